Context: an optimization exercise on an open-source flow, tuned for small area, a short achievable clock period and few clock cycles. The choices shown serve that exercise and are no tape-out recipe. Only simulation tests tie the RTL to the original design; equivalence was not proved. Runs are listed by start time; runs that overlapped did not see each other's results, and the first one shown may already differ from the original design. Not every run is shown, and edits may drop behaviour that the tests do not exercise. In runs 2 to 12 the design's own scripts or RTL, not TritonCTS, make the clock network. No driver is modelled on the clock port, so clock power and skew are understated where the tree is cut down; a real chip needs a root buffer or a tree. Power figures rest on the tool's default switching activity, not on a simulated workload.

==> flow/design.v <==
module ALU(
	input [3:0] ALUop,
	input signed [31:0] alu_a,
	input signed [31:0] alu_b,
	output reg signed [31:0] Result,
	output Zero
); 
wire carry, Inv_a, Inv_b;
wire [31:0] a,b;
assign Zero = ~|Result;
assign a = alu_a;
assign b = alu_b;
always @(*)
begin
	case(ALUop)
		4'h0 : Result = a & b;
		4'h1 : Result = a | b;
		4'h2 : Result = a + b;
		4'h7 : Result = a < b;
		4'h8 : Result = a <= b;
		4'hc : Result = ~(a | b);
		default : Result = 32'd0;
	endcase
end
endmodule
module Ext #(parameter SIZE=16)(
	input sigExt,
	input [SIZE-1:0] imm,
	output [31:0] Ext_out
);
assign Ext_out = {{(32 - SIZE){sigExt & imm[SIZE-1]}}, imm};
endmodule
module pc(
	input clk,
	input rst_n,
	input PCSrc,
	input [31:0] SignImm,
	input [25:0] jaddr,
	input Jump,
	output reg [31:0] PC,
	output [31:0] PCPlus
);
wire [31:0] PCj, PCb;
assign PCPlus = PC + 4;
assign PCj = Jump ? {PCPlus[31:28], jaddr, 2'b0} : PCb;
assign PCb = PCSrc ? PCPlus + (SignImm << 2) : PCPlus;
always @(posedge clk, negedge rst_n)
begin
	if(~rst_n)
		PC <= 32'd0;
	else
		PC <= PCj;
end
endmodule
module control(
	input [5:0] op,
	input [5:0] funct,
	output RegDst,
	output ALUSrc,
	output MemtoReg,
	output RegWrite,
	output MemRead,
	output MemWrite,
	output Branch,
	output [3:0]ALUOp,
	output Jump
);
parameter ADD = 6'b0;
parameter ADDI = 6'b1000;
parameter AND = 6'b0;
parameter BGTZ = 6'b111;
parameter J = 6'b10;
parameter LW = 6'b100011;
parameter SW = 6'b101011;
parameter ORI = 6'b001101;
reg [11:0] pack;
assign Jump = pack[11];
assign ALUOp = pack[10:7];
assign Branch = pack[6];
assign MemWrite = pack[5];
assign MemRead = pack[4];
assign RegWrite = pack[3];
assign MemtoReg = pack[2];
assign ALUSrc = pack[1];
assign RegDst = pack[0];
always @*
begin
	case(op)
		ADD: pack = 'b0_0010_0_001_001;
		ADDI:pack = 'b0_0010_0_001_010;
		BGTZ:pack = 'b0_1000_1_000_010;
		J:   pack = 'b1_0000_0_000_000;
		LW:  pack = 'b0010_0_011_110;
		ORI: pack = 'b0001_0_001_010;
		SW:  pack = 'b0010_0_100_010;
		default:
			pack = 0;
	endcase
end
endmodule
module mux(
    input opt,
    input [31:0] op1,
    input [31:0] op2,
    output [31:0] out
    );
assign out = opt ? op2 : op1;
endmodule
module reg_file(
	input	clk,
	input	rst_n,
	input[4:0]	r1_addr,
	input[4:0]	r2_addr,
	input[4:0]	r3_addr,
	input[31:0]	r3_din,
	input		r3_wr,
	output	[31:0]	r1_dout,
	output	[31:0]	r2_dout
);
reg	[31:0] regs[31:0];
integer i;
always @(posedge clk, negedge rst_n)
begin
	if(~rst_n)
	begin
		for(i = 0;i <= 31;i = i + 1)
			regs[i] <= 0;
	end
	else
	begin
		if(r3_wr)
			regs[r3_addr] <= r3_din;
	end
end
assign r1_dout = regs[r1_addr];
assign r2_dout = regs[r2_addr];
endmodule
`timescale 1ns/1ps
module mips_cpu(
	input clk,
	input rst_n,
	output [9:0] imem_addr,
	input [31:0] imem_rdata,
	output [9:0] dmem_addr,
	output [31:0] dmem_wdata,
	output dmem_we,
	input [31:0] dmem_rdata
);
wire [31:0] Instr, PC, ALUResult, WriteData, ReadData, RD1, RD2, SrcA, SrcB, PCPlus, SigImm, Result;
wire [4:0] Regfile_A3;
wire [3:0] ALUOp;
wire ALUSrc, MemtoReg, RegDst, Zero;
assign SrcA = RD1;
assign WriteData = RD2;
and branch(
    PCSrc,
    Zero,
    Branch
);
assign imem_addr = PC[11:2];
assign Instr = imem_rdata;
assign dmem_addr = ALUResult[11:2];
assign dmem_wdata = WriteData;
assign dmem_we = MemWrite;
assign ReadData = dmem_rdata;
ALU mainALU (
    ALUOp,
    SrcA,
    SrcB,
    ALUResult,
    Zero
);
Ext SignExt(
    1'b1,
    Instr[15:0],
    SigImm
);
pc prog_cnt(
    clk,
    rst_n,
	PCSrc,
	SigImm,
	Instr[25:0],
	Jump,
	PC,
	PCPlus
);
control ct1 (
    Instr[31:26],
    Instr[5:0],
	RegDst,
	ALUSrc,
	MemtoReg,
	RegWrite,
	MemRead,
	MemWrite,
	Branch,
	ALUOp,
	Jump
);
reg_file Reg(
    clk,
    rst_n,
    Instr[25:21],
    Instr[20:16],
    Regfile_A3,
    Result,
    RegWrite,
    RD1,
    RD2
);
mux alumux(
    ALUSrc,
    RD2,
    SigImm,
    SrcB
);
mux resmux(
    MemtoReg,
    ALUResult,
    ReadData,
    Result
);
mux regmux(
    RegDst,
    {27'd0,Instr[20:16]},
    {27'd0,Instr[15:11]},
    Regfile_A3
);
endmodule
==> flow/run.sh <==
#!/bin/bash
# synth_recipe.tcl (not shown) runs the flow's synth.tcl, then flattens the netlist and writes it again
# the make line also repeats each setting of config.mk as NAME=value (left out here)
make -C /OpenROAD-flow-scripts/flow DESIGN_CONFIG=/design/flow/config.mk WORK_HOME=/design/flow/orfs CLKGATE_MAP_FILE= SYNTH_SCRIPT=/design/flow/synth_recipe.tcl finish
==> flow/config.mk <==
export PLATFORM = sky130hd
export DESIGN_NAME = mips_cpu
export DESIGN_NICKNAME = mips_cpu
export VERILOG_FILES = /design/flow/design.v
export SDC_FILE = /design/flow/constraint.sdc
export NUM_CORES = 8
export LEC_CHECK = 0
export CAP_MARGIN = 20
export CORE_MARGIN = 2
export CORE_UTILIZATION = 40
export SETUP_SLACK_MARGIN = 0.2
export SLEW_MARGIN = 20
==> flow/constraint.sdc <==
create_clock -name core_clock -period 7.0 [get_ports {clk}]
set_input_delay 1.4000 -clock core_clock [delete_from_list [all_inputs] [get_ports {clk}]]
set_output_delay 1.4000 -clock core_clock [all_outputs]
set_load 0.01 [all_outputs]
==> flow_summary.toml, run 1 <==
[outcome]
status = "complete, no violations"

[power_and_ir_drop]
power_mw = 14.3
p_clk_share_pct = 44.9
switching_share_pct = 27.3
p_sw_mw = 3.90
p_leak_nw = 30.4
p_comb_share_pct = 11.0
vdd_drop_max_mv = 0.217
powerDensity_nw_per_um2 = 207
p_seq_share_pct = 44.1
p_int_mw = 10.4

[yosys]
synth.largest_area_cell = "dfrtp_1"
netlist_instances = 5906
synth_cell_types = 83
yosys_most_used_dff = "dfrtp_1"
yosysTopAreaCellShare_pct = 47.5
yosys_warnings = 12
async_reset_ff_share_pct = 100
synth.area.top_cells = "dfrtp_1 48%, nand2_1 6.7%, a22oi_1 6.7%"
synth-seq-cells = 1034
yosysSeqAreaShare_pct = 47.5
syn-cell-area_um2 = 54400
avgSynthCellArea_um2 = 9.22
synth_edf_count = 0

[sta]
fmax_mhz = 148
fin_skew_ns = 0.0340
rsz0062_at_grt = "false"
hold_violations = 0
tightest_slew_ns = 1.23
slew_violations = 0
finalSetupViolCount = 0
period_share_pct = 96.6
post-route-min-period_ns = 6.76
fin_hold_ws_ns = 0.511
max_slew_margin_pct = 17.5

[layout]
layout_common_cells = "1,034 x dfrtp_1, 941 x nand2_1, 692 x buf_4, 537 x o21ai_0, 479 x a22oi_1"
area_growth_pct = 26.5
drive_gt1_share_pct = 22.2
final_common_cell = "dfrtp_1"
num-nets-final = 6609
finalCoreUtilization_pct = 50.9
n_fill_cell = 12500

[clocking]
clk_pin_slew_ns = 0.06
cts_tree = "done"
root_buffer = "clkbuf_16"
htree_levels = 3
clock-sinks = 1034
clock_path_buffers = 3
numCtsBuffers = 115
clkLatencyLatePin_ns = 0.80

[critical_path]
arrival_ns = 5.36
crit_type = "in2out"
startpoint_type = "primary input"
crit_slowest_cell = "nor2_4"
crit_path_start = "imem_rdata[23]"
critPathRequiredTime_ns = 5.60
reg2reg_slack_ns = 1.98
reg2reg_to = "Reg.regs[23][26]$_DFFE_PN0P_"
cp-end-kind = "output port"
cp_cell_sequence = "buf_2, buf_4, nand3b_1, buf_4, nor2_4, buf_12, buf_4, a22oi_1, nand4_1, nor3_1, nand3_1, o21a_1, ha_2, inv_2, nand4_1, a211oi_4, nor2_2, xor2_1, o221ai_2, buf_2"
critPathMaxFanout = 8
r2r-start = "Reg.regs[11][0]$_DFFE_PN0P_"
crit_path_frequent_cell = "buf_4"
cpPeakStageDelay_ns = 0.42
ff2ff_path_depth = 18

[hold_path]
hold_start = "Reg.regs[28][17]$_DFFE_PN0P_"
min_delay_worst_endpoint = "Reg.regs[28][17]$_DFFE_PN0P_"
hold_path.class = "reg2reg"
worstHoldPathCells = 2

[floorplan]
initial_utilization_pct = 40.2
core_um2 = 135000
die_h_um = 373
dieArea_um2 = 139000
rows = 135
pin_count = 119
die_x_um = 373

[drt]
drt_pre_antenna_iters = 13
post_drt_wl_per_cell_um = 38.9
totalWireLength_mm = 324
num_vias = 57600
route.detailed.drc = 0
drt_iter0_markers = 10100
ant_nets = 0
via_per_inst = 6.92

[place]
port_buffers = 118
post-dp-hpwl_mm = 217
routabilityCongestion = 1.06

[flow_run]
cap_violations = 0

[grt]
grt_pass1_wl_mm = 444
grt_max_degree = 157
first_global_vias = 53900
grtUsageTotal_pct = 45.4
overflow = 0
antenna_found_initial = 16
[cell type report]
type	instances	area, µm²	share of cell area [%]
clock inverters	47	566	0.821
well taps	1781	2230	3.23
multi-input cells	4283	27800	40.3
repair buffers	947	8870	12.9
clock buffers	164	3330	4.84
diodes	12	30.0	0.0436
inverters	54	203	0.294
flip-flops and latches	1034	25900	37.6
[cell usage after synthesis (7+ instances only)]
| master | instances |
|---|---|
| o221ai_1 | 11 |
| o31ai_1 | 106 |
| o32a_1 | 31 |
| nand2_1 | 977 |
| inv_1 | 53 |
| mux2_4 | 30 |
| nand2b_1 | 19 |
| o21ai_0 | 539 |
| dfrtp_1 | 1034 |
| buf_2 | 50 |
| a31oi_1 | 106 |
| mux2i_1 | 49 |
| xnor2_1 | 24 |
| nor3_1 | 32 |
| a22o_1 | 183 |
| clkbuf_1 | 463 |
| nand4_1 | 100 |
| buf_6 | 7 |
| o211ai_1 | 12 |
| a21oi_1 | 200 |
| nor4_1 | 33 |
| a221oi_1 | 192 |
| o21ai_1 | 157 |
| a222oi_1 | 62 |
| o21bai_1 | 7 |
| nor2_1 | 413 |
| or3_1 | 10 |
| a21o_1 | 28 |
| and3_1 | 9 |
| nand3_1 | 108 |
| or2_2 | 11 |
| a211oi_1 | 11 |
| a22oi_1 | 485 |
| mux2_2 | 110 |
| a221o_1 | 8 |
| ha_1 | 106 |
| nor2b_1 | 13 |
| buf_1 | 15 |
[per-layer routing]
| layer | track usage, % | wire length [µm] | part of all wire [%] |
|---|---|---|---|
| met5 | 0.349 | 115 | 0.036 |
| met4 | 31.8 | 29700 | 9.2 |
| met3 | 16.7 | 45300 | 14 |
| met2 | 62.2 | 127000 | 39 |
| met1 | 58.8 | 122000 | 38 |
[critical path, delay by kind of cell]
kind	cells	cell delay, ns
compound gates	4	0.93
fa+ha+maj	1	0.34
buf+inv	7	1.33
xor+xnor	1	0.16
simple gates	7	1.18
[registers in the layout (all words and copies together) (netlist names)]
register,flops
prog_cnt.PC,10
Reg.regs,1024
[how the worst max path moves through the flow]
stage	to	slack, ns	cells past startpoint
after floorplan	dmem_addr[6]	0.27	18
after global placement	dmem_addr[9]	-0.98	21
after detailed placement	dmem_addr[9]	-0.97	21
after CTS	dmem_addr[8]	0.20	21
after global routing	dmem_addr[6]	0.14	19
final	dmem_addr[9]	0.24	20
[stage by stage]
stage / setup WS [ns] / std cells / setup TNS, ns / area [µm²]
after global placement: -0.984 / 8062 / -172.50 / 63900
after CTS: 0.197 / 8293 / 0 / 68400
after floorplan: 0.273 / 5906 / 0 / 54500
after detailed placement: -0.971 / 8062 / -180.75 / 63900
after global routing: 0.138 / 8311 / 0 / 68900
final: 0.237 / 8322 / 0 / 68900
[power by group through the flow]
| stage | clock network, mW | registers, mW | logic [mW] |
|---|---|---|---|
| floorplan | 0 | 6.34 | 0.679 |
| global placement | 0 | 6.39 | 1.47 |
| detailed placement | 0 | 6.39 | 1.49 |
| CTS | 6.40 | 6.28 | 1.51 |
| global route | 6.63 | 6.30 | 1.66 |
| finish | 6.41 | 6.29 | 1.57 |
[cells by family (layout without fill, tap and decap cells)]
group	after synthesis	after routing	synth area share, %
other cells	0	12	0
flops	1034	1034	47.5
fa+ha+maj	108	108	2.51
mux	189	189	4.00
xor+xnor	29	29	0.466
buf+inv	589	1212	4.27
simple gates	1761	1761	13.7
compound gates	2196	2196	27.6
[repair_timing]
action / 4_1_cts / 5_1_grt
setup endpoints to repair: 10 / 9
gates resized for setup: 144 / 83
buffers inserted: 20 / 16
endpoints found under the hold margin: 0 / 0
pin swaps: 37 / 49
hold buffers: 0 / 0
Testbench counts, summed over its fixed seeds: cycles 195,638.
==> run 2: changes to the inputs <==
==> flow/design.v (replaced) <==
module add32(input [31:0] a, input [31:0] b, output [31:0] s);
wire [31:0] g0, t0, p;
c_nand2 #(32) u_g0(a, b, g0);
c_nor2  #(32) u_t0(a, b, t0);
c_xor2  #(32) u_p(a, b, p);
wire [31:0] g1;
c_o21ai #(16) u_g1({t0[31],t0[29],t0[27],t0[25],t0[23],t0[21],t0[19],t0[17],t0[15],t0[13],t0[11],t0[9],t0[7],t0[5],t0[3],t0[1]}, {g0[30],g0[28],g0[26],g0[24],g0[22],g0[20],g0[18],g0[16],g0[14],g0[12],g0[10],g0[8],g0[6],g0[4],g0[2],g0[0]}, {g0[31],g0[29],g0[27],g0[25],g0[23],g0[21],g0[19],g0[17],g0[15],g0[13],g0[11],g0[9],g0[7],g0[5],g0[3],g0[1]}, {g1[31],g1[29],g1[27],g1[25],g1[23],g1[21],g1[19],g1[17],g1[15],g1[13],g1[11],g1[9],g1[7],g1[5],g1[3],g1[1]});
c_inv #(16) u_gi1({g0[30],g0[28],g0[26],g0[24],g0[22],g0[20],g0[18],g0[16],g0[14],g0[12],g0[10],g0[8],g0[6],g0[4],g0[2],g0[0]}, {g1[30],g1[28],g1[26],g1[24],g1[22],g1[20],g1[18],g1[16],g1[14],g1[12],g1[10],g1[8],g1[6],g1[4],g1[2],g1[0]});
wire [31:0] t1;
c_nor2 #(15) u_t1({t0[31],t0[29],t0[27],t0[25],t0[23],t0[21],t0[19],t0[17],t0[15],t0[13],t0[11],t0[9],t0[7],t0[5],t0[3]}, {t0[30],t0[28],t0[26],t0[24],t0[22],t0[20],t0[18],t0[16],t0[14],t0[12],t0[10],t0[8],t0[6],t0[4],t0[2]}, {t1[31],t1[29],t1[27],t1[25],t1[23],t1[21],t1[19],t1[17],t1[15],t1[13],t1[11],t1[9],t1[7],t1[5],t1[3]});
c_inv #(15) u_ti1({t0[30],t0[28],t0[26],t0[24],t0[22],t0[20],t0[18],t0[16],t0[14],t0[12],t0[10],t0[8],t0[6],t0[4],t0[2]}, {t1[30],t1[28],t1[26],t1[24],t1[22],t1[20],t1[18],t1[16],t1[14],t1[12],t1[10],t1[8],t1[6],t1[4],t1[2]});
wire [31:0] g2;
c_a21oi #(16) u_g2({t1[31],t1[30],t1[27],t1[26],t1[23],t1[22],t1[19],t1[18],t1[15],t1[14],t1[11],t1[10],t1[7],t1[6],t1[3],t1[2]}, {g1[29],g1[29],g1[25],g1[25],g1[21],g1[21],g1[17],g1[17],g1[13],g1[13],g1[9],g1[9],g1[5],g1[5],g1[1],g1[1]}, {g1[31],g1[30],g1[27],g1[26],g1[23],g1[22],g1[19],g1[18],g1[15],g1[14],g1[11],g1[10],g1[7],g1[6],g1[3],g1[2]}, {g2[31],g2[30],g2[27],g2[26],g2[23],g2[22],g2[19],g2[18],g2[15],g2[14],g2[11],g2[10],g2[7],g2[6],g2[3],g2[2]});
c_inv #(16) u_gi2({g1[29],g1[28],g1[25],g1[24],g1[21],g1[20],g1[17],g1[16],g1[13],g1[12],g1[9],g1[8],g1[5],g1[4],g1[1],g1[0]}, {g2[29],g2[28],g2[25],g2[24],g2[21],g2[20],g2[17],g2[16],g2[13],g2[12],g2[9],g2[8],g2[5],g2[4],g2[1],g2[0]});
wire [31:0] t2;
c_nand2 #(14) u_t2({t1[31],t1[30],t1[27],t1[26],t1[23],t1[22],t1[19],t1[18],t1[15],t1[14],t1[11],t1[10],t1[7],t1[6]}, {t1[29],t1[29],t1[25],t1[25],t1[21],t1[21],t1[17],t1[17],t1[13],t1[13],t1[9],t1[9],t1[5],t1[5]}, {t2[31],t2[30],t2[27],t2[26],t2[23],t2[22],t2[19],t2[18],t2[15],t2[14],t2[11],t2[10],t2[7],t2[6]});
c_inv #(14) u_ti2({t1[29],t1[28],t1[25],t1[24],t1[21],t1[20],t1[17],t1[16],t1[13],t1[12],t1[9],t1[8],t1[5],t1[4]}, {t2[29],t2[28],t2[25],t2[24],t2[21],t2[20],t2[17],t2[16],t2[13],t2[12],t2[9],t2[8],t2[5],t2[4]});
wire [31:0] g3;
c_o21ai #(16) u_g3({t2[31],t2[30],t2[29],t2[28],t2[23],t2[22],t2[21],t2[20],t2[15],t2[14],t2[13],t2[12],t2[7],t2[6],t2[5],t2[4]}, {g2[27],g2[27],g2[27],g2[27],g2[19],g2[19],g2[19],g2[19],g2[11],g2[11],g2[11],g2[11],g2[3],g2[3],g2[3],g2[3]}, {g2[31],g2[30],g2[29],g2[28],g2[23],g2[22],g2[21],g2[20],g2[15],g2[14],g2[13],g2[12],g2[7],g2[6],g2[5],g2[4]}, {g3[31],g3[30],g3[29],g3[28],g3[23],g3[22],g3[21],g3[20],g3[15],g3[14],g3[13],g3[12],g3[7],g3[6],g3[5],g3[4]});
c_inv #(16) u_gi3({g2[27],g2[26],g2[25],g2[24],g2[19],g2[18],g2[17],g2[16],g2[11],g2[10],g2[9],g2[8],g2[3],g2[2],g2[1],g2[0]}, {g3[27],g3[26],g3[25],g3[24],g3[19],g3[18],g3[17],g3[16],g3[11],g3[10],g3[9],g3[8],g3[3],g3[2],g3[1],g3[0]});
wire [31:0] t3;
c_nor2 #(12) u_t3({t2[31],t2[30],t2[29],t2[28],t2[23],t2[22],t2[21],t2[20],t2[15],t2[14],t2[13],t2[12]}, {t2[27],t2[27],t2[27],t2[27],t2[19],t2[19],t2[19],t2[19],t2[11],t2[11],t2[11],t2[11]}, {t3[31],t3[30],t3[29],t3[28],t3[23],t3[22],t3[21],t3[20],t3[15],t3[14],t3[13],t3[12]});
c_inv #(12) u_ti3({t2[27],t2[26],t2[25],t2[24],t2[19],t2[18],t2[17],t2[16],t2[11],t2[10],t2[9],t2[8]}, {t3[27],t3[26],t3[25],t3[24],t3[19],t3[18],t3[17],t3[16],t3[11],t3[10],t3[9],t3[8]});
wire [31:0] g4;
c_a21oi #(16) u_g4({t3[31],t3[30],t3[29],t3[28],t3[27],t3[26],t3[25],t3[24],t3[15],t3[14],t3[13],t3[12],t3[11],t3[10],t3[9],t3[8]}, {g3[23],g3[23],g3[23],g3[23],g3[23],g3[23],g3[23],g3[23],g3[7],g3[7],g3[7],g3[7],g3[7],g3[7],g3[7],g3[7]}, {g3[31],g3[30],g3[29],g3[28],g3[27],g3[26],g3[25],g3[24],g3[15],g3[14],g3[13],g3[12],g3[11],g3[10],g3[9],g3[8]}, {g4[31],g4[30],g4[29],g4[28],g4[27],g4[26],g4[25],g4[24],g4[15],g4[14],g4[13],g4[12],g4[11],g4[10],g4[9],g4[8]});
c_inv #(16) u_gi4({g3[23],g3[22],g3[21],g3[20],g3[19],g3[18],g3[17],g3[16],g3[7],g3[6],g3[5],g3[4],g3[3],g3[2],g3[1],g3[0]}, {g4[23],g4[22],g4[21],g4[20],g4[19],g4[18],g4[17],g4[16],g4[7],g4[6],g4[5],g4[4],g4[3],g4[2],g4[1],g4[0]});
wire [31:0] t4;
c_nand2 #(8) u_t4({t3[31],t3[30],t3[29],t3[28],t3[27],t3[26],t3[25],t3[24]}, {t3[23],t3[23],t3[23],t3[23],t3[23],t3[23],t3[23],t3[23]}, {t4[31],t4[30],t4[29],t4[28],t4[27],t4[26],t4[25],t4[24]});
c_inv #(8) u_ti4({t3[23],t3[22],t3[21],t3[20],t3[19],t3[18],t3[17],t3[16]}, {t4[23],t4[22],t4[21],t4[20],t4[19],t4[18],t4[17],t4[16]});
wire [31:0] g5;
c_o21ai #(16) u_g5({t4[31],t4[30],t4[29],t4[28],t4[27],t4[26],t4[25],t4[24],t4[23],t4[22],t4[21],t4[20],t4[19],t4[18],t4[17],t4[16]}, {g4[15],g4[15],g4[15],g4[15],g4[15],g4[15],g4[15],g4[15],g4[15],g4[15],g4[15],g4[15],g4[15],g4[15],g4[15],g4[15]}, {g4[31],g4[30],g4[29],g4[28],g4[27],g4[26],g4[25],g4[24],g4[23],g4[22],g4[21],g4[20],g4[19],g4[18],g4[17],g4[16]}, {g5[31],g5[30],g5[29],g5[28],g5[27],g5[26],g5[25],g5[24],g5[23],g5[22],g5[21],g5[20],g5[19],g5[18],g5[17],g5[16]});
c_inv #(16) u_gi5({g4[15],g4[14],g4[13],g4[12],g4[11],g4[10],g4[9],g4[8],g4[7],g4[6],g4[5],g4[4],g4[3],g4[2],g4[1],g4[0]}, {g5[15],g5[14],g5[13],g5[12],g5[11],g5[10],g5[9],g5[8],g5[7],g5[6],g5[5],g5[4],g5[3],g5[2],g5[1],g5[0]});
c_xor2 #(31) u_s(p[31:1], g5[30:0], s[31:1]);
assign s[0] = p[0];
endmodule
module add11(input [10:0] a, input [10:0] b, output [10:0] s);
wire [10:0] g0, t0, p;
c_nand2 #(11) u_g0(a, b, g0);
c_nor2  #(11) u_t0(a, b, t0);
c_xor2  #(11) u_p(a, b, p);
wire [10:0] g1;
c_o21ai #(10) u_g1(t0[10:1], g0[9:0], g0[10:1], g1[10:1]);
c_inv #(1) u_gi1(g0[0:0], g1[0:0]);
wire [10:2] t1;
c_nor2 #(9) u_t1(t0[10:2], t0[9:1], t1[10:2]);
wire [10:0] g2;
c_a21oi #(9) u_g2(t1[10:2], g1[8:0], g1[10:2], g2[10:2]);
c_inv #(2) u_gi2(g1[1:0], g2[1:0]);
wire [10:4] t2;
c_nand2 #(7) u_t2(t1[10:4], t1[8:2], t2[10:4]);
wire [10:0] g3;
c_o21ai #(7) u_g3(t2[10:4], g2[6:0], g2[10:4], g3[10:4]);
c_inv #(4) u_gi3(g2[3:0], g3[3:0]);
wire [10:8] t3;
c_nor2 #(3) u_t3(t2[10:8], t2[6:4], t3[10:8]);
wire [10:0] g4;
c_a21oi #(3) u_g4(t3[10:8], g3[2:0], g3[10:8], g4[10:8]);
c_inv #(8) u_gi4(g3[7:0], g4[7:0]);
c_xnor2 #(10) u_s(p[10:1], g4[9:0], s[10:1]);
assign s[0] = p[0];
endmodule
module gt32(input [31:0] a, input [31:0] b, output y);
wire [31:0] g0, t0;
c_andn  #(32) u_g0(a, b, g0);    
c_orn   #(32) u_t0(a, b, t0);    
wire [15:0] g1;
wire [15:0] t1;
c_o21ai #(16) u_g1({t0[31],t0[29],t0[27],t0[25],t0[23],t0[21],t0[19],t0[17],t0[15],t0[13],t0[11],t0[9],t0[7],t0[5],t0[3],t0[1]}, {g0[30],g0[28],g0[26],g0[24],g0[22],g0[20],g0[18],g0[16],g0[14],g0[12],g0[10],g0[8],g0[6],g0[4],g0[2],g0[0]}, {g0[31],g0[29],g0[27],g0[25],g0[23],g0[21],g0[19],g0[17],g0[15],g0[13],g0[11],g0[9],g0[7],g0[5],g0[3],g0[1]}, g1);
c_nor2 #(16) u_t1({t0[31],t0[29],t0[27],t0[25],t0[23],t0[21],t0[19],t0[17],t0[15],t0[13],t0[11],t0[9],t0[7],t0[5],t0[3],t0[1]}, {t0[30],t0[28],t0[26],t0[24],t0[22],t0[20],t0[18],t0[16],t0[14],t0[12],t0[10],t0[8],t0[6],t0[4],t0[2],t0[0]}, t1);
wire [7:0] g2;
wire [7:0] t2;
c_a21oi #(8) u_g2({t1[15],t1[13],t1[11],t1[9],t1[7],t1[5],t1[3],t1[1]}, {g1[14],g1[12],g1[10],g1[8],g1[6],g1[4],g1[2],g1[0]}, {g1[15],g1[13],g1[11],g1[9],g1[7],g1[5],g1[3],g1[1]}, g2);
c_nand2 #(8) u_t2({t1[15],t1[13],t1[11],t1[9],t1[7],t1[5],t1[3],t1[1]}, {t1[14],t1[12],t1[10],t1[8],t1[6],t1[4],t1[2],t1[0]}, t2);
wire [3:0] g3;
wire [3:0] t3;
c_o21ai #(4) u_g3({t2[7],t2[5],t2[3],t2[1]}, {g2[6],g2[4],g2[2],g2[0]}, {g2[7],g2[5],g2[3],g2[1]}, g3);
c_nor2 #(4) u_t3({t2[7],t2[5],t2[3],t2[1]}, {t2[6],t2[4],t2[2],t2[0]}, t3);
wire [1:0] g4;
wire [1:0] t4;
c_a21oi #(2) u_g4({t3[3],t3[1]}, {g3[2],g3[0]}, {g3[3],g3[1]}, g4);
c_nand2 #(2) u_t4({t3[3],t3[1]}, {t3[2],t3[0]}, t4);
wire [0:0] g5;
c_o21ai #(1) u_g5({t4[1]}, {g4[0]}, {g4[1]}, g5);
assign y = g5[0];
endmodule
module pc_sel(
	input  [9:0] alt, pc, inc, tgt, jt,
	input        s_pc, s_inc, s_tgt, s_jt,
	input        taken, m1, m0,
	output [9:0] y
);
wire [9:0] u, v, pn;
c_aoi2s #(10) a(tgt, {10{s_tgt}}, jt, {10{s_jt}}, u);
c_aoi2s #(10) b(pc, {10{s_pc}}, inc, {10{s_inc}}, v);
c_nand2 #(10) n(u, v, pn);
wire misp;
c_mux2 #(1)  ms(m0, m1, taken, misp);
c_mux2 #(10) o(pn, alt, {10{misp}}, y);
endmodule
module c_inv   #(parameter W=1) (input [W-1:0] a, output [W-1:0] y); assign y = ~a; endmodule
module c_nand2 #(parameter W=1) (input [W-1:0] a, b, output [W-1:0] y); assign y = ~(a & b); endmodule
module c_nand3 #(parameter W=1) (input [W-1:0] a, b, c, output [W-1:0] y); assign y = ~(a & b & c); endmodule
module c_nand4 #(parameter W=1) (input [W-1:0] a, b, c, d, output [W-1:0] y); assign y = ~(a & b & c & d); endmodule
module c_nor2  #(parameter W=1) (input [W-1:0] a, b, output [W-1:0] y); assign y = ~(a | b); endmodule
module c_xor2  #(parameter W=1) (input [W-1:0] a, b, output [W-1:0] y); assign y = a ^ b; endmodule
module c_xnor2 #(parameter W=1) (input [W-1:0] a, b, output [W-1:0] y); assign y = ~(a ^ b); endmodule
module c_andn  #(parameter W=1) (input [W-1:0] a, b, output [W-1:0] y); assign y = ~(a & ~b); endmodule
module c_orn   #(parameter W=1) (input [W-1:0] a, b, output [W-1:0] y); assign y = ~(a | ~b); endmodule
module c_o21ai #(parameter W=1) (input [W-1:0] a1, a2, b1, output [W-1:0] y); assign y = ~((a1 | a2) & b1); endmodule
module c_a21oi #(parameter W=1) (input [W-1:0] a1, a2, b1, output [W-1:0] y); assign y = ~((a1 & a2) | b1); endmodule
module c_aoi2s #(parameter W=32) (input [W-1:0] a0, s0, a1, s1, output [W-1:0] y);
	assign y = ~((a0 & s0) | (a1 & s1));
endmodule
module c_aoi3s #(parameter W=32) (input [W-1:0] a0, s0, a1, s1, a2, s2, output [W-1:0] y);
	assign y = ~((a0 & s0) | (a1 & s1) | (a2 & s2));
endmodule
module c_o31ais #(parameter W=32) (input [W-1:0] a, b, c, s, output [W-1:0] y);
	assign y = ~((a | b | c) & s);
endmodule
module c_wen #(parameter W=32) (input [W-1:0] q, wdn, wen_n, output [W-1:0] d);
	assign d = ~((wdn | wen_n) & ~(q & wen_n));
endmodule
module c_mux2 #(parameter W=1) (input [W-1:0] a, b, s, output [W-1:0] y);
	assign y = (s & b) | (~s & a);
endmodule
module rd_port #(parameter FIVE = 0) (
	input  [1023:0] r,
	input  [31:0]   s,
	input           sv,
	input  [31:0]   f0, f1, f2, f3, f4,
	input           sf0, sf1, sf2, sf3, sf4,
	output [31:0]   y
);
wire [32*11-1:0] yl;
genvar j;
generate
	for (j = 0; j < 10; j = j + 1) begin : l1
		c_aoi3s u(r[96*j +: 32], {32{s[3*j]}}, r[96*j+32 +: 32], {32{s[3*j+1]}},
		          r[96*j+64 +: 32], {32{s[3*j+2]}}, yl[32*j +: 32]);
	end
endgenerate
c_aoi2s u10(r[960 +: 32], {32{s[30]}}, r[992 +: 32], {32{s[31]}}, yl[320 +: 32]);
wire [31:0] z0, z1, z2;
c_nand4 #(32) n0(yl[0 +: 32], yl[32 +: 32], yl[64 +: 32], yl[96 +: 32], z0);
c_nand4 #(32) n1(yl[128 +: 32], yl[160 +: 32], yl[192 +: 32], yl[224 +: 32], z1);
c_nand3 #(32) n2(yl[256 +: 32], yl[288 +: 32], yl[320 +: 32], z2);
wire [31:0] p, q, u;
c_o31ais o(z0, z1, z2, {32{sv}}, p);
c_aoi2s  fq(f0, {32{sf0}}, f1, {32{sf1}}, q);
generate
	if (FIVE) begin : g5
		c_aoi3s fu(f2, {32{sf2}}, f3, {32{sf3}}, f4, {32{sf4}}, u);
	end else begin : g4
		c_aoi2s fu(f2, {32{sf2}}, f3, {32{sf3}}, u);
	end
endgenerate
c_nand3 #(32) ny(p, q, u, y);
endmodule
`timescale 1ns/1ps
module mips_cpu(
	input clk,
	input rst_n,
	output [9:0] imem_addr,
	input [31:0] imem_rdata,
	output [9:0] dmem_addr,
	output [31:0] dmem_wdata,
	output dmem_we,
	input [31:0] dmem_rdata
);
localparam OP_R = 6'h00, OP_J = 6'h02, OP_BGTZ = 6'h07, OP_ADDI = 6'h08,
           OP_ORI = 6'h0d, OP_LW = 6'h23, OP_SW = 6'h2b;
reg  [9:0]  pc;
reg         d_v, d_pred;
reg  [31:0] d_ir;
reg  [9:0]  d_alt;
reg  [31:0] d_srs, d_srt;    
reg         d_hz;            
reg         e_v, e_wr, e_islw, e_issw, e_isb, e_logic, e_pred;
reg  [4:0]  e_dst;
reg  [31:0] e_a, e_b;
reg  [11:0] e_imm;
reg  [9:0]  e_alt;
reg         m_wr, m_we, m_islw;
reg  [4:0]  m_dst;
reg  [31:0] m_res;
reg  [9:0]  m_addr;
reg  [31:0] regs [0:31];
wire [31:0] sum;
add32 adder(.a(e_a), .b(e_b), .s(sum));
wire [31:0] lg   = (e_a & {32{~e_issw}}) | e_b;    
wire [31:0] res  = e_logic ? lg : sum;
wire [11:0] addr = e_a[11:0] + e_imm;
wire taken;
gt32 cmp(.a(e_a), .b(e_b), .y(taken));
wire e_m1 = e_v && e_isb && !e_pred;    
wire e_m0 = e_v && e_isb && e_pred;     
wire e_misp = taken ? e_m1 : e_m0;
assign imem_addr = pc;
wire [31:0] ins = imem_rdata;
wire f_isj = ins[31:26] == OP_J;
wire f_bt  = ins[31:26] == OP_BGTZ && ins[25:21] != 5'd0;    
wire stall;
wire [9:0] pcp1 = pc + 10'd1;
wire [10:0] tgt2;
add11 tadd(.a({pc, 1'b1}), .b({ins[9:0], 1'b1}), .s(tgt2));    
wire [9:0] tgt = tgt2[10:1];
wire ps_hold = rst_n && stall;
wire ps_j    = rst_n && !stall && f_isj;
wire ps_t    = rst_n && !stall && !f_isj && f_bt;
wire ps_p    = rst_n && !stall && !f_isj && !f_bt;
wire [9:0] pc_next;
pc_sel psel(.alt(e_alt), .pc(pc), .inc(pcp1), .tgt(tgt), .jt(ins[9:0]),
            .s_pc(ps_hold), .s_inc(ps_p), .s_tgt(ps_t), .s_jt(ps_j),
            .taken(taken), .m1(e_m1), .m0(e_m0), .y(pc_next));
always @(posedge clk)
	pc <= pc_next;
always @(posedge clk or negedge rst_n)
	if (!rst_n)
		d_v <= 1'b0;
	else if (e_misp)
		d_v <= 1'b0;
	else if (!stall)
		d_v <= 1'b1;
wire [4:0] f_rs = stall ? d_ir[25:21] : ins[25:21];
wire [4:0] f_rt = stall ? d_ir[20:16] : ins[20:16];
always @(posedge clk) begin
	d_srs <= 32'd1 << f_rs;
	d_srt <= 32'd1 << f_rt;
end
always @(posedge clk)
	if (!stall) begin
		d_ir   <= ins;
		d_pred <= f_bt;
		d_alt  <= f_bt ? pcp1 : tgt;
	end
wire [5:0] op = d_ir[31:26];
wire [4:0] rs = d_ir[25:21];
wire [4:0] rt = d_ir[20:16];
wire [4:0] rd = d_ir[15:11];
wire [31:0] sext = {{16{d_ir[15]}}, d_ir[15:0]};
wire isr    = op == OP_R;
wire isb    = op == OP_BGTZ;
wire isaddi = op == OP_ADDI;
wire isori  = op == OP_ORI;
wire islw   = op == OP_LW;
wire issw   = op == OP_SW;
wire wr     = isr | isaddi | isori | islw;
wire [4:0] dst = isr ? rd : rt;
wire useimm = isaddi | isori | isb;
wire [5:0] f_op = ins[31:26];
wire f_use_rs = f_op == OP_R || f_op == OP_ADDI || f_op == OP_ORI || f_op == OP_LW ||
                f_op == OP_SW || f_op == OP_BGTZ;
wire f_use_rt = f_op == OP_R || f_op == OP_SW;
wire f_hz = d_v && islw && ((f_use_rs && ins[25:21] == rt) || (f_use_rt && ins[20:16] == rt));
always @(posedge clk)
	d_hz <= f_hz && !stall;
assign stall = d_v && d_hz;
wire [31:0] m_val = m_islw ? dmem_rdata : m_res;
wire [31:0] m_val_n = ~m_val | {32{!rst_n}};
wire [31:0] wen_n = ~({31'd0, m_wr} << m_dst) & {32{rst_n}};
genvar gk;
generate
	for (gk = 0; gk < 32; gk = gk + 1) begin : g
		wire [31:0] d;
		c_wen wc(.q(regs[gk]), .wdn(m_val_n), .wen_n({32{wen_n[gk]}}), .d(d));
		always @(posedge clk)
			regs[gk] <= d;
	end
endgenerate
wire [1023:0] rflat;
generate
	for (gk = 0; gk < 32; gk = gk + 1) begin : fl
		assign rflat[32*gk +: 32] = regs[gk];
	end
endgenerate
wire [31:0] s_rs = d_srs;
wire [31:0] s_rt = d_srt;
wire e_fw = e_v && e_wr && !e_islw;
wire fa_e = e_fw && e_dst == rs;
wire fb_e = e_fw && e_dst == rt;
wire fa_m = m_wr && m_dst == rs;
wire fb_m = m_wr && m_dst == rt;
wire sa_sum = fa_e && !e_logic;
wire sa_lg  = fa_e && e_logic;
wire sa_ld  = !fa_e && fa_m && m_islw;
wire sa_m   = !fa_e && fa_m && !m_islw;
wire sa_rf  = !fa_e && !fa_m;
wire sb_imm = useimm;
wire sb_sum = !useimm && fb_e && !e_logic;
wire sb_lg  = !useimm && fb_e && e_logic;
wire sb_ld  = !useimm && !fb_e && fb_m && m_islw;
wire sb_m   = !useimm && !fb_e && fb_m && !m_islw;
wire sb_rf  = !useimm && !fb_e && !fb_m;
wire [31:0] fd_a, fd_b;
rd_port #(0) ra(.r(rflat), .s(s_rs), .sv(sa_rf),
                .f0(sum), .f1(lg), .f2(m_res), .f3(dmem_rdata), .f4(32'd0),
                .sf0(sa_sum), .sf1(sa_lg), .sf2(sa_m), .sf3(sa_ld), .sf4(1'b0), .y(fd_a));
rd_port #(1) rb(.r(rflat), .s(s_rt), .sv(sb_rf),
                .f0(sum), .f1(lg), .f2(m_res), .f3(dmem_rdata), .f4(sext),
                .sf0(sb_sum), .sf1(sb_lg), .sf2(sb_m), .sf3(sb_ld), .sf4(sb_imm), .y(fd_b));
always @(posedge clk or negedge rst_n)
	if (!rst_n)
		e_v <= 1'b0;
	else
		e_v <= d_v && !e_misp && !stall;
always @(posedge clk) begin
	e_wr    <= wr;
	e_islw  <= islw;
	e_issw  <= issw;
	e_isb   <= isb;
	e_logic <= isori | issw;
	e_pred  <= d_pred;
	e_alt   <= d_alt;
	e_dst   <= dst;
	e_a     <= fd_a;
	e_b     <= fd_b;
	e_imm   <= d_ir[11:0];
end
always @(posedge clk or negedge rst_n)
	if (!rst_n)
		m_wr <= 1'b0;
	else
		m_wr <= e_v && e_wr;
always @(posedge clk)
	m_we <= e_v && e_issw;
always @(posedge clk) begin
	m_islw <= e_islw;
	m_dst  <= e_dst;
	m_res  <= res;
	m_addr <= addr[11:2];
end
assign dmem_addr  = m_addr;
assign dmem_wdata = m_res;
assign dmem_we    = m_we;
endmodule
==> flow/flow/run.sh (new file) <==
#!/bin/bash
# Own flow: the standard layout (standard.sh) with three changes made through ORFS's
# hooks, after the standard synthesis has run unchanged:
#  - the input and output ports get buf_4 buffers (BUFFER_PORTS_ARGS);
#  - the resizer may not use delay cells as buffers (nodly.tcl before each step);
#  - the clock tree is the balanced two-level tree of mcts.tcl instead of TritonCTS's
#    (pre_cts.tcl, before CTS): 4 root buffers fed by the clock port, 64 leaf buffers.
# Each step's output goes to a log file in the work folder; ORFS's own logs are under orfs/logs.
set -euo pipefail
here="$(cd "$(dirname "${BASH_SOURCE[0]}")" && pwd)"
bash standard.sh synth > synth.log 2>&1
export BUFFER_PORTS_ARGS="-buffer_cell sky130_fd_sc_hd__buf_4"
for s in FLOORPLAN GLOBAL_PLACE RESIZE DETAIL_PLACE REPAIR_TIMING_POST_PLACE GLOBAL_ROUTE DETAIL_ROUTE; do
	export PRE_${s}_TCL="$here/nodly.tcl"
done
export PRE_CTS_TCL="$here/pre_cts.tcl"
bash standard.sh finish > layout.log 2>&1
==> flow/flow/mcts.tcl (new file) <==
# Manual clock tree, balanced by construction: the clock sinks are split by recursive
# bisection (alternately on x and y at the median) into 2^LEAFBITS clusters of equal size,
# each driven by a leaf buffer at its centroid; the leaf buffers are split the same way
# into 2^ROOTBITS groups, each driven by a root buffer at its centroid, fed by the clock port.
proc mcts_split {items bits axis} {
  # items: list of {obj x y}; returns list of groups
  if {$bits == 0} { return [list $items] }
  set idx [expr {$axis == 0 ? 1 : 2}]
  set s [lsort -real -index $idx $items]
  set h [expr {[llength $s] / 2}]
  set a [lrange $s 0 [expr {$h-1}]]
  set b [lrange $s $h end]
  set na [expr {1-$axis}]
  return [concat [mcts_split $a [expr {$bits-1}] $na] [mcts_split $b [expr {$bits-1}] $na]]
}
proc mcts_centroid {grp} {
  set sx 0.0; set sy 0.0
  foreach e $grp { set sx [expr {$sx+[lindex $e 1]}]; set sy [expr {$sy+[lindex $e 2]}] }
  return [list [expr {int($sx/[llength $grp])}] [expr {int($sy/[llength $grp])}]]
}
proc mcts_build {leafbits rootbits leafcell rootcell} {
  set block [ord::get_db_block]
  set db [ord::get_db]
  set clk [$block findNet clk]
  set items {}
  foreach it [$clk getITerms] {
    set b [[$it getInst] getBBox]
    lappend items [list $it [expr {([$b xMin]+[$b xMax])/2}] [expr {([$b yMin]+[$b yMax])/2}]]
  }
  puts "mcts: [llength $items] sinks"
  set lm [$db findMaster $leafcell]
  set rm [$db findMaster $rootcell]
  set leaves {}
  set n 0
  foreach grp [mcts_split $items $leafbits 0] {
    lassign [mcts_centroid $grp] cx cy
    set inst [odb::dbInst_create $block $lm "mcts_leaf_$n"]
    $inst setLocation $cx $cy; $inst setPlacementStatus PLACED
    set net [odb::dbNet_create $block "mcts_lnet_$n"]; $net setSigType CLOCK
    foreach e $grp { set it [lindex $e 0]; $it disconnect; $it connect $net }
    [$inst findITerm X] connect $net
    lappend leaves [list $inst $cx $cy]
    incr n
  }
  set m 0
  foreach grp [mcts_split $leaves $rootbits 0] {
    lassign [mcts_centroid $grp] cx cy
    set inst [odb::dbInst_create $block $rm "mcts_root_$m"]
    $inst setLocation $cx $cy; $inst setPlacementStatus PLACED
    set net [odb::dbNet_create $block "mcts_rnet_$m"]; $net setSigType CLOCK
    foreach e $grp { [[lindex $e 0] findITerm A] connect $net }
    [$inst findITerm X] connect $net
    [$inst findITerm A] connect $clk
    incr m
  }
  $clk setSigType CLOCK
  puts "mcts: $n leaves, $m roots"
}
==> flow/flow/nodly.tcl (new file) <==
# Keep the resizer from using delay cells as buffers.
set_dont_use [get_lib_cells {sky130_fd_sc_hd__dlygate* sky130_fd_sc_hd__clkdlybuf* sky130_fd_sc_hd__dlymetal*}]
==> flow/flow/pre_cts.tcl (new file) <==
# Before CTS: no delay cells as buffers, and replace TritonCTS with the balanced
# two-level tree of mcts.tcl (4 root buffers fed by the clock port, 64 leaf buffers).
source [file join [file dirname [info script]] nodly.tcl]
source [file join [file dirname [info script]] mcts.tcl]
rename clock_tree_synthesis tritoncts_clock_tree_synthesis
proc clock_tree_synthesis {args} {
  mcts_build 6 2 sky130_fd_sc_hd__clkbuf_16 sky130_fd_sc_hd__clkbuf_16
  set_propagated_clock [all_clocks]
}
==> flow/standard.sh (new file) <==
#!/bin/bash
# synth_recipe.tcl (not shown) runs the flow's synth.tcl, then flattens the netlist and writes it again
# the make line also repeats each setting of config.mk as NAME=value (left out here)
make -C /OpenROAD-flow-scripts/flow DESIGN_CONFIG=/design/flow/config.mk WORK_HOME=/design/flow/orfs CLKGATE_MAP_FILE= SYNTH_SCRIPT=/design/flow/synth_recipe.tcl "${@:-finish}"
--- a/flow/config.mk
+++ b/flow/config.mk
@@ -8,5 +8,7 @@
 export CAP_MARGIN = 20
 export CORE_MARGIN = 2
 export CORE_UTILIZATION = 40
-export SETUP_SLACK_MARGIN = 0.2
+export SETUP_SLACK_MARGIN = 4.6
 export SLEW_MARGIN = 20
+export SYNTH_HIERARCHICAL = 1
+export TNS_END_PERCENT = 100
removed: flow/run.sh
==> run 2 against run 1 <==
Critical path depth down 15. Worst hold slack lost 0.17 ns. Setup slack gained 4.3 ns. Register-to-register slack better by 2.5 ns. Fmax rose to 2.7 times the previous value. Total power rose by 32%. Synthesized cell count decreased by 4.1%. Global-route usage down 14 points. Die area fell by 1.3%. Cell area decreased by 9.0%. Cell count down 5.1%. Critical path type is now reg2reg. Highest routed layer unchanged.
==> flow_summary.toml, run 2 <==
[outcome]
status = "complete, no violations"

[sta]
post-route-min-period_ns = 2.50
tns_ns = 0
period_share_pct = 35.6
fin_skew_ns = 0.0339
fin_hold_ws_ns = 0.344
fmax_mhz = 401
fin_ws_ns = 4.50
finalSetupViolCount = 0
rsz0062_at_grt = "true"
hold_violations = 0
max_slew_margin_pct = 19.9
slew_violations = 0
tightest_slew_ns = 1.20

[critical_path]
reg2reg_slack_ns = 4.50
ff2ff_path_depth = 5
cp-end-kind = "flop"
reg2reg_to = "e_b[9]$_DFF_P_"
startpoint_type = "flop"
r2r-start = "d_srt[3]$_SDFF_PP0_"
cp_top_family = "compound AO/OA/AOI/OAI gates"
crit_type = "reg2reg"
arrival_ns = 2.92
crit_slowest_cell = "dfxtp_2"
critPathRequiredTime_ns = 7.42
critPathMaxFanout = 17
cpPeakStageDelay_ns = 0.51
crit_buf_inv = 1
cp_cell_sequence = "buf_2, a222oi_1, nand4_1, o31ai_4, nand3_1"

[grt]
overflow = 0
antenna_found_initial = 14
first_global_vias = 47800
grt_pass1_wl_mm = 326
grtUsageTotal_pct = 31.4
grt_max_degree = 69

[layout]
largest_register = "regs"
largest_reg_flops = 1024
layout_common_cells = "1,151 x dfxtp_1, 1,135 x nand2_1, 1,096 x o21ai_1, 672 x a222oi_1, 180 x a22oi_2"
n_fill_cell = 12700
area_growth_pct = 16.8
final_common_cell = "dfxtp_1"
regArea_um2 = 26500
multi_input_area_um2 = 28400
drive_gt1_share_pct = 17.0
finalCoreUtilization_pct = 47.0
num-nets-final = 6206

[flow_run]
cap_violations = 0

[floorplan]
core_um2 = 133000
rows = 134
die_h_um = 370
initial_utilization_pct = 40.3
dieArea_um2 = 137000
die_x_um = 370
pin_count = 119

[hold_path]
worstHoldPathCells = 0
min_delay_worst_endpoint = "e_pred$_DFF_P_"
hold_start = "d_pred$_DFFE_PN_"
hold_path.class = "reg2reg"

[drt]
ant_nets = 0
totalWireLength_mm = 233
drt_iter0_markers = 11800
drt_pre_antenna_iters = 14
num_vias = 52700
route.detailed.drc = 0
via_per_inst = 6.68
post_drt_wl_per_cell_um = 29.6

[power_and_ir_drop]
powerDensity_nw_per_um2 = 300
p_leak_nw = 22.4
vdd_drop_max_mv = 0.225
power_mw = 18.8

[place]
port_buffers = 118
post-dp-hpwl_mm = 136
place_ws_ns = 3.29
routabilityCongestion = 0.894

[yosys]
yosys_warnings = 9
syn-cell-area_um2 = 53700
avgSynthCellArea_um2 = 9.48
netlist_instances = 5665

[clocking]
cts_hold_buf = 0
clkLatencyLatePin_ns = 0.55
clk_pin_slew_ns = 0.09
==> run 2: cell types whose count changed in the layout (fill, tap and decap cells not counted), moves of 156 or more <==
cell,before,now
a22o_1,183,0
a222oi_1,62,672
o21ai_1,151,1096
o21ai_0,537,4
dfxtp_1,0,1151
dfrtp_1,1034,2
a21oi_1,195,8
nor2_1,344,152
a22oi_1,479,0
a221oi_1,156,0
a22oi_2,6,180
nand2_1,941,1135
buf_4,692,92
==> run 2: layout make-up <==
cell class | count | area share (%)
well taps | 1768 | 3.53
inverters | 159 | 0.988
flip-flops and latches | 1291 | 42.3
plain buffers | 68 | 2.71
diodes | 1 | 0.00399
repair buffers | 405 | 5.18
multi-input cells | 4204 | 45.3
==> run 2: worst max path at each step <==
stage | start | endpoint | slack (ns) | cells past startpoint
after detailed placement | rst_n | regs[18][8]$_DFF_P_ | 3.29 | 5
after global placement | d_ir[27]$_DFFE_PN_ | e_b[15]$_DFF_P_ | 3.33 | 8
final | d_srt[3]$_SDFF_PP0_ | e_b[9]$_DFF_P_ | 4.50 | 5
after global routing | imem_rdata[1] | pc[7]$_DFF_P_ | 4.45 | 10
after floorplan | d_ir[27]$_DFFE_PN_ | e_b[30]$_DFF_P_ | 4.20 | 8
after CTS | imem_rdata[1] | pc[9]$_DFF_P_ | 4.54 | 10
==> run 2: stage by stage <==
stage          area, µm²  cells
2_1_floorplan      54300   5666
3_3_place_gp       57800   7621
3_5_place_dp       57800   7622
4_1_cts            61700   7809
5_1_grt            62700   7895
6_report           62700   7896
==> run 2: metal layers <==
layer  vias up  share of wire (%)  global-route usage, %
met4        26                6.3                   17.2
met3       629                 13                   6.46
met5         -               0.14                  0.839
met2      3655                 42                   46.2
li1      23100                  -                      -
met1     25300                 39                   42.8
==> run 2: repair_timing <==
item	4_1_cts	5_1_grt
cloned	18	10
buffers inserted	101	76
endpoints found under the setup margin	1210	701
pin swaps	59	48
gates resized for setup	389	158
==> run 2: worst reg2reg max path, stage by stage (launching register included) <==
cell	delay, ns
dfxtp_2	0.51
buf_2	0.40
a222oi_1	0.48
nand4_1	0.40
o31ai_4	0.49
nand3_1	0.11
==> run 2: where the power goes <==
group	internal, mW	total [mW]	switching, mW
clock network	1.71	4.10	2.39
registers	9.06	10.5	1.44
logic	1.61	4.24	2.63
Testbench counts for the RTL of run 2, summed over its fixed seeds: cycles 208,537.
==> run 3: changes to the inputs <==
--- a/flow/config.mk
+++ b/flow/config.mk
@@ -8,7 +8,7 @@
 export CAP_MARGIN = 20
 export CORE_MARGIN = 2
 export CORE_UTILIZATION = 40
-export SETUP_SLACK_MARGIN = 4.6
+export SETUP_SLACK_MARGIN = 4.75
 export SLEW_MARGIN = 20
 export SYNTH_HIERARCHICAL = 1
 export TNS_END_PERCENT = 100
==> run 3 against run 2 <==
Critical endpoint is now pc[9]$_DFF_P_. Worst hold slack better by 0.0019 ns. Critical path depth is 5 higher. Clock skew is 0.0024 ns lower. Register-to-register slack hardly changed. Total power is 0.95% higher. Synthesized cell count stayed put. Still clean on timing, DRC and antenna. Highest routed layer unchanged. Die area stayed put. Wire length is 1.1% higher.
==> flow_summary.toml, run 3 <==
[floorplan]
dieArea_um2 = 137000
die_x_um = 370
pin_count = 119
rows = 134
die_h_um = 370
initial_utilization_pct = 40.3
core_um2 = 133000

[layout]
layout_common_cells = "1,134 x nand2_1, 1,120 x dfxtp_1, 1,083 x o21ai_1, 672 x a222oi_1, 180 x a22oi_2"
area_growth_pct = 19.4
num-nets-final = 6244
n_antenna_cell = 0
largest_reg_flops = 1024
drive_gt1_share_pct = 18.7
fin_area_um2 = 64100
final_common_cell = "nand2_1"
largest_register = "regs"
finalCoreUtilization_pct = 48.1

[drt]
route.detailed.drc = 0
drt_iter0_markers = 11400
num_vias = 53000
drt_pre_antenna_iters = 13
ant_nets = 0
via_per_inst = 6.68
post_drt_wl_per_cell_um = 29.7
totalWireLength_mm = 236

[sta]
slew_violations = 0
max_slew_margin_pct = 35.4
hold_violations = 0
rsz0062_at_grt = "true"
post-route-min-period_ns = 2.52
tns_ns = 0
fin_skew_ns = 0.0315
tightest_slew_ns = 0.969
fmax_mhz = 397
finalSetupViolCount = 0
period_share_pct = 36.0

[power_and_ir_drop]
vdd_drop_max_mv = 0.228
powerDensity_nw_per_um2 = 297
p_leak_nw = 22.9

[yosys]
avgSynthCellArea_um2 = 9.48
yosys_warnings = 9
syn-cell-area_um2 = 53700
netlist_instances = 5665

[critical_path]
cp-end-kind = "flop"
startpoint_type = "primary input"
cp_cell_sequence = "buf_4, nor2_2, o21ai_1, a21oi_2, o21ai_1, a21oi_2, xnor2_1, a22oi_2, nand2_1, mux2_4"
cpPeakStageDelay_ns = 0.26
crit_type = "in2reg"
arrival_ns = 2.92
critPathRequiredTime_ns = 7.40
crit_slowest_cell = "mux2_4"
critPathMaxFanout = 5

[place]
routabilityCongestion = 0.898
port_buffers = 118
post-dp-hpwl_mm = 133
dpl_cell_area_um2 = 58000

[grt]
grt_pass1_wl_mm = 324
overflow = 0
grtUsageTotal_pct = 31.0
grt_max_degree = 69
first_global_vias = 47700
antenna_found_initial = 2

[clocking]
clkLatencyLatePin_ns = 0.53
clk_pin_slew_ns = 0.08
cts_hold_buf = 0

[outcome]
status = "complete, no violations"

[flow_run]
cap_violations = 0

[hold_path]
hold_path.class = "reg2reg"
run 3: path summary, 6_finish.rpt:
| check | depth (start not counted) | startpoint | slack [ns] | to |
|---|---|---|---|---|
| setup / recovery | 10 | imem_rdata[6] | 4.48 | pc[9]$_DFF_P_ |
| hold / removal | 0 | d_alt[4]$_DFFE_PN_ | 0.35 | e_alt[4]$_DFF_P_ |
| setup reg to reg | 5 | d_srt[14]$_SDFF_PP0_ | 4.50 | e_b[30]$_DFF_P_ |
| hold reg to reg | 0 | d_alt[4]$_DFFE_PN_ | 0.35 | e_alt[4]$_DFF_P_ |
| max in group asynchronous | 1 | rst_n | 6.07 | e_v$_DFF_PN0_ |
| min in group asynchronous | 1 | rst_n | 0.76 | d_v$_DFFE_PN0P_ |
run 3: report_power, final:
group | total (mW) | switching, mW | internal, mW
clock | 4.11 | 2.40 | 1.71
sequential | 10.6 | 1.47 | 9.08
combinational | 4.36 | 2.67 | 1.69
run 3: final cells by class:
cell class / instances / area (µm²)
fill: 12500 / 69200
multi-input combinational: 4212 / 29000
sequential: 1291 / 26600
timing repair buffer: 435 / 3990
tap: 1768 / 2210
buffer: 68 / 1700
inverter: 159 / 616
run 3: repair_timing:
item,in CTS,in global routing
gates cloned,30,18
setup buffers,125,75
resized for setup,471,244
setup endpoints to repair,1243,572
pin swaps,114,93
run 3: per-layer routing:
metal	wire [µm]	GRT usage, %	vias to the layer above
li1	-	-	23200
met2	99200	47.1	3595
met1	90300	40.9	25500
met4	18000	19.4	4
met5	45	0	-
met3	28500	5.33	720
run 3: critical path: cells and delay by family:
family	cells	cell delay (ns)
AOI/OAI and AO/OA	5	0.69
xor gates and xnor gates	1	0.14
and+or+nand+nor	2	0.26
buffers and inverters	1	0.15
muxes	1	0.26
run 3: through the flow:
| step | worst slack (ns) | hold slack, ns | total power [mW] | cells |
|---|---|---|---|---|
| after floorplan | 4.20 | 0.322 | 12.8 | 5666 |
| after global placement | 3.33 | 0.325 | 14.1 | 7615 |
| after detailed placement | 3.29 | 0.327 | 14.3 | 7617 |
| after CTS | 4.54 | 0.347 | 18.6 | 7840 |
| after global routing | 4.43 | 0.353 | 19.8 | 7933 |
| final | 4.48 | 0.346 | 19.0 | 7933 |
==> run 4: changes to the inputs <==
--- a/flow/design.v
+++ b/flow/design.v
@@ -85,17 +85,14 @@
 endmodule
 module pc_sel(
 	input  [9:0] alt, pc, inc, tgt, jt,
-	input        s_pc, s_inc, s_tgt, s_jt,
-	input        taken, m1, m0,
+	input        s_alt, s_pc, s_inc, s_tgt, s_jt,
 	output [9:0] y
 );
-wire [9:0] u, v, pn;
+wire [9:0] u, v, w;
 c_aoi2s #(10) a(tgt, {10{s_tgt}}, jt, {10{s_jt}}, u);
 c_aoi2s #(10) b(pc, {10{s_pc}}, inc, {10{s_inc}}, v);
-c_nand2 #(10) n(u, v, pn);
-wire misp;
-c_mux2 #(1)  ms(m0, m1, taken, misp);
-c_mux2 #(10) o(pn, alt, {10{misp}}, y);
+c_nand2 #(10) c(alt, {10{s_alt}}, w);
+c_nand3 #(10) n(u, v, w, y);
 endmodule
 module c_inv   #(parameter W=1) (input [W-1:0] a, output [W-1:0] y); assign y = ~a; endmodule
 module c_nand2 #(parameter W=1) (input [W-1:0] a, b, output [W-1:0] y); assign y = ~(a & b); endmodule
@@ -204,14 +201,15 @@
 wire [10:0] tgt2;
 add11 tadd(.a({pc, 1'b1}), .b({ins[9:0], 1'b1}), .s(tgt2));    
 wire [9:0] tgt = tgt2[10:1];
-wire ps_hold = rst_n && stall;
-wire ps_j    = rst_n && !stall && f_isj;
-wire ps_t    = rst_n && !stall && !f_isj && f_bt;
-wire ps_p    = rst_n && !stall && !f_isj && !f_bt;
+wire ps_alt  = e_misp;
+wire ps_hold = rst_n && !e_misp && stall;
+wire ps_j    = rst_n && !e_misp && !stall && f_isj;
+wire ps_t    = rst_n && !e_misp && !stall && !f_isj && f_bt;
+wire ps_p    = rst_n && !e_misp && !stall && !f_isj && !f_bt;
 wire [9:0] pc_next;
 pc_sel psel(.alt(e_alt), .pc(pc), .inc(pcp1), .tgt(tgt), .jt(ins[9:0]),
-            .s_pc(ps_hold), .s_inc(ps_p), .s_tgt(ps_t), .s_jt(ps_j),
-            .taken(taken), .m1(e_m1), .m0(e_m0), .y(pc_next));
+            .s_alt(ps_alt), .s_pc(ps_hold), .s_inc(ps_p), .s_tgt(ps_t), .s_jt(ps_j),
+            .y(pc_next));
 always @(posedge clk)
 	pc <= pc_next;
 always @(posedge clk or negedge rst_n)
==> flow/flow/mcts.tcl (replaced) <==
# Manual clock tree, balanced by construction: the clock sinks are split by recursive
# bisection (alternately on x and y) into NLEAF clusters of equal size, each driven by a
# leaf buffer at its centroid; the leaf buffers are split the same way into NROOT groups,
# each driven by a root buffer at its centroid, fed by the clock port.
proc mcts_split {items n axis} {
  # items: list of {obj x y}; returns n groups of (nearly) equal size, by recursive
  # splits at the weighted median, alternately on x and y
  if {$n <= 1} { return [list $items] }
  set idx [expr {$axis == 0 ? 1 : 2}]
  set s [lsort -real -index $idx $items]
  set n1 [expr {$n / 2}]
  set h [expr {([llength $s] * $n1) / $n}]
  set a [lrange $s 0 [expr {$h-1}]]
  set b [lrange $s $h end]
  set na [expr {1-$axis}]
  return [concat [mcts_split $a $n1 $na] [mcts_split $b [expr {$n-$n1}] $na]]
}
proc mcts_centroid {grp} {
  set sx 0.0; set sy 0.0
  foreach e $grp { set sx [expr {$sx+[lindex $e 1]}]; set sy [expr {$sy+[lindex $e 2]}] }
  return [list [expr {int($sx/[llength $grp])}] [expr {int($sy/[llength $grp])}]]
}
proc mcts_build {nleaf nroot leafcell rootcell} {
  set block [ord::get_db_block]
  set db [ord::get_db]
  set clk [$block findNet clk]
  set items {}
  foreach it [$clk getITerms] {
    set b [[$it getInst] getBBox]
    lappend items [list $it [expr {([$b xMin]+[$b xMax])/2}] [expr {([$b yMin]+[$b yMax])/2}]]
  }
  puts "mcts: [llength $items] sinks"
  set lm [$db findMaster $leafcell]
  set rm [$db findMaster $rootcell]
  set leaves {}
  set n 0
  foreach grp [mcts_split $items $nleaf 0] {
    lassign [mcts_centroid $grp] cx cy
    set inst [odb::dbInst_create $block $lm "mcts_leaf_$n"]
    $inst setLocation $cx $cy; $inst setPlacementStatus PLACED
    set net [odb::dbNet_create $block "mcts_lnet_$n"]; $net setSigType CLOCK
    foreach e $grp { set it [lindex $e 0]; $it disconnect; $it connect $net }
    [$inst findITerm [mcts_out $inst]] connect $net
    lappend leaves [list $inst $cx $cy]
    incr n
  }
  set m 0
  foreach grp [mcts_split $leaves $nroot 0] {
    lassign [mcts_centroid $grp] cx cy
    set inst [odb::dbInst_create $block $rm "mcts_root_$m"]
    $inst setLocation $cx $cy; $inst setPlacementStatus PLACED
    set net [odb::dbNet_create $block "mcts_rnet_$m"]; $net setSigType CLOCK
    foreach e $grp { [[lindex $e 0] findITerm A] connect $net }
    [$inst findITerm [mcts_out $inst]] connect $net
    [$inst findITerm A] connect $clk
    incr m
  }
  $clk setSigType CLOCK
  puts "mcts: $n leaves, $m roots"
}
proc mcts_out {inst} {
  if {[string match "*inv*" [[$inst getMaster] getName]]} { return Y }
  return X
}
--- a/flow/flow/pre_cts.tcl
+++ b/flow/flow/pre_cts.tcl
@@ -4,6 +4,6 @@
 source [file join [file dirname [info script]] mcts.tcl]
 rename clock_tree_synthesis tritoncts_clock_tree_synthesis
 proc clock_tree_synthesis {args} {
-  mcts_build 6 2 sky130_fd_sc_hd__clkbuf_16 sky130_fd_sc_hd__clkbuf_16
+  mcts_build 64 4 sky130_fd_sc_hd__clkbuf_16 sky130_fd_sc_hd__clkbuf_16
   set_propagated_clock [all_clocks]
 }
--- a/flow/config.mk
+++ b/flow/config.mk
@@ -8,7 +8,7 @@
 export CAP_MARGIN = 20
 export CORE_MARGIN = 2
 export CORE_UTILIZATION = 40
-export SETUP_SLACK_MARGIN = 4.75
+export SETUP_SLACK_MARGIN = 4.6
 export SLEW_MARGIN = 20
 export SYNTH_HIERARCHICAL = 1
 export TNS_END_PERCENT = 100
==> run 4 against run 3 <==
Still clean. Die area decreased by 0.11%. Sequential cell count did not move. Utilization decreased by 0.91 points. Synthesized cell count increased by 0.41%. Global-route usage up 0.45 points. Clock skew decreased by 0.0087 ns. Via count decreased by 1.1%. Critical path type is now reg2reg. Critical endpoint is now e_b[20]$_DFF_P_. Largest cell class unchanged.
==> flow_summary.toml, run 4 <==
[floorplan]
die_h_um = 370
dieArea_um2 = 137000
initial_utilization_pct = 40.2
core_um2 = 133000
pin_count = 119
die_x_um = 370
rows = 134

[grt]
antenna_found_initial = 10
grtUsageTotal_pct = 31.5
grt_pass1_wl_mm = 327
grt_max_degree = 65
first_global_vias = 47800
overflow = 0

[outcome]
status = "complete, no violations"

[power_and_ir_drop]
p_leak_nw = 22.5
vdd_drop_max_mv = 0.190
powerDensity_nw_per_um2 = 301

[drt]
via_per_inst = 6.60
drt_pre_antenna_iters = 15
route.detailed.drc = 0
totalWireLength_mm = 230
num_vias = 52400
post_drt_wl_per_cell_um = 28.9
ant_nets = 0
drt_iter0_markers = 12200

[sta]
fin_skew_ns = 0.0227
hold_violations = 0
post-route-min-period_ns = 2.63
tightest_slew_ns = 1.21
fmax_mhz = 381
max_slew_margin_pct = 19.4
finalSetupViolCount = 0
slew_violations = 0
period_share_pct = 37.5
rsz0062_at_grt = "true"
tns_ns = 0

[critical_path]
crit_type = "reg2reg"
cp_top_family = "compound AO/OA/AOI/OAI gates"
cp_cell_sequence = "buf_4, a222oi_1, nand4_1, o31ai_4, nand3_1"
reg2reg_slack_ns = 4.37
crit_slowest_cell = "o31ai_4"
arrival_ns = 3.01
startpoint_type = "flop"
cpPeakStageDelay_ns = 0.60
critPathRequiredTime_ns = 7.38
cp-end-kind = "flop"
crit_buf_inv = 1
critPathMaxFanout = 24

[place]
routabilityCongestion = 0.926
post-dp-hpwl_mm = 144
dpl_cell_area_um2 = 57800
port_buffers = 118

[clocking]
clkLatencyLatePin_ns = 0.52
cts_hold_buf = 0
clk_pin_slew_ns = 0.10

[flow_run]
cap_violations = 0

[yosys]
netlist_instances = 5688
yosys_warnings = 9
syn-cell-area_um2 = 53600
avgSynthCellArea_um2 = 9.43

[layout]
layout_common_cells = "1,138 x nand2_1, 1,138 x dfxtp_1, 1,086 x o21ai_1, 672 x a222oi_1, 180 x a22oi_2"
fin_area_um2 = 62900
drive_gt1_share_pct = 18.0
n_fill_cell = 12700
num-nets-final = 6244
largest_register = "regs"
largest_reg_flops = 1024
area_growth_pct = 17.2

[hold_path]
hold_path.class = "reg2reg"
## run 4: cell count changes in the layout (fill, tap and decap cells not counted), sizes merged, moves of 4 or more
cell | before | now
mux2 | 89 | 81
nor3 | 14 | 18
nand3 | 143 | 151
o31a | 16 | 3
a21boi | 23 | 0
o21a | 31 | 1
a31oi | 10 | 5
nor2 | 179 | 243
nand4 | 132 | 136
a21oi | 58 | 66
buf | 420 | 402
## run 4: timing repair
| item | CTS | global route |
|---|---|---|
| pin swaps | 83 | 50 |
| setup buffers | 132 | 24 |
| gates cloned | 25 | 7 |
| gates resized for setup | 473 | 164 |
| endpoints found under the setup margin | 1245 | 780 |
## run 4: final cells by class
type | count | area, µm² | area share (%)
antenna | 2 | 5.00 | 0.00796
buffer | 68 | 1700 | 2.71
inverter | 159 | 642 | 1.02
multi-input combinational | 4224 | 28100 | 44.7
sequential | 1291 | 26500 | 42.2
tap | 1768 | 2210 | 3.52
timing repair buffer | 421 | 3640 | 5.78
timing repair inverter | 2 | 18.8 | 0.0298
## run 4: report_power, final
group | switching (mW) | internal [mW] | leakage [nW]
Combinational | 2.66 | 1.63 | 10.9
Sequential | 1.49 | 9.07 | 10.7
Clock | 2.38 | 1.71 | 0.838
## run 4: worst paths after layout
kind / startpoint / end / cells after the start
setup / recovery: d_srt[22]$_SDFF_PN0_ / e_b[20]$_DFF_P_ / 5
hold / removal: d_alt[2]$_DFFE_PN_ / e_alt[2]$_DFF_P_ / 0
setup reg to reg: d_srt[22]$_SDFF_PN0_ / e_b[20]$_DFF_P_ / 5
hold reg to reg: d_alt[2]$_DFFE_PN_ / e_alt[2]$_DFF_P_ / 0
max in group asynchronous: rst_n / e_v$_DFF_PN0_ / 1
min in group asynchronous: rst_n / d_v$_DFFE_PN0P_ / 1
## run 4: per-layer routing
layer | track usage (%) | up-vias | wire length (µm)
met5 | 0 | - | 85
met4 | 16.6 | 10 | 14100
met3 | 6.82 | 583 | 28800
met2 | 46.3 | 3582 | 96400
met1 | 43.0 | 25100 | 90200
li1 | - | 23200 | -
## run 4: worst reg2reg max path: cells and delay by family, from the launching register on
kind | cells | cell delay [ns]
compound gates | 2 | 0.95
buf+inv | 1 | 0.38
simple gates | 2 | 0.68
flops | 1 | 0.51
## run 4: metrics by stage
stage | total power, mW | instances | hold WS [ns] | utilization, % | setup WS (ns)
2_1_floorplan | 12.7 | 5689 | 0.323 | - | 3.74
3_3_place_gp | 14.2 | 7673 | 0.326 | 43.3 | 2.94
3_5_place_dp | 14.4 | 7677 | 0.327 | 43.3 | 2.90
4_1_cts | 18.7 | 7902 | 0.347 | 46.5 | 4.47
5_1_grt | 19.7 | 7933 | 0.360 | 47.2 | 4.32
6_report | 18.9 | 7935 | 0.346 | 47.2 | 4.37
Testbench counts for the RTL of run 4, summed over its fixed seeds: cycles 208,537.
==> run 5: changes to the inputs <==
--- a/flow/design.v
+++ b/flow/design.v
@@ -120,9 +120,13 @@
 module c_mux2 #(parameter W=1) (input [W-1:0] a, b, s, output [W-1:0] y);
 	assign y = (s & b) | (~s & a);
 endmodule
+module c_dec5 (input [4:0] a, output [31:0] y);
+	assign y = 32'd1 << a;
+endmodule
 module rd_port #(parameter FIVE = 0) (
 	input  [1023:0] r,
-	input  [31:0]   s,
+	input  [31:0]   s0,     
+	input  [31:0]   s1,     
 	input           sv,
 	input  [31:0]   f0, f1, f2, f3, f4,
 	input           sf0, sf1, sf2, sf3, sf4,
@@ -132,11 +136,12 @@
 genvar j;
 generate
 	for (j = 0; j < 10; j = j + 1) begin : l1
-		c_aoi3s u(r[96*j +: 32], {32{s[3*j]}}, r[96*j+32 +: 32], {32{s[3*j+1]}},
-		          r[96*j+64 +: 32], {32{s[3*j+2]}}, yl[32*j +: 32]);
+		c_aoi3s u(r[96*j +: 32], {{16{s1[3*j]}}, {16{s0[3*j]}}},
+		          r[96*j+32 +: 32], {{16{s1[3*j+1]}}, {16{s0[3*j+1]}}},
+		          r[96*j+64 +: 32], {{16{s1[3*j+2]}}, {16{s0[3*j+2]}}}, yl[32*j +: 32]);
 	end
 endgenerate
-c_aoi2s u10(r[960 +: 32], {32{s[30]}}, r[992 +: 32], {32{s[31]}}, yl[320 +: 32]);
+c_aoi2s u10(r[960 +: 32], {{16{s1[30]}}, {16{s0[30]}}}, r[992 +: 32], {{16{s1[31]}}, {16{s0[31]}}}, yl[320 +: 32]);
 wire [31:0] z0, z1, z2;
 c_nand4 #(32) n0(yl[0 +: 32], yl[32 +: 32], yl[64 +: 32], yl[96 +: 32], z0);
 c_nand4 #(32) n1(yl[128 +: 32], yl[160 +: 32], yl[192 +: 32], yl[224 +: 32], z1);
@@ -170,7 +175,7 @@
 reg         d_v, d_pred;
 reg  [31:0] d_ir;
 reg  [9:0]  d_alt;
-reg  [31:0] d_srs, d_srt;    
+reg  [31:0] d_srs0, d_srs1, d_srt0, d_srt1;
 reg         d_hz;            
 reg         e_v, e_wr, e_islw, e_issw, e_isb, e_logic, e_pred;
 reg  [4:0]  e_dst;
@@ -221,9 +226,16 @@
 		d_v <= 1'b1;
 wire [4:0] f_rs = stall ? d_ir[25:21] : ins[25:21];
 wire [4:0] f_rt = stall ? d_ir[20:16] : ins[20:16];
+wire [31:0] dec_rs0, dec_rs1, dec_rt0, dec_rt1;
+c_dec5 drs0(f_rs, dec_rs0);
+c_dec5 drs1(f_rs, dec_rs1);
+c_dec5 drt0(f_rt, dec_rt0);
+c_dec5 drt1(f_rt, dec_rt1);
 always @(posedge clk) begin
-	d_srs <= 32'd1 << f_rs;
-	d_srt <= 32'd1 << f_rt;
+	d_srs0 <= dec_rs0;
+	d_srs1 <= dec_rs1;
+	d_srt0 <= dec_rt0;
+	d_srt1 <= dec_rt1;
 end
 always @(posedge clk)
 	if (!stall) begin
@@ -271,8 +283,6 @@
 		assign rflat[32*gk +: 32] = regs[gk];
 	end
 endgenerate
-wire [31:0] s_rs = d_srs;
-wire [31:0] s_rt = d_srt;
 wire e_fw = e_v && e_wr && !e_islw;
 wire fa_e = e_fw && e_dst == rs;
 wire fb_e = e_fw && e_dst == rt;
@@ -290,10 +300,10 @@
 wire sb_m   = !useimm && !fb_e && fb_m && !m_islw;
 wire sb_rf  = !useimm && !fb_e && !fb_m;
 wire [31:0] fd_a, fd_b;
-rd_port #(0) ra(.r(rflat), .s(s_rs), .sv(sa_rf),
+rd_port #(0) ra(.r(rflat), .s0(d_srs0), .s1(d_srs1), .sv(sa_rf),
                 .f0(sum), .f1(lg), .f2(m_res), .f3(dmem_rdata), .f4(32'd0),
                 .sf0(sa_sum), .sf1(sa_lg), .sf2(sa_m), .sf3(sa_ld), .sf4(1'b0), .y(fd_a));
-rd_port #(1) rb(.r(rflat), .s(s_rt), .sv(sb_rf),
+rd_port #(1) rb(.r(rflat), .s0(d_srt0), .s1(d_srt1), .sv(sb_rf),
                 .f0(sum), .f1(lg), .f2(m_res), .f3(dmem_rdata), .f4(sext),
                 .sf0(sb_sum), .sf1(sb_lg), .sf2(sb_m), .sf3(sb_ld), .sf4(sb_imm), .y(fd_b));
 always @(posedge clk or negedge rst_n)
==> run 5 against run 4 <==
Sequential cell count up 64. Clock power rose by 2%. Wire length shrank 0.89%. Synthesized area is 2.9% higher. Critical endpoint is now e_b[13]$_DFF_P_. Cell count increased by 0.81%. Largest cell class unchanged. Cell area is 1.4% higher.
==> flow_summary.toml, run 5 <==
[clocking]
clk_pin_slew_ns = 0.09
clkLatencyLatePin_ns = 0.53

[grt]
grt_max_degree = 65
grtUsageTotal_pct = 30.4
overflow = 0
first_global_vias = 46700
grt_pass1_wl_mm = 324
antenna_found_initial = 3

[layout]
layout_common_cells = "1,170 x dfxtp_1, 1,130 x nand2_1, 1,095 x o21ai_1, 672 x a222oi_1, 221 x nor2_1"
area_growth_pct = 15.5
largest_reg_flops = 1024
num-nets-final = 6283
fin_cells = 7999
drive_gt1_share_pct = 17.2
n_fill_cell = 13100
final_common_cell = "dfxtp_1"
largest_register = "regs"

[sta]
period_share_pct = 37.4
rsz0062_at_grt = "true"
max_slew_margin_pct = 21.5
hold_violations = 0
fmax_mhz = 382
slew_violations = 0
finalSetupViolCount = 0
fin_skew_ns = 0.0314
post-route-min-period_ns = 2.62
tns_ns = 0
tightest_slew_ns = 1.18

[floorplan]
rows = 136
core_um2 = 137000
pin_count = 119
die_h_um = 376
initial_utilization_pct = 40.2
die_x_um = 376
dieArea_um2 = 141000

[power_and_ir_drop]
p_sw_mw = 6.58
p_comb_share_pct = 21.4
p_int_mw = 12.7
p_seq_share_pct = 57.0
p_leak_nw = 22.6
vdd_drop_max_mv = 0.243
switching_share_pct = 34.0
p_clk_share_pct = 21.6
powerDensity_nw_per_um2 = 303

[drt]
post_drt_wl_per_cell_um = 28.4
drt_iter0_markers = 11100
route.detailed.drc = 0
drt_pre_antenna_iters = 15
num_vias = 52300
ant_nets = 0
totalWireLength_mm = 228
via_per_inst = 6.54

[place]
routabilityCongestion = 0.960
port_buffers = 118
post-dp-hpwl_mm = 141
place_inst = 7760

[critical_path]
crit_path_start = "d_srt0[4]$_DFF_P_"
crit_type = "reg2reg"
arrival_ns = 3.02
r2r-start = "d_srt0[4]$_DFF_P_"
cpPeakStageDelay_ns = 0.77
cp-end-kind = "flop"
crit_slowest_cell = "a222oi_1"
critPathRequiredTime_ns = 7.40
critPathMaxFanout = 16
startpoint_type = "flop"
cp_cell_sequence = "a222oi_1, nand4_1, o31ai_4, nand3_1"

[yosys]
netlist_instances = 5823
syn-cell-area_um2 = 55200
yosys_warnings = 9
avgSynthCellArea_um2 = 9.48

[outcome]
status = "complete, no violations"

[flow_run]
cap_violations = 0

[hold_path]
hold_path.class = "reg2reg"
hold_start = "d_alt[7]$_DFFE_PN_"
## run 5: stage by stage
| step | area, µm² | hold slack [ns] | worst slack, ns | utilization (%) | total power [mW] |
|---|---|---|---|---|---|
| floorplan | 55800 | 0.323 | 4.10 | - | 13.1 |
| global placement | 59100 | 0.325 | 3.13 | 43.0 | 14.5 |
| detailed placement | 59100 | 0.327 | 3.12 | 43.1 | 14.7 |
| CTS | 63000 | 0.346 | 4.45 | 45.9 | 19.1 |
| global route | 63800 | 0.356 | 4.43 | 46.4 | 20.1 |
| finish | 63800 | 0.345 | 4.38 | 46.4 | 19.3 |
## run 5: path summary, 6_finish.rpt
check                      cells past startpoint          endpoint  slack (ns)
min reg2reg                                    0  e_alt[7]$_DFF_P_        0.34
max in group asynchronous                      1    m_wr$_DFF_PN0_        6.03
min                                            0  e_alt[7]$_DFF_P_        0.34
max                                            4   e_b[13]$_DFF_P_        4.38
max reg2reg                                    4   e_b[13]$_DFF_P_        4.38
min in group asynchronous                      1   d_v$_DFFE_PN0P_        0.72
## run 5: critical path: cells and delay by family (launching register included)
family | cells | cell delay [ns]
compound gates | 2 | 1.26
simple gates | 2 | 0.63
flops | 1 | 0.61
## run 5: layer usage
layer | part of all wire (%) | up-vias | routed length [µm] | track usage [%]
met5 | 0.0092 | - | 21 | 0
met2 | 42 | 3218 | 96500 | 45.6
met4 | 4.8 | 4 | 10900 | 11.9
met1 | 40 | 25100 | 91000 | 41.0
met3 | 13 | 493 | 29100 | 8.63
li1 | - | 23500 | - | -
## run 5: final cells by class
class | instances | area (µm²) | area share [%]
multi-input combinational | 4294 | 28600 | 44.9
timing repair inverter | 2 | 18.8 | 0.0294
sequential | 1355 | 27900 | 43.7
inverter | 157 | 621 | 0.973
buffer | 68 | 1700 | 2.67
tap | 1794 | 2240 | 3.52
antenna | 1 | 2.50 | 0.00392
timing repair buffer | 328 | 2700 | 4.23
## run 5: what timing repair did
item                        CTS  global route
pin swaps                    52            90
gates cloned                 33             2
buffers inserted            108            27
gates resized for setup     386           177
setup endpoints to repair  1250           759
hold buffers                  0             0
## run 5: power groups by stage
stage                     Sequential [mW]  Clock, mW  Combinational (mW)
after global routing                 11.2       4.45                4.47
after floorplan                      10.7          0                2.41
after detailed placement             11.1          0                3.60
after global placement               11.0          0                3.50
final                                11.0       4.18                4.14
after CTS                            10.9       4.20                3.96
Testbench counts for the RTL of run 5, summed over its fixed seeds: cycles 208,537.
==> run 6: changes to the inputs <==
==> flow/design.v: back to that of run 2 <==
==> flow/flow/mcts.tcl (replaced) <==
# Manual clock tree, balanced by construction: the clock sinks are split by recursive
# bisection (alternately on x and y at the median) into 2^LEAFBITS clusters of equal size,
# each driven by a leaf buffer at its centroid; the leaf buffers are split the same way
# into 2^ROOTBITS groups, each driven by a root buffer at its centroid, fed by the clock port.
proc mcts_split {items bits axis} {
  # items: list of {obj x y}; returns list of groups
  if {$bits == 0} { return [list $items] }
  set idx [expr {$axis == 0 ? 1 : 2}]
  set s [lsort -real -index $idx $items]
  set h [expr {[llength $s] / 2}]
  set a [lrange $s 0 [expr {$h-1}]]
  set b [lrange $s $h end]
  set na [expr {1-$axis}]
  return [concat [mcts_split $a [expr {$bits-1}] $na] [mcts_split $b [expr {$bits-1}] $na]]
}
proc mcts_centroid {grp} {
  set sx 0.0; set sy 0.0
  foreach e $grp { set sx [expr {$sx+[lindex $e 1]}]; set sy [expr {$sy+[lindex $e 2]}] }
  return [list [expr {int($sx/[llength $grp])}] [expr {int($sy/[llength $grp])}]]
}
proc mcts_build {leafbits rootbits leafcell rootcell} {
  set block [ord::get_db_block]
  set db [ord::get_db]
  set clk [$block findNet clk]
  set items {}
  foreach it [$clk getITerms] {
    set b [[$it getInst] getBBox]
    lappend items [list $it [expr {([$b xMin]+[$b xMax])/2}] [expr {([$b yMin]+[$b yMax])/2}]]
  }
  puts "mcts: [llength $items] sinks"
  set lm [$db findMaster $leafcell]
  set rm [$db findMaster $rootcell]
  set leaves {}
  set n 0
  foreach grp [mcts_split $items $leafbits 0] {
    lassign [mcts_centroid $grp] cx cy
    set inst [odb::dbInst_create $block $lm "mcts_leaf_$n"]
    $inst setLocation $cx $cy; $inst setPlacementStatus PLACED
    set net [odb::dbNet_create $block "mcts_lnet_$n"]; $net setSigType CLOCK
    foreach e $grp { set it [lindex $e 0]; $it disconnect; $it connect $net }
    [$inst findITerm X] connect $net
    lappend leaves [list $inst $cx $cy]
    incr n
  }
  set m 0
  foreach grp [mcts_split $leaves $rootbits 0] {
    lassign [mcts_centroid $grp] cx cy
    set inst [odb::dbInst_create $block $rm "mcts_root_$m"]
    $inst setLocation $cx $cy; $inst setPlacementStatus PLACED
    set net [odb::dbNet_create $block "mcts_rnet_$m"]; $net setSigType CLOCK
    foreach e $grp { [[lindex $e 0] findITerm A] connect $net }
    [$inst findITerm X] connect $net
    [$inst findITerm A] connect $clk
    incr m
  }
  $clk setSigType CLOCK
  puts "mcts: $n leaves, $m roots"
}
--- a/flow/flow/pre_cts.tcl
+++ b/flow/flow/pre_cts.tcl
@@ -4,6 +4,6 @@
 source [file join [file dirname [info script]] mcts.tcl]
 rename clock_tree_synthesis tritoncts_clock_tree_synthesis
 proc clock_tree_synthesis {args} {
-  mcts_build 64 4 sky130_fd_sc_hd__clkbuf_16 sky130_fd_sc_hd__clkbuf_16
+  mcts_build 6 2 sky130_fd_sc_hd__clkbuf_16 sky130_fd_sc_hd__clkbuf_16
   set_propagated_clock [all_clocks]
 }
--- a/flow/config.mk
+++ b/flow/config.mk
@@ -8,7 +8,7 @@
 export CAP_MARGIN = 20
 export CORE_MARGIN = 2
 export CORE_UTILIZATION = 40
-export SETUP_SLACK_MARGIN = 4.6
+export SETUP_SLACK_MARGIN = 4.45
 export SLEW_MARGIN = 20
 export SYNTH_HIERARCHICAL = 1
 export TNS_END_PERCENT = 100
==> run 6 against run 5 <==
Still clean on timing, DRC and antenna. Critical path depth is 1 higher. Sequential share of layout area is 0.44 points lower. Worst hold slack better by 0.0015 ns. Synthesized cell count is 2.7% lower. Register-to-register slack worse by 0.14 ns. Fmax is 5.2% lower. Cell count is 2.9% lower. Critical path type unchanged. Critical endpoint is now e_a[24]$_DFF_P_.
==> flow_summary.toml, run 6 <==
[layout]
regArea_um2 = 26400
area_growth_pct = 13.6
num-nets-final = 6082
n_fill_cell = 12800
multi_input_area_um2 = 28100
n_antenna_cell = 0
final_common_cell = "dfxtp_1"
largest_register = "regs"
drive_gt1_share_pct = 15.7
layout_common_cells = "1,177 x dfxtp_1, 1,139 x nand2_1, 1,105 x o21ai_1, 672 x a222oi_1, 180 x a22oi_2"
fin_area_um2 = 61000
largest_reg_flops = 1024

[place]
post-dp-hpwl_mm = 141
port_buffers = 118
place_ws_ns = 3.05
routabilityCongestion = 0.925
dpl_cell_area_um2 = 57700

[sta]
finalSetupViolCount = 0
post-route-min-period_ns = 2.76
fin_ws_ns = 4.24
period_share_pct = 39.4
fin_skew_ns = 0.0229
fmax_mhz = 362
tightest_slew_ns = 1.18
rsz0062_at_grt = "true"
slew_violations = 0
max_slew_margin_pct = 21.5
hold_violations = 0
tns_ns = 0

[critical_path]
startpoint_type = "flop"
crit_type = "reg2reg"
endpoint = "e_a[24]$_DFF_P_"
r2r-start = "d_srs[15]$_SDFF_PP0_"
critPathMaxFanout = 25
cp-end-kind = "flop"
reg2reg_slack_ns = 4.24
arrival_ns = 3.15
critPathRequiredTime_ns = 7.39
crit_path_start = "d_srs[15]$_SDFF_PP0_"
reg2reg_to = "e_a[24]$_DFF_P_"
ff2ff_path_depth = 5

[grt]
grt_max_degree = 69
use_met2_pct = 46.8
use_met3_pct = 6.05
use_met1_pct = 41.6
grtUsageTotal_pct = 31.3
overflow = 0
grt_pass1_wl_mm = 326
busiest_layer = "met2"
first_global_vias = 47200
antenna_found_initial = 5

[drt]
via_per_inst = 6.65
ant_nets = 0
totalWireLength_mm = 230
route.detailed.drc = 0
drt_pre_antenna_iters = 14
num_vias = 51700
drt_iter0_markers = 11100
post_drt_wl_per_cell_um = 29.6

[clocking]
clkLatencyLatePin_ns = 0.52
clk_pin_slew_ns = 0.09
cts_hold_buf = 0

[floorplan]
initial_utilization_pct = 40.3
die_x_um = 370
dieArea_um2 = 137000
pin_count = 119
die_h_um = 370
core_um2 = 133000
rows = 134

[power_and_ir_drop]
p_leak_nw = 21.9
vdd_drop_max_mv = 0.232
powerDensity_nw_per_um2 = 305

[yosys]
avgSynthCellArea_um2 = 9.48
yosys_warnings = 9
netlist_instances = 5665
syn-cell-area_um2 = 53700

[flow_run]
cap_violations = 0

[outcome]
status = "complete, no violations"

[hold_path]
hold_path.class = "reg2reg"
hold_start = "d_alt[1]$_DFFE_PN_"
run 6: worst min-delay path by stage:
stage               slack (ns)  depth (start not counted)                to
floorplan                 0.32                          0    m_islw$_DFF_P_
global placement          0.33                          0  e_alt[0]$_DFF_P_
detailed placement        0.33                          0  e_alt[0]$_DFF_P_
CTS                       0.35                          0    m_islw$_DFF_P_
global route              0.35                          0  e_alt[0]$_DFF_P_
finish                    0.35                          0  e_alt[1]$_DFF_P_
run 6: what timing repair did:
item,in CTS,in global routing
setup buffers,32,24
pin swaps,37,38
endpoints found under the hold margin,0,0
endpoints found under the setup margin,1162,340
cloned,20,3
resized for setup,196,94
run 6: per-stage QoR:
| step | cells | hold WS (ns) | power [mW] | util [%] |
|---|---|---|---|---|
| 4_1_cts | 7744 | 0.349 | 18.4 | 45.5 |
| 5_1_grt | 7771 | 0.355 | 19.4 | 45.8 |
| 2_1_floorplan | 5666 | 0.322 | 12.7 | - |
| 6_report | 7771 | 0.346 | 18.6 | 45.8 |
| 3_5_place_dp | 7624 | 0.329 | 14.3 | 43.3 |
| 3_3_place_gp | 7624 | 0.326 | 14.1 | 43.3 |
run 6: final cells by class:
type,instances,share of cell area (%)
plain buffers,68,2.79
inverters,159,1.00
multi-input cells,4203,46.0
flip-flops and latches,1291,43.3
well taps,1768,3.62
repair buffers,282,3.33
run 6: metal layers:
metal	up-vias	wire, µm
li1	22900	-
met1	24700	88700
met2	3394	96900
met3	647	26600
met4	6	17400
met5	-	38
run 6: critical path: stages (launching register included):
cell and delay [ns]:
dfxtp_1 0.47, buf_4 0.36, a222oi_1 0.54, nand4_1 0.52
o31ai_2 0.58, nand3_1 0.14
run 6: power breakdown:
group / switching (mW) / internal, mW
clock: 2.39 / 1.71
sequential: 1.54 / 9.04
combinational: 2.45 / 1.46
Testbench counts for the RTL of run 6, summed over its fixed seeds: cycles 208,537.
==> run 7: changes to the inputs <==
--- a/flow/config.mk
+++ b/flow/config.mk
@@ -7,8 +7,8 @@
 export LEC_CHECK = 0
 export CAP_MARGIN = 20
 export CORE_MARGIN = 2
-export CORE_UTILIZATION = 40
-export SETUP_SLACK_MARGIN = 4.45
+export CORE_UTILIZATION = 52
+export SETUP_SLACK_MARGIN = 4.6
 export SLEW_MARGIN = 20
 export SYNTH_HIERARCHICAL = 1
 export TNS_END_PERCENT = 100
==> run 7 against run 6 <==
Still clean. Cell count is 4.4% lower. Clock skew is 0.013 ns higher. Synthesized area stayed put. Critical path depth stayed put.
==> flow_summary.toml, run 7 <==
[outcome]
status = "complete, no violations"

[floorplan]
die_h_um = 325
pin_count = 119
rows = 117
initial_utilization_pct = 52.6
core_um2 = 102000
die_x_um = 325
dieArea_um2 = 106000

[critical_path]
reg2reg_slack_ns = 4.50
critPathRequiredTime_ns = 7.39
crit_path_start = "d_srt[15]$_SDFF_PP0_"
arrival_ns = 2.89
reg2reg_to = "e_b[31]$_DFF_P_"
endpoint = "e_b[31]$_DFF_P_"
r2r-start = "d_srt[15]$_SDFF_PP0_"
ff2ff_path_depth = 5
crit_type = "reg2reg"
critPathMaxFanout = 28
startpoint_type = "flop"
cp-end-kind = "flop"

[layout]
largest_reg_flops = 1024
regArea_um2 = 26500
num-nets-final = 6138
area_growth_pct = 14.5
n_antenna_cell = 0
multi_input_area_um2 = 28300
layout_common_cells = "1,171 x dfxtp_1, 1,137 x nand2_1, 1,098 x o21ai_1, 672 x a222oi_1, 180 x a22oi_2"
fin_cells = 7427
n_fill_cell = 9152
drive_gt1_share_pct = 16.0
fin_area_um2 = 61500
largest_register = "regs"
final_common_cell = "dfxtp_1"

[drt]
drt_pre_antenna_iters = 12
post_drt_wl_per_cell_um = 30.1
met2_length_mm = 92.8
totalWireLength_mm = 224
num_vias = 52100
wl_met1_mm = 88.9
top_layer_used = "met5"
drt_iter0_markers = 11300
route.detailed.drc = 0
via_per_inst = 7.01
ant_nets = 0
wl_met3_mm = 27.1

[place]
post-dp-hpwl_mm = 129
routabilityCongestion = 0.909
port_buffers = 118
dpl_cell_area_um2 = 57300
place_inst = 7219

[sta]
max_slew_margin_pct = 20.9
rsz0062_at_grt = "true"
period_share_pct = 35.7
hold_violations = 0
slew_violations = 0
tns_ns = 0
post-route-min-period_ns = 2.50
fmax_mhz = 400
tightest_slew_ns = 1.19
finalSetupViolCount = 0
fin_skew_ns = 0.0358

[hold_path]
worstHoldPathCells = 0
hold_path.class = "reg2reg"

[grt]
overflow = 0
grt_max_degree = 69
grtUsageTotal_pct = 39.2
first_global_vias = 47100
grt_pass1_wl_mm = 316
antenna_found_initial = 2

[yosys]
netlist_instances = 5665
syn-cell-area_um2 = 53700
avgSynthCellArea_um2 = 9.48
yosys_warnings = 9

[power_and_ir_drop]
vdd_drop_max_mv = 0.237
powerDensity_nw_per_um2 = 304
p_leak_nw = 22.2
power_mw = 18.7

[clocking]
clk_pin_slew_ns = 0.09
clkLatencyLatePin_ns = 0.52

[flow_run]
cap_violations = 0
==> run 7: area by class of cell <==
cell class                      count  area share, %
Inverter                          159           1.02
Multi-Input combinational cell   4203           46.0
Sequential cell                  1291           43.1
Tap cell                         1368           2.78
Buffer                             68           2.77
Timing Repair Buffer              338           4.40
==> run 7: timing repair <==
action,CTS,global route
setup endpoints to repair,1213,548
hold buffers,0,0
gates cloned,18,8
resized for setup,320,118
hold endpoints to repair,0,0
buffers inserted,84,30
pin swaps,33,24
==> run 7: how the worst min path moves through the flow <==
stage	to	from	slack (ns)
floorplan	m_islw$_DFF_P_	e_islw$_DFF_P_	0.32
global placement	e_alt[9]$_DFF_P_	d_alt[9]$_DFFE_PN_	0.32
detailed placement	e_alt[8]$_DFF_P_	d_alt[8]$_DFFE_PN_	0.33
CTS	m_islw$_DFF_P_	e_islw$_DFF_P_	0.34
global route	e_alt[7]$_DFF_P_	d_alt[7]$_DFFE_PN_	0.35
finish	m_islw$_DFF_P_	e_islw$_DFF_P_	0.34
==> run 7: metrics by stage <==
stage / hold slack (ns) / util [%] / setup slack [ns]
3_5_place_dp: 0.327 / 56.1 / 2.97
2_1_floorplan: 0.322 / - / 4.20
3_3_place_gp: 0.324 / 56.1 / 3.06
6_report: 0.343 / 60.3 / 4.50
5_1_grt: 0.355 / 60.3 / 4.43
4_1_cts: 0.345 / 59.5 / 4.53
==> run 7: power by group <==
part	total [mW]	switching (mW)	leakage [nW]	internal, mW
sequential	10.5	1.44	10.7	9.06
combinational	4.10	2.53	10.6	1.58
clock	4.10	2.39	0.838	1.71
==> run 7: critical path, stage by stage (launching register included) <==
cell	delay, ns
dfxtp_1	0.42
buf_6	0.29
a222oi_1	0.42
nand4_1	0.56
o31ai_4	0.57
nand3_1	0.12
==> run 7: routing by layer <==
| metal | global-route usage, % | vias up |
|---|---|---|
| li1 | - | 23000 |
| met1 | 54.4 | 24900 |
| met2 | 57.4 | 3577 |
| met3 | 6.78 | 562 |
| met4 | 22.7 | 2 |
| met5 | 0 | - |
==> run 8: changes to the inputs <==
--- a/flow/flow/run.sh
+++ b/flow/flow/run.sh
@@ -4,7 +4,7 @@
 #  - the input and output ports get buf_4 buffers (BUFFER_PORTS_ARGS);
 #  - the resizer may not use delay cells as buffers (nodly.tcl before each step);
 #  - the clock tree is the balanced two-level tree of mcts.tcl instead of TritonCTS's
-#    (pre_cts.tcl, before CTS): 4 root buffers fed by the clock port, 64 leaf buffers.
+#    (pre_cts.tcl, before CTS): 4 root buffers fed by the clock port, 96 leaf buffers.
 # Each step's output goes to a log file in the work folder; ORFS's own logs are under orfs/logs.
 set -euo pipefail
 here="$(cd "$(dirname "${BASH_SOURCE[0]}")" && pwd)"
==> flow/flow/mcts.tcl: back to that of run 4 <==
==> flow/flow/pre_cts.tcl (replaced) <==
# Before CTS: no delay cells as buffers, and replace TritonCTS with the balanced
# two-level tree of mcts.tcl (4 clkbuf_16 root buffers fed by the clock port,
# 96 clkbuf_8 leaf buffers).
source [file join [file dirname [info script]] nodly.tcl]
source [file join [file dirname [info script]] mcts.tcl]
rename clock_tree_synthesis tritoncts_clock_tree_synthesis
proc clock_tree_synthesis {args} {
  mcts_build 96 4 sky130_fd_sc_hd__clkbuf_8 sky130_fd_sc_hd__clkbuf_16
  set_propagated_clock [all_clocks]
}
==> run 8 against run 7 <==
Still clean. Worst hold slack gained 0.0047 ns. Combinational power is essentially flat. Fmax shrank 0.96%. Die area is the same. Synthesized area is the same. Critical path depth is the same. Cell area shrank 0.66%. Wire length grew 0.73%. Global-route usage grew 0.38 points. Synthesized cell count is the same. First-iteration DRC count grew 3.5%. Clock power shrank 9.5%. Largest power group unchanged.
==> flow_summary.toml, run 8 <==
[critical_path]
crit_type = "reg2reg"
startpoint_type = "flop"
r2r-start = "d_srt[15]$_SDFF_PP0_"
crit_path_start = "d_srt[15]$_SDFF_PP0_"
arrival_ns = 2.92
critPathRequiredTime_ns = 7.39
critPathMaxFanout = 28
cp-end-kind = "flop"

[drt]
totalWireLength_mm = 226
route.detailed.drc = 0
drt_iter0_markers = 11700
via_per_inst = 6.99
drt_pre_antenna_iters = 14
ant_nets = 0
post_drt_wl_per_cell_um = 30.3
num_vias = 52100

[layout]
n_antenna_cell = 0
final_common_cell = "dfxtp_1"
layout_common_cells = "1,169 x dfxtp_1, 1,137 x nand2_1, 1,098 x o21ai_1, 672 x a222oi_1, 180 x a22oi_2"
largest_reg_flops = 1024
largest_register = "regs"
finalCoreUtilization_pct = 59.9
n_fill_cell = 9220
multi_input_area_um2 = 28300
regArea_um2 = 26500
num-nets-final = 6158
area_growth_pct = 13.8
drive_gt1_share_pct = 16.4

[grt]
grt_max_degree = 69
grtUsageTotal_pct = 39.6
grt_pass1_wl_mm = 319
overflow = 0
antenna_found_initial = 4
first_global_vias = 47600

[sta]
post-route-min-period_ns = 2.53
fin_skew_ns = 0.0265
tns_ns = 0
period_share_pct = 36.1
tightest_slew_ns = 1.16
fmax_mhz = 396
rsz0062_at_grt = "true"
slew_violations = 0
max_slew_margin_pct = 22.7
finalSetupViolCount = 0
hold_violations = 0
fin_ws_ns = 4.47

[yosys]
syn-cell-area_um2 = 53700
netlist_instances = 5665
yosys_warnings = 9
avgSynthCellArea_um2 = 9.48

[floorplan]
rows = 117
initial_utilization_pct = 52.6
core_um2 = 102000
die_h_um = 325
pin_count = 119
die_x_um = 325
dieArea_um2 = 106000

[power_and_ir_drop]
p_seq_share_pct = 57.3
p_sw_mw = 6.37
p_int_mw = 12.0
p_leak_nw = 22.0
power_mw = 18.3
switching_share_pct = 34.8
p_comb_share_pct = 22.4
vdd_drop_max_mv = 0.204
powerDensity_nw_per_um2 = 300
p_clk_share_pct = 20.2

[place]
port_buffers = 118
post-dp-hpwl_mm = 129
place_ws_ns = 2.97
routabilityCongestion = 0.909

[flow_run]
cap_violations = 0

[hold_path]
hold_path.class = "reg2reg"
hold_start = "d_alt[8]$_DFFE_PN_"

[outcome]
status = "complete, no violations"

[clocking]
cts_hold_buf = 0
clkLatencyLatePin_ns = 0.52
clk_pin_slew_ns = 0.10
-- run 8: path summary, 6_finish.rpt --
| path | endpoint | slack, ns | depth (start not counted) |
|---|---|---|---|
| min in group asynchronous | d_v$_DFFE_PN0P_ | 0.81 | 1 |
| max reg2reg | e_b[31]$_DFF_P_ | 4.47 | 5 |
| min reg2reg | e_alt[8]$_DFF_P_ | 0.35 | 0 |
| min | e_alt[8]$_DFF_P_ | 0.35 | 0 |
| max | e_b[31]$_DFF_P_ | 4.47 | 5 |
| max in group asynchronous | m_wr$_DFF_PN0_ | 5.96 | 1 |
-- run 8: power groups by stage --
stage | Sequential, mW | Combinational, mW | Clock, mW
2_1_floorplan | 10.3 | 2.42 | 0
3_3_place_gp | 10.5 | 3.53 | 0
3_5_place_dp | 10.6 | 3.61 | 0
4_1_cts | 10.4 | 3.95 | 3.74
5_1_grt | 10.7 | 4.42 | 3.98
6_report | 10.5 | 4.11 | 3.71
-- run 8: critical path: stages, from the launching register on --
cell and delay [ns]:
dfxtp_1 0.42, buf_6 0.29, a222oi_1 0.39, nand4_1 0.58, o31ai_4 0.59, nand3_1 0.12
-- run 8: metal layers --
layer	vias up	track usage (%)	share of wire, %
met5	-	0	0.010
met1	24900	54.6	39
li1	23000	-	-
met2	3597	57.9	41
met4	4	22.8	6.8
met3	612	7.48	13
-- run 8: timing repair --
item / 4_1_cts / 5_1_grt
buffers inserted: 80 / 22
gates cloned: 19 / 7
setup endpoints to repair: 1215 / 541
pin swaps: 36 / 35
resized for setup: 325 / 114
-- run 8: final cells by class --
type | instances | area share [%]
inverter | 159 | 1.02
multi-input combinational | 4204 | 46.3
sequential | 1291 | 43.3
tap | 1368 | 2.80
buffer | 100 | 2.33
timing repair buffer | 325 | 4.18
-- run 8: through the flow --
step / hold slack [ns] / instances / area [µm²]
after floorplan: 0.322 / 5666 / 54300
after global placement: 0.324 / 7217 / 57200
after detailed placement: 0.327 / 7219 / 57300
after CTS: 0.349 / 7418 / 60500
after global routing: 0.356 / 7447 / 61100
final: 0.348 / 7447 / 61100
==> run 9: changes to the inputs <==
--- a/flow/design.v
+++ b/flow/design.v
@@ -172,7 +172,7 @@
 reg  [9:0]  pc;
 reg         d_v, d_pred;
 reg  [31:0] d_ir;
-reg  [9:0]  d_alt;
+reg  [9:0]  d_pc1;           
 reg  [31:0] d_srs, d_srt;    
 reg         d_hz;            
 reg         e_v, e_wr, e_islw, e_issw, e_isb, e_logic, e_pred;
@@ -231,7 +231,7 @@
 	if (!stall) begin
 		d_ir   <= ins;
 		d_pred <= f_bt;
-		d_alt  <= f_bt ? pcp1 : tgt;
+		d_pc1  <= pcp1;
 	end
 wire [5:0] op = d_ir[31:26];
 wire [4:0] rs = d_ir[25:21];
@@ -247,6 +247,7 @@
 wire wr     = isr | isaddi | isori | islw;
 wire [4:0] dst = isr ? rd : rt;
 wire useimm = isaddi | isori | isb;
+wire [9:0] d_alt = d_pred ? d_pc1 : d_pc1 + d_ir[9:0];
 wire [5:0] f_op = ins[31:26];
 wire f_use_rs = f_op == OP_R || f_op == OP_ADDI || f_op == OP_ORI || f_op == OP_LW ||
                 f_op == OP_SW || f_op == OP_BGTZ;
@@ -310,7 +311,7 @@
 	e_isb   <= isb;
 	e_logic <= isori | issw;
 	e_pred  <= d_pred;
-	e_alt   <= d_alt;
+	e_alt   <= d_alt;    
 	e_dst   <= dst;
 	e_a     <= fd_a;
 	e_b     <= fd_b;
==> run 9 against run 8 <==
First-iteration DRC count rose by 8.6%. Total power grew 1.3%. Worst hold slack got worse by 0.0010 ns. Cell count rose by 3.0%. Via count up 3.7%. Sequential power about the same. Clock power barely moved. Setup slack got worse by 0.16 ns. Cell area up 3.4%. Critical path depth increased by 1. Die area grew 0.67%. Clock skew is 0.0025 ns higher.
==> flow_summary.toml, run 9 <==
[outcome]
status = "complete, no violations"

[floorplan]
die_h_um = 326
rows = 118
initial_utilization_pct = 52.3
die_x_um = 326
pin_count = 119
core_um2 = 103000
dieArea_um2 = 107000

[layout]
area_growth_pct = 16.8
final_common_cell = "nand2_1"
drive_gt1_share_pct = 18.3
fin_cells = 7669
multi_input_area_um2 = 28700
regArea_um2 = 26600
largest_reg_flops = 1024
n_fill_cell = 9248
num-nets-final = 6376
finalCoreUtilization_pct = 61.1
layout_common_cells = "1,154 x nand2_1, 1,121 x dfxtp_1, 1,105 x o21ai_1, 672 x a222oi_1, 180 x a22oi_2"
largest_register = "regs"

[grt]
overflow = 0
grt_max_degree = 65
grtUsageTotal_pct = 41.8
grt_pass1_wl_mm = 332
antenna_found_initial = 6
first_global_vias = 48000

[critical_path]
cp_top_family = "compound AO/OA/AOI/OAI gates"
arrival_ns = 3.09
cp-end-kind = "flop"
cp_cell_sequence = "buf_1, clkbuf_16, a222oi_1, nand4_1, o31ai_4, nand3_1"
startpoint_type = "flop"
crit_type = "reg2reg"
critPathRequiredTime_ns = 7.40
crit_slowest_cell = "o31ai_4"
cpPeakStageDelay_ns = 0.63
crit_buf_inv = 2
critPathMaxFanout = 13

[sta]
post-route-min-period_ns = 2.69
slew_violations = 0
period_share_pct = 38.4
tns_ns = 0
fmax_mhz = 372
tightest_slew_ns = 1.10
hold_violations = 0
finalSetupViolCount = 0
rsz0062_at_grt = "true"
max_slew_margin_pct = 26.4
fin_hold_ws_ns = 0.347
fin_skew_ns = 0.0290

[drt]
totalWireLength_mm = 249
drt_iter0_markers = 12700
route.detailed.drc = 0
num_vias = 54000
ant_nets = 0
post_drt_wl_per_cell_um = 32.5
drt_pre_antenna_iters = 14
via_per_inst = 7.04

[power_and_ir_drop]
vdd_drop_max_mv = 0.240
power_mw = 18.6
p_leak_nw = 23.0
powerDensity_nw_per_um2 = 294

[yosys]
avgSynthCellArea_um2 = 9.44
yosys_warnings = 9
syn-cell-area_um2 = 54100
netlist_instances = 5729

[place]
post-dp-hpwl_mm = 140
port_buffers = 118
routabilityCongestion = 0.990
place_inst = 7303

[hold_path]
hold_path.class = "reg2reg"

[clocking]
clk_pin_slew_ns = 0.10
clkLatencyLatePin_ns = 0.53
cts_hold_buf = 0

[flow_run]
cap_violations = 0
run 9: layout make-up:
type / instances / area share [%]
multi-input cells: 4269 / 45.5
flip-flops and latches: 1291 / 42.1
repair buffers: 471 / 6.49
well taps: 1380 / 2.73
plain buffers: 100 / 2.25
inverters: 156 / 0.959
diodes: 2 / 0.00792
run 9: power by group:
part	internal, mW	switching, mW	total, mW
Sequential	9.04	1.49	10.5
Clock	1.32	2.42	3.74
Combinational	1.61	2.69	4.30
Total	12.0	6.60	18.6
run 9: path summary, 6_finish.rpt:
kind	from	endpoint	slack, ns	cells after the start
min	e_islw$_DFF_P_	m_islw$_DFF_P_	0.35	0
max in group asynchronous	rst_n	d_v$_DFFE_PN0P_	5.96	1
max	d_srt[13]$_SDFF_PP0_	e_b[22]$_DFF_P_	4.31	6
min in group asynchronous	rst_n	e_v$_DFF_PN0_	0.79	1
max reg2reg	d_srt[13]$_SDFF_PP0_	e_b[22]$_DFF_P_	4.31	6
min reg2reg	e_islw$_DFF_P_	m_islw$_DFF_P_	0.35	0
run 9: routing by layer:
| metal | part of all wire (%) | routed length, µm | vias up | track usage [%] |
|---|---|---|---|---|
| met5 | 0.011 | 27 | - | 0 |
| met4 | 7.1 | 17800 | 4 | 24.0 |
| met3 | 15 | 36900 | 902 | 12.7 |
| met1 | 37 | 91000 | 25500 | 53.9 |
| met2 | 41 | 103000 | 4084 | 62.0 |
| li1 | - | - | 23600 | - |
run 9: worst reg2reg max path: cells and delay by family, from the launching register on:
| family | cells | cell delay [ns] |
|---|---|---|
| AOI/OAI and AO/OA | 2 | 0.99 |
| and+or+nand+nor | 2 | 0.74 |
| buffers and inverters | 2 | 0.47 |
| DFF | 1 | 0.37 |
run 9: per-stage QoR:
step,setup slack [ns],area [µm²]
final,4.31,63200
after global placement,2.59,57700
after CTS,4.37,61200
after detailed placement,2.56,57700
after global routing,4.32,63200
after floorplan,4.32,54600
run 9: what timing repair did:
action,4_1_cts,5_1_grt
cloned,18,26
pin swaps,46,121
gates resized for setup,372,260
buffers inserted,102,118
endpoints found under the hold margin,0,0
endpoints found under the setup margin,1249,1035
Testbench counts for the RTL of run 9, summed over its fixed seeds: cycles 208,537.
==> run 10: changes to the inputs <==
--- a/flow/flow/run.sh
+++ b/flow/flow/run.sh
@@ -1,10 +1,11 @@
 #!/bin/bash
-# Own flow: the standard layout (standard.sh) with three changes made through ORFS's
+# Own flow: the standard layout (standard.sh) with these changes made through ORFS's
 # hooks, after the standard synthesis has run unchanged:
 #  - the input and output ports get buf_4 buffers (BUFFER_PORTS_ARGS);
 #  - the resizer may not use delay cells as buffers (nodly.tcl before each step);
 #  - the clock tree is the balanced two-level tree of mcts.tcl instead of TritonCTS's
-#    (pre_cts.tcl, before CTS): 4 root buffers fed by the clock port, 96 leaf buffers.
+#    (pre_cts.tcl, before CTS): 4 root buffers fed by the clock port, 96 leaf buffers;
+#  - before CTS, flip-flops with a fanout of 6 or more get the strongest drive (upsize.tcl).
 # Each step's output goes to a log file in the work folder; ORFS's own logs are under orfs/logs.
 set -euo pipefail
 here="$(cd "$(dirname "${BASH_SOURCE[0]}")" && pwd)"
==> flow/flow/pre_cts.tcl (replaced) <==
# Before CTS: no delay cells as buffers; flip-flops whose output drives 6 or more pins
# become dfxtp_4 (upsize.tcl); and TritonCTS is replaced by the balanced two-level tree
# of mcts.tcl (4 clkbuf_16 root buffers fed by the clock port, 96 clkbuf_8 leaf buffers).
source [file join [file dirname [info script]] nodly.tcl]
source [file join [file dirname [info script]] mcts.tcl]
source [file join [file dirname [info script]] upsize.tcl]
rename clock_tree_synthesis tritoncts_clock_tree_synthesis
proc clock_tree_synthesis {args} {
  upsize_drivers 6 100000
  mcts_build 96 4 sky130_fd_sc_hd__clkbuf_8 sky130_fd_sc_hd__clkbuf_16
  set_propagated_clock [all_clocks]
}
==> flow/flow/upsize.tcl (new file) <==
# Flip-flops and buffers whose output drives many pins get a stronger cell of the same
# function and footprint (only the drive strength changes).
proc upsize_drivers {ffmin bufmin} {
  set nf 0; set nb 0
  foreach inst [[ord::get_db_block] getInsts] {
    set m [[$inst getMaster] getName]
    if {[regexp {^sky130_fd_sc_hd__dfxtp_[12]$} $m]} {
      set pin Q; set to sky130_fd_sc_hd__dfxtp_4; set min $ffmin; set kind f
    } elseif {[regexp {^sky130_fd_sc_hd__buf_[124]$} $m]} {
      set pin X; set to sky130_fd_sc_hd__buf_8; set min $bufmin; set kind b
    } else { continue }
    set net [[$inst findITerm $pin] getNet]
    if {$net == "NULL"} { continue }
    if {[llength [$net getITerms]] - 1 >= $min} {
      replace_cell [$inst getName] $to
      if {$kind == "f"} { incr nf } else { incr nb }
    }
  }
  puts "upsize_drivers: $nf flip-flops, $nb buffers"
}
==> run 10 against run 9 <==
Register-to-register slack worse by 0.11 ns. Highest routed layer unchanged. Fmax down 3.8%. Wire length increased by 1.1%. Synthesized area is the same. Clock power about the same. Cell area hardly changed. Sequential power barely moved. Still clean. Utilization barely moved. Synthesized cell count did not move. Largest power group unchanged. Combinational power barely moved. Worst hold slack improved by 0.0015 ns. Sequential cell count is the same.
==> flow_summary.toml, run 10 <==
[sta]
hold_violations = 0
slew_violations = 0
rsz0062_at_grt = "true"
fin_skew_ns = 0.0520
tns_ns = 0
fmax_mhz = 358
max_slew_margin_pct = 21.5
finalSetupViolCount = 0
period_share_pct = 39.9
post-route-min-period_ns = 2.79
tightest_slew_ns = 1.18

[yosys]
yosys_warnings = 9
avgSynthCellArea_um2 = 9.44
netlist_instances = 5729
syn-cell-area_um2 = 54100

[layout]
largest_register = "regs"
drive_gt1_share_pct = 18.7
regArea_um2 = 26900
largest_reg_flops = 1024
final_common_cell = "nand2_1"
multi_input_area_um2 = 28800
num-nets-final = 6357
area_growth_pct = 16.8
layout_common_cells = "1,153 x nand2_1, 1,106 x o21ai_1, 1,079 x dfxtp_1, 672 x a222oi_1, 180 x a22oi_2"
n_fill_cell = 9233
fin_cells = 7651

[floorplan]
die_h_um = 326
dieArea_um2 = 107000
die_x_um = 326
initial_utilization_pct = 52.3
rows = 118
core_um2 = 103000
pin_count = 119

[hold_path]
hold_path.class = "reg2reg"
hold_start = "e_islw$_DFF_P_"

[clocking]
clkLatencyLatePin_ns = 0.54
clk_pin_slew_ns = 0.10

[drt]
totalWireLength_mm = 252
via_per_inst = 7.13
drt_pre_antenna_iters = 14
post_drt_wl_per_cell_um = 32.9
drt_iter0_markers = 12700
route.detailed.drc = 0
ant_nets = 0
num_vias = 54600

[power_and_ir_drop]
powerDensity_nw_per_um2 = 295
vdd_drop_max_mv = 0.240
p_leak_nw = 22.9

[place]
post-dp-hpwl_mm = 140
port_buffers = 118
place_inst = 7303
routabilityCongestion = 0.990

[critical_path]
cp-end-kind = "flop"
arrival_ns = 3.20
r2r-start = "d_srs[12]$_SDFF_PP0_"
critPathMaxFanout = 7
startpoint_type = "flop"
crit_path_start = "d_srs[12]$_SDFF_PP0_"
crit_type = "reg2reg"
critPathRequiredTime_ns = 7.41

[grt]
antenna_found_initial = 6
overflow = 0
first_global_vias = 47800
grt_pass1_wl_mm = 330
grtUsageTotal_pct = 41.6
grt_max_degree = 65

[flow_run]
cap_violations = 0

[outcome]
status = "complete, no violations"
## run 10: critical path, stage by stage, from the launching register on
cell,delay (ns)
dfxtp_4,0.38
buf_12,0.15
buf_1,0.11
buf_2,0.12
a222oi_1,0.51
nand4_1,0.68
o31ai_4,0.60
nand3_1,0.11
## run 10: routing by layer
layer,vias up,GRT usage [%],share of wire (%)
li1,23500,-,-
met1,25800,53.8,36
met2,4276,61.6,41
met3,954,12.4,15
met4,4,24.0,7.4
met5,-,0,0.011
## run 10: final cells by class
type	instances	share of cell area [%]
diodes	3	0.0119
well taps	1380	2.74
flip-flops and latches	1291	42.6
inverters	156	0.948
plain buffers	100	2.25
multi-input cells	4275	45.5
repair buffers	446	5.93
## run 10: final timing paths
check / end / slack, ns / cells after the start
min in group asynchronous: e_v$_DFF_PN0_ / 0.79 / 1
setup reg to reg: e_a[21]$_DFF_P_ / 4.21 / 7
setup / recovery: e_a[21]$_DFF_P_ / 4.21 / 7
max in group asynchronous: d_v$_DFFE_PN0P_ / 5.96 / 1
hold reg to reg: m_islw$_DFF_P_ / 0.35 / 0
hold / removal: m_islw$_DFF_P_ / 0.35 / 0
## run 10: timing repair
item,CTS,global route
resized for setup,290,189
cloned,16,28
pin swaps,44,78
hold endpoints to repair,0,0
hold buffers,0,0
endpoints found under the setup margin,1246,918
setup buffers,100,101
## run 10: power breakdown
group	switching, mW	internal, mW	total [mW]
logic	2.70	1.60	4.31
registers	1.49	9.07	10.6
clock network	2.42	1.32	3.73
## run 10: per-stage QoR
stage / hold slack, ns / total power, mW / cell area, µm² / setup slack (ns) / util [%]
finish: 0.348 / 18.6 / 63100 / 4.21 / 61.1
global route: 0.361 / 19.3 / 63100 / 4.40 / 61.1
CTS: 0.348 / 18.2 / 61400 / 4.36 / 59.4
detailed placement: 0.336 / 14.3 / 57700 / 2.56 / 55.8
global placement: 0.336 / 14.2 / 57700 / 2.59 / 55.8
floorplan: 0.331 / 12.7 / 54600 / 4.32 / -
==> run 11: changes to the inputs <==
--- a/flow/design.v
+++ b/flow/design.v
@@ -172,7 +172,7 @@
 reg  [9:0]  pc;
 reg         d_v, d_pred;
 reg  [31:0] d_ir;
-reg  [9:0]  d_pc1;           
+reg  [9:0]  d_alt;
 reg  [31:0] d_srs, d_srt;    
 reg         d_hz;            
 reg         e_v, e_wr, e_islw, e_issw, e_isb, e_logic, e_pred;
@@ -231,7 +231,7 @@
 	if (!stall) begin
 		d_ir   <= ins;
 		d_pred <= f_bt;
-		d_pc1  <= pcp1;
+		d_alt  <= f_bt ? pcp1 : tgt;
 	end
 wire [5:0] op = d_ir[31:26];
 wire [4:0] rs = d_ir[25:21];
@@ -247,7 +247,6 @@
 wire wr     = isr | isaddi | isori | islw;
 wire [4:0] dst = isr ? rd : rt;
 wire useimm = isaddi | isori | isb;
-wire [9:0] d_alt = d_pred ? d_pc1 : d_pc1 + d_ir[9:0];
 wire [5:0] f_op = ins[31:26];
 wire f_use_rs = f_op == OP_R || f_op == OP_ADDI || f_op == OP_ORI || f_op == OP_LW ||
                 f_op == OP_SW || f_op == OP_BGTZ;
@@ -311,7 +310,7 @@
 	e_isb   <= isb;
 	e_logic <= isori | issw;
 	e_pred  <= d_pred;
-	e_alt   <= d_alt;    
+	e_alt   <= d_alt;
 	e_dst   <= dst;
 	e_a     <= fd_a;
 	e_b     <= fd_b;
==> flow/flow/run.sh (replaced) <==
#!/bin/bash
# Own flow: the standard layout (standard.sh) with three changes made through ORFS's
# hooks, after the standard synthesis has run unchanged:
#  - the input and output ports get buf_4 buffers (BUFFER_PORTS_ARGS);
#  - the resizer may not use delay cells as buffers (nodly.tcl before each step);
#  - the clock tree is the balanced two-level tree of mcts.tcl instead of TritonCTS's
#    (pre_cts.tcl, before CTS): 4 root buffers fed by the clock port, 96 leaf buffers.
# Each step's output goes to a log file in the work folder; ORFS's own logs are under orfs/logs.
set -euo pipefail
here="$(cd "$(dirname "${BASH_SOURCE[0]}")" && pwd)"
bash standard.sh synth > synth.log 2>&1
export BUFFER_PORTS_ARGS="-buffer_cell sky130_fd_sc_hd__buf_4"
for s in FLOORPLAN GLOBAL_PLACE RESIZE DETAIL_PLACE REPAIR_TIMING_POST_PLACE GLOBAL_ROUTE DETAIL_ROUTE; do
	export PRE_${s}_TCL="$here/nodly.tcl"
done
export PRE_CTS_TCL="$here/pre_cts.tcl"
bash standard.sh finish > layout.log 2>&1
==> flow/flow/pre_cts.tcl (replaced) <==
# Before CTS: no delay cells as buffers, and replace TritonCTS with the balanced
# two-level tree of mcts.tcl (4 clkbuf_16 root buffers fed by the clock port,
# 96 clkbuf_8 leaf buffers).
source [file join [file dirname [info script]] nodly.tcl]
source [file join [file dirname [info script]] mcts.tcl]
rename clock_tree_synthesis tritoncts_clock_tree_synthesis
proc clock_tree_synthesis {args} {
  mcts_build 96 4 sky130_fd_sc_hd__clkbuf_8 sky130_fd_sc_hd__clkbuf_16
  set_propagated_clock [all_clocks]
}
--- a/flow/config.mk
+++ b/flow/config.mk
@@ -8,6 +8,7 @@
 export CAP_MARGIN = 20
 export CORE_MARGIN = 2
 export CORE_UTILIZATION = 52
+export PLACE_DENSITY = 0.7
 export SETUP_SLACK_MARGIN = 4.6
 export SLEW_MARGIN = 20
 export SYNTH_HIERARCHICAL = 1
removed: flow/flow/upsize.tcl
==> run 11 against run 10 <==
Still clean on timing, DRC and antenna. Wire length shrank 16%. Global-route usage shrank 4.4 points. Setup slack improved by 0.26 ns. Sequential cell count stayed put. Register-to-register slack better by 0.26 ns. Clock power fell by 2%. Critical endpoint is now regs[17][20]$_DFF_P_. Highest routed layer unchanged.
==> flow_summary.toml, run 11 <==
[drt]
num_vias = 51900
totalWireLength_mm = 211
route.detailed.drc = 0
via_per_inst = 6.96
post_drt_wl_per_cell_um = 28.3
drt_pre_antenna_iters = 13
drt_iter0_markers = 11500
ant_nets = 0

[layout]
largest_register = "regs"
drive_gt1_share_pct = 16.9
layout_common_cells = "1,156 x dfxtp_1, 1,140 x nand2_1, 1,097 x o21ai_1, 672 x a222oi_1, 180 x a22oi_2"
fin_cells = 7464
final_common_cell = "dfxtp_1"
finalCoreUtilization_pct = 59.8
largest_reg_flops = 1024
area_growth_pct = 13.7
n_antenna_cell = 0
num-nets-final = 6175

[sta]
max_slew_margin_pct = 22.1
finalSetupViolCount = 0
post-route-min-period_ns = 2.54
rsz0062_at_grt = "true"
fin_skew_ns = 0.0424
tightest_slew_ns = 1.17
fmax_mhz = 394
slew_violations = 0
period_share_pct = 36.2
tns_ns = 0
hold_violations = 0

[floorplan]
die_x_um = 325
die_h_um = 325
initial_utilization_pct = 52.6
rows = 117
core_um2 = 102000
dieArea_um2 = 106000
pin_count = 119

[yosys]
netlist_instances = 5665
syn-cell-area_um2 = 53700
avgSynthCellArea_um2 = 9.48
yosys_warnings = 9

[critical_path]
cp_cell_sequence = "buf_12, o21a_4, nand2_1, o21ai_1"
crit_slowest_cell = "o21a_4"
crit_type = "in2reg"
reg2reg_to = "e_b[23]$_DFF_P_"
arrival_ns = 2.95
cpPeakStageDelay_ns = 0.78
cp-end-kind = "flop"
startpoint_type = "primary input"
ff2ff_path_depth = 5
r2r-start = "d_srt[16]$_SDFF_PN0_"
reg2reg_slack_ns = 4.47
crit_path_start = "rst_n"
critPathMaxFanout = 64
critPathRequiredTime_ns = 7.42

[place]
post-dp-hpwl_mm = 129
port_buffers = 118
place_inst = 7215
routabilityCongestion = 0.949

[grt]
grt_pass1_wl_mm = 304
grtUsageTotal_pct = 37.1
grt_max_degree = 69
first_global_vias = 47900
overflow = 0
antenna_found_initial = 6

[flow_run]
cap_violations = 0

[clocking]
clkLatencyLatePin_ns = 0.52
clk_pin_slew_ns = 0.09

[hold_path]
hold_path.class = "reg2reg"
min_delay_worst_endpoint = "e_alt[0]$_DFF_P_"
worstHoldPathCells = 0
hold_start = "d_alt[0]$_DFFE_PN_"

[power_and_ir_drop]
p_leak_nw = 22.1
vdd_drop_max_mv = 0.242
powerDensity_nw_per_um2 = 299

[outcome]
status = "complete, no violations"
==> run 11: worst max-delay path by stage <==
stage,to,slack (ns),cells past startpoint
final,regs[17][20]$_DFF_P_,4.46,4
after global routing,regs[17][20]$_DFF_P_,4.42,4
after CTS,pc[8]$_DFF_P_,4.52,9
after detailed placement,regs[20][17]$_DFF_P_,3.06,5
after global placement,regs[14][17]$_DFF_P_,3.11,5
after floorplan,e_b[30]$_DFF_P_,4.20,8
==> run 11: layout make-up <==
type	instances	area, µm²
Fill cell	8858	41000
Multi-Input combinational cell	4197	28200
Sequential cell	1291	26500
Timing Repair Buffer	349	2570
Tap cell	1368	1710
Buffer	100	1420
Inverter	159	629
==> run 11: stage by stage <==
step                      area [µm²]  hold slack [ns]  setup WS (ns)  total power [mW]
after floorplan                54300            0.322           4.20              12.7
after global placement         57200            0.324           3.11              14.0
after detailed placement       57200            0.327           3.06              14.2
after CTS                      60400            0.342           4.52              18.0
after global routing           61000            0.352           4.42              19.0
final                          61000            0.342           4.46              18.2
==> run 11: power breakdown <==
group          switching, mW  internal (mW)  leakage, nW  total (mW)
logic                   2.49           1.55         10.6        4.04
clock network           2.33           1.32        0.740        3.65
registers               1.48           9.06         10.7        10.5
total                   6.30           11.9         22.1        18.2
==> run 11: worst max-delay path: cells and delay by family <==
family / cells / cell delay, ns
and+or+nand+nor: 1 / 0.14
AOI/OAI and AO/OA: 2 / 0.88
buffers and inverters: 1 / 0.33
==> run 11: timing repair <==
action,in CTS,in global routing
endpoints found under the hold margin,0,0
gates resized for setup,331,118
pin swaps,46,36
hold buffers,0,0
setup buffers,93,39
endpoints found under the setup margin,1199,808
gates cloned,13,4
==> run 11: layer usage <==
layer	global-route usage, %	share of wire [%]
met2	54.9	42
met4	25.1	7.9
met3	8.53	13
met5	0	0.020
met1	48.3	37
Testbench counts for the RTL of run 11, summed over its fixed seeds: cycles 208,537.
==> run 12: changes to the inputs <==
--- a/flow/config.mk
+++ b/flow/config.mk
@@ -8,7 +8,7 @@
 export CAP_MARGIN = 20
 export CORE_MARGIN = 2
 export CORE_UTILIZATION = 52
-export PLACE_DENSITY = 0.7
+export PLACE_DENSITY = 0.8
 export SETUP_SLACK_MARGIN = 4.6
 export SLEW_MARGIN = 20
 export SYNTH_HIERARCHICAL = 1
==> run 12 against run 11 <==
Sequential power about the same. Largest power group unchanged. Cell area up 0.55%. Clock skew down 0.015 ns. Still clean. Register-to-register slack worse by 0.09 ns. Fmax down 3.2%. Critical path depth up 1. Synthesized area unchanged. Sequential share of layout area down 0.26 points. Global-route usage up 2.5 points. Utilization up 0.33 points. Synthesized cell count unchanged.
==> flow_summary.toml, run 12 <==
[critical_path]
critPathMaxFanout = 32
reg2reg_slack_ns = 4.38
critPathRequiredTime_ns = 7.40
ff2ff_path_depth = 5
cp-end-kind = "flop"
crit_type = "reg2reg"
startpoint_type = "flop"
arrival_ns = 3.03

[layout]
fin_area_um2 = 61400
drive_gt1_share_pct = 17.6
largest_reg_flops = 1024
area_growth_pct = 14.3
num-nets-final = 6189
n_fill_cell = 8338
layout_common_cells = "1,159 x dfxtp_1, 1,135 x nand2_1, 1,095 x o21ai_1, 672 x a222oi_1, 180 x a22oi_2"
largest_register = "regs"
final_common_cell = "dfxtp_1"

[drt]
via_per_inst = 7.47
route.detailed.drc = 0
num_vias = 55900
post_drt_wl_per_cell_um = 30.3
totalWireLength_mm = 227
ant_nets = 0
drt_pre_antenna_iters = 19
drt_iter0_markers = 14600

[clocking]
cts_hold_buf = 0
clk_pin_slew_ns = 0.10
clkLatencyLatePin_ns = 0.52

[sta]
tightest_slew_ns = 1.05
hold_violations = 0
tns_ns = 0
period_share_pct = 37.4
max_slew_margin_pct = 29.9
finalSetupViolCount = 0
slew_violations = 0
rsz0062_at_grt = "true"
fmax_mhz = 381
fin_skew_ns = 0.0275
post-route-min-period_ns = 2.62

[grt]
grtUsageTotal_pct = 39.6
grt_max_degree = 84
first_global_vias = 51600
antenna_found_initial = 4
overflow = 0
grt_pass1_wl_mm = 324

[floorplan]
core_um2 = 102000
pin_count = 119
dieArea_um2 = 106000
rows = 117
die_h_um = 325
initial_utilization_pct = 52.6
die_x_um = 325

[power_and_ir_drop]
p_leak_nw = 22.2
vdd_drop_max_mv = 0.228
powerDensity_nw_per_um2 = 300

[yosys]
avgSynthCellArea_um2 = 9.48
netlist_instances = 5665
yosys_warnings = 9
syn-cell-area_um2 = 53700

[outcome]
status = "complete, no violations"

[place]
post-dp-hpwl_mm = 126
port_buffers = 118
routabilityCongestion = 0.977
dpl_cell_area_um2 = 57200

[flow_run]
cap_violations = 0

[hold_path]
worstHoldPathCells = 0
hold_path.class = "reg2reg"
-- run 12: cell count changes in the layout (fill, tap and decap cells not counted), sizes merged --
| cell | previous run | this run |
|---|---|---|
| buf | 341 | 330 |
| clkbuf | 108 | 119 |
| clkinv | 1 | 0 |
| diode | 0 | 3 |
| inv | 157 | 158 |
| nor2 | 181 | 182 |
| o21a | 18 | 25 |
| o31a | 10 | 16 |
-- run 12: where the power goes --
group,switching [mW],internal [mW],leakage (nW),total [mW]
registers,1.50,9.06,10.7,10.6
logic,2.61,1.56,10.7,4.17
clock network,2.38,1.32,0.740,3.69
-- run 12: repair_timing --
item                                    in CTS  in global routing
endpoints found under the setup margin    1209                804
setup buffers                               98                 32
resized for setup                          318                168
pin swaps                                   38                 82
cloned                                      28                  4
-- run 12: per-layer routing --
layer	track usage [%]	routed length, µm
met1	50.0	76600
met2	54.9	89500
met3	15.0	40000
met4	28.9	20600
met5	0	218
-- run 12: metrics by stage --
| step | worst slack (ns) | hold slack [ns] | total power [mW] | utilization, % | cells |
|---|---|---|---|---|---|
| finish | 4.38 | 0.347 | 18.4 | 60.1 | 7481 |
| global route | 4.43 | 0.350 | 19.0 | 60.1 | 7478 |
| CTS | 4.50 | 0.349 | 17.9 | 59.3 | 7440 |
| detailed placement | 2.80 | 0.328 | 14.2 | 56.1 | 7214 |
| global placement | 2.90 | 0.324 | 13.9 | 56.0 | 7213 |
| floorplan | 4.20 | 0.322 | 12.7 | - | 5666 |
-- run 12: worst paths after layout --
path	from	end
min reg2reg	d_alt[3]$_DFFE_PN_	e_alt[3]$_DFF_P_
min in group asynchronous	rst_n	m_wr$_DFF_PN0_
min	d_alt[3]$_DFFE_PN_	e_alt[3]$_DFF_P_
max in group asynchronous	rst_n	e_v$_DFF_PN0_
max reg2reg	d_srs[13]$_SDFF_PP0_	e_a[11]$_DFF_P_
max	d_srs[13]$_SDFF_PP0_	e_a[11]$_DFF_P_
-- run 12: worst max-delay path: stages (launching register included) --
cell	delay, ns
dfxtp_1	0.31
buf_4	0.32
a222oi_1	0.48
nand4_1	0.73
o31ai_4	0.52
nand3_1	0.11
-- run 12: area by class of cell --
| class | instances | area (µm²) | area share [%] |
|---|---|---|---|
| multi-input cells | 4211 | 28400 | 46.3 |
| flip-flops and latches | 1291 | 26500 | 43.2 |
| inverters | 159 | 611 | 0.995 |
| plain buffers | 100 | 1420 | 2.32 |
| repair buffers | 349 | 2720 | 4.42 |
| well taps | 1368 | 1710 | 2.79 |
| diodes | 3 | 7.51 | 0.0122 |

## re-timing with driven ports
Ports are ideal in the flow. The routed layouts listed here were re-timed in OpenROAD.
Step 1 (the two cells are an assumption about what drives the block):
set clk [get_ports {clk}]
set_driving_cell -lib_cell sky130_fd_sc_hd__clkbuf_16 $clk
set_driving_cell -lib_cell sky130_fd_sc_hd__buf_2 [delete_from_list [all_inputs] $clk]
Step 2 also shifts input and output timing later by t, the mid clock arrival at the registers, as if the neighbouring blocks saw the same clock.
Three values: no drivers, after step 1, after step 2; two values: the first two.
| run | t, ns | setup slack, ns | hold WS [ns] |
|---|---|---|---|
| run 1 | 0.861 | 0.237 / 0.096 / -0.273 | 0.511 / 0.511 / 0.511 |
| run 2 | 0.680 | 4.505 / 4.406 / 3.892 | 0.344 / 0.344 / 0.344 |
| run 3 | 0.679 | 4.481 / 4.408 / 3.939 | 0.346 / 0.346 / 0.346 |
| run 4 | 0.673 | 4.373 / 4.373 / 3.907 | 0.346 / 0.346 / 0.346 |
| run 5 | 0.682 | 4.381 / 4.355 / 3.886 | 0.345 / 0.345 / 0.345 |
| run 6 | 0.688 | 4.239 / 4.239 / 3.873 | 0.346 / 0.346 / 0.346 |
| run 7 | 0.670 | 4.498 / 4.421 / 3.927 | 0.343 / 0.343 / 0.343 |
| run 8 | 0.664 | 4.474 / 4.413 / 3.895 | 0.348 / 0.348 / 0.348 |
| run 9 | 0.685 | 4.313 / 4.313 / 3.820 | 0.347 / 0.347 / 0.347 |
| run 10 | 0.690 | 4.207 / 4.207 / 3.819 | 0.348 / 0.348 / 0.348 |
| run 11 | 0.659 | 4.463 / 4.425 / 3.894 | 0.342 / 0.342 / 0.342 |
| run 12 | 0.680 | 4.379 / 4.361 / 3.875 | 0.347 / 0.347 / 0.347 |
With both steps, setup timing fails in run 1, where it was met with ideal ports. The setup slack of run 2, which loses most, moves by -0.099 ns with the drivers and by -0.613 ns with both steps.
